This design comes from an exercise in tuning for small area on the open sky130 flow, not from production work.
At most, simulation tests tie the RTL to the original design; equivalence was not proved.
The runs stand in the order in which they began. Some may have run side by side, so a run need not build on the results above it, and the first need not be the original design.
The series may have gaps, and a smaller design here may also do less where the tests do not look.
Function not checked in runs 2 to 7: the RTL went through the layout flow alone.
Power figures rest on the tool's default switching activity, not on a simulated workload.

==> design.v <==
module spi(
clk,
reset_n,
din,
din_ready,
din_rw,
dout,
dout_ready,
ack,
spi_clk,
spi_cs_n,
spi_do,
spi_dir,
spi_di,
last_byte
);
parameter clk_freq = 1000000;  
localparam clk_freq_l = (clk_freq > 1000000) ? clk_freq : 1000001;
localparam clk_div = (clk_freq_l % 1000000 > 0) ? (clk_freq_l / 1000000)+1:(clk_freq_l / 1000000);
localparam clk_div_bits = $clog2(clk_div);   
input wire clk;
input wire reset_n;
input wire [7:0] din;
input wire din_ready;
input wire din_rw;
output wire [7:0] dout;
output reg dout_ready;
output wire ack;
output reg spi_clk;
output reg spi_cs_n;
output wire spi_do;
output reg spi_dir;
input wire spi_di;
input wire last_byte;
reg [clk_div_bits :0] divider ;
reg [7:0] shift;
reg [7:0] in_buf;
reg rw; 
reg busy; 
reg [3:0] bit_cnt;
reg last_byte_r;
assign ack = (din_ready & !busy & !last_byte_r) ; 
assign spi_do = (spi_dir) ? shift[bit_cnt[2:0]] : 1'b0;
assign dout = shift;
always @(posedge clk) begin
	if (!reset_n) begin
	  divider <= 0;
		spi_clk <= 1'b1;
		busy <= 1'b0;
		bit_cnt <= 0;
		spi_cs_n <= 1'b1;
		spi_dir <= 1'b1;
		dout_ready <= 1'b0;
	end else begin
	  if (dout_ready !=1'b0) dout_ready <= 1'b0;   
	  if (divider != 0) begin 
		  divider <= divider - 1'b1;
		end else begin
		  divider <= clk_div - 1'b1; 
			if (busy) begin
			  spi_dir <= !rw;
				if (spi_cs_n) begin
				  spi_cs_n <= 1'b0;
				end else
				begin
					if (spi_clk) begin
						if ((bit_cnt[3:0]==4'b1111)&&(!rw)) shift<=in_buf; 
						if ((bit_cnt[3:0] < 4'b0111) || (bit_cnt[3:0] == 4'b1111)) begin
						spi_clk <= 1'b0;
						end
						if (!rw) begin 
						end
						bit_cnt <= bit_cnt + 1'b1;
					end else begin   
						spi_clk <= 1'b1;
						if ((bit_cnt[3:0]<=4'b0111) && (rw)) shift[bit_cnt[2:0]] <= spi_di;
						if (bit_cnt == 4'b0111) begin
							busy <= 1'b0;
							if (rw) dout_ready <= 1'b1; 
						end
					end 
				end
			end else begin   
				  spi_cs_n <= 1'b1;
					spi_dir <= 1'b1;
					last_byte_r<= 1'b0;
			end
		end
		if (ack) begin
		  busy 	<= 1'b1;
			rw 		<= din_rw;
			last_byte_r <= last_byte;
			if (!din_rw) begin   
			  in_buf <= din; 
			  bit_cnt <= 4'b1111;
			end else begin   
			  if (rw) bit_cnt <= 4'b1111; else bit_cnt <= 4'b1100;   
			end
		end
	end
end
endmodule
module tm1638 (
clk,
reset_n,
spi_di,
spi_clk,
spi_cs_n,
spi_dir,
spi_do,
buttons,
dig_1,
dig_2,
dig_3,
dig_4,
dig_5,
dig_6,
dig_7,
dig_8,
leds,
disp_on,
bright
);
parameter clk_freq = 1000000;  
input wire 	clk;
input wire 	reset_n;
input wire	spi_di;
output wire spi_clk;
output wire spi_cs_n;
output wire spi_dir;
output wire spi_do;
output reg [7:0] buttons;
input wire [7:0] dig_1;
input wire [7:0] dig_2;
input wire [7:0] dig_3;
input wire [7:0] dig_4;
input wire [7:0] dig_5;
input wire [7:0] dig_6;
input wire [7:0] dig_7;
input wire [7:0] dig_8;
input wire [7:0] leds;
input wire	 		 disp_on;
input wire [2:0] bright;
localparam INIT=0;
localparam MODE=1;
localparam LEDS_OUT=2;
localparam BUTTONS_IN=3;
reg [7:0] din;
reg din_ready;
reg din_rw;
wire [7:0] dout;
wire dout_ready;
wire ack;
reg	last_byte;
reg [2:0]cnt;
reg [1:0]cnt1;
reg [3:0]w_cnt;
reg cs_n_1;
always @(posedge clk)  begin
  if (!reset_n) begin
	  cnt <= INIT;
	  cnt1[1:0] <= 2'b0;
		w_cnt[3:0] <= 4'b0;
		din_ready <= 1'b0;
		din_rw <= 1'b0;
		last_byte <= 1'b0;
		buttons <= 8'h00;
	end else begin
	  cs_n_1 <= spi_cs_n;
	  if (cnt==INIT) begin
			din_rw <= 1'b0;
			din<={4'h8,disp_on,bright[2:0]};
			din_ready <= 1'b1;
			last_byte <= 1'b1;
			if (ack) begin
				cnt <= MODE;
			end
		end else
		if (cnt==MODE) begin
			din_rw <= 1'b0;
			din<=8'h40;
			din_ready <= 1'b1;
			last_byte <= 1'b1;
			if (ack) begin
				cnt <= LEDS_OUT;
				cnt1 <= 0;
			end	
		end else
		if (cnt==LEDS_OUT) begin
		  if (cnt1==0) begin
			  din<=8'hC0;
				din_rw <= 1'b0;
				din_ready <= 1'b1;
				last_byte <= 1'b0;
				if (ack) begin
					cnt1 <= 1;
					w_cnt <= 0;
				end
			end else
			if (cnt1==1) begin
				if (w_cnt ==0) begin
					din<=dig_1;
					din_ready <= 1'b1;
					if (ack) begin
						din_ready <= 1'b0;
						w_cnt <= 1;
					end
				end else if (w_cnt ==1) begin
					din<={7'b0,leds[7]};
					din_ready <= 1'b1;
					if (ack) begin
						din_ready <= 1'b0;
						w_cnt <= 2;
					end
				end else if (w_cnt ==2) begin
					din<=dig_2;
					din_ready <= 1'b1;
					if (ack) begin
						din_ready <= 1'b0;
						w_cnt <= 3;
					end
				end else if (w_cnt ==3) begin
					din<={7'b0,leds[6]};
					din_ready <= 1'b1;
					if (ack) begin
						din_ready <= 1'b0;
						w_cnt <= 4;
					end
				end else if (w_cnt ==4) begin
					din<=dig_3;
					din_ready <= 1'b1;
					if (ack) begin
						din_ready <= 1'b0;
						w_cnt <= 5;
					end
				end else if (w_cnt ==5) begin
					din<={7'b0,leds[5]};
					din_ready <= 1'b1;
					if (ack) begin
						din_ready <= 1'b0;
						w_cnt <= 6;
					end
				end else if (w_cnt ==6) begin
					din<=dig_4;
					din_ready <= 1'b1;
					if (ack) begin
						din_ready <= 1'b0;
						w_cnt <= 7;
					end
				end else if (w_cnt ==7) begin
					din<={7'b0,leds[4]};
					din_ready <= 1'b1;
					if (ack) begin
						din_ready <= 1'b0;
						w_cnt <= 8;
					end
				end else if (w_cnt ==8) begin
					din<=dig_5;
					din_ready <= 1'b1;
					if (ack) begin
						din_ready <= 1'b0;
						w_cnt <= 9;
					end
				end else if (w_cnt ==9) begin
					din<={7'b0,leds[3]};
					din_ready <= 1'b1;
					if (ack) begin
						din_ready <= 1'b0;
						w_cnt <= 10;
					end
				end else if (w_cnt ==10) begin
					din<=dig_6;
					din_ready <= 1'b1;
					if (ack) begin
						din_ready <= 1'b0;
						w_cnt <= 11;
					end
				end else if (w_cnt ==11) begin
					din<={7'b0,leds[2]};
					din_ready <= 1'b1;
					if (ack) begin
						din_ready <= 1'b0;
						w_cnt <= 12;
					end
				end else if (w_cnt ==12) begin
					din<=dig_7;
					din_ready <= 1'b1;
					if (ack) begin
						din_ready <= 1'b0;
						w_cnt <= 13;
					end
				end else if (w_cnt ==13) begin
					din<={7'b0,leds[1]};
					din_ready <= 1'b1;
					if (ack) begin
						din_ready <= 1'b0;
						w_cnt <= 14;
					end
				end else if (w_cnt ==14) begin
					din<=dig_8;
					din_ready <= 1'b1;
					if (ack) begin
						din_ready <= 1'b0;
						w_cnt <= 15;
					end
				end else if (w_cnt ==15) begin
					din<={7'b0,leds[0]};
					din_ready <= 1'b1;
					last_byte <= 1'b1;
					if (ack) begin
						cnt <= BUTTONS_IN;
						cnt1 <= 0;
						w_cnt <= 0;
					end
				end  		
		  end 	
		end 
		if (cnt==BUTTONS_IN) begin
		  if (cnt1==0) begin
			  din<=8'h42;   
				din_ready <= 1'b1;
				last_byte <= 1'b0;
				if (ack) begin
					cnt1 <= 1;
				end
			end else   
		  if (cnt1==1) begin
			  if (w_cnt ==0) begin
					din_rw <= 1'b1;
					if (ack) begin
						din_ready <= 1'b0;
						w_cnt <= 1;
					end
				end else if (w_cnt ==1) begin
					if (dout_ready) {buttons[7],buttons[3]} <= {dout[0],dout[4]};
					din_ready <= 1'b1;
					if (ack) begin
						din_ready <= 1'b0;
						w_cnt <= 2;
					end
				end else if (w_cnt ==2) begin
					if (dout_ready) {buttons[6],buttons[2]} <= {dout[0],dout[4]};
					din_ready <= 1'b1;
					if (ack) begin
						din_ready <= 1'b0;
						w_cnt <= 3;
					end
				end else if (w_cnt ==3) begin
					if (dout_ready) {buttons[5],buttons[1]} <= {dout[0],dout[4]};
					din_ready <= 1'b1;
					last_byte <= 1'b1;
					if (ack) begin
						din_ready <= 1'b0;
						cnt1 <= 2;
					end
				end
			end else
			if (cnt1==2) begin
			  if (dout_ready) begin
				  {buttons[4],buttons[0]} <= {dout[0],dout[4]};
					cnt1 <= 0;
					cnt <= INIT;
				end
			end 	
		end		
  end
end
spi #(.clk_freq( clk_freq))spi_1(
.clk(clk),
.reset_n(reset_n),
.din(din),
.din_ready(din_ready),
.din_rw(din_rw),
.dout(dout),
.dout_ready(dout_ready),
.ack(ack),
.spi_clk(spi_clk),
.spi_cs_n(spi_cs_n),
.spi_do(spi_do),
.spi_dir(spi_dir),
.spi_di(spi_di),
.last_byte(last_byte)
);
endmodule
module tm1638_bus (
clk,
reset_n,
din,
dout,
wr,
rd,
addr,
spi_di,
spi_clk,
spi_cs_n,
spi_dir,
spi_do,
cs_tm1638
);
parameter cfg_addr = 12'hff0;
parameter clk_freq = 50000000;  
input wire 	clk;
input wire 	reset_n;
input wire	spi_di;
output wire spi_clk;
output wire spi_cs_n;
output wire spi_dir;
output wire spi_do;
output reg cs_tm1638;
input wire  [7:0] din;
output reg [7:0] dout;
input wire   			wr;
input wire   			rd;
input wire [15:0] addr;
reg [7:0] dig_1; 
reg [7:0] dig_2; 
reg [7:0] dig_3; 
reg [7:0] dig_4; 
reg [7:0] dig_5; 
reg [7:0] dig_6; 
reg [7:0] dig_7; 
reg [7:0] dig_8; 
reg [7:0] leds; 
reg 			disp_on;
reg [2:0] bright;
wire [7:0] buttons;
always @* begin
  if (addr[15:4] == cfg_addr) begin
	  cs_tm1638 = rd;
	end else begin
	  cs_tm1638 = 1'b0;
	end
	  case (addr[3:0]) 
			4'b 0000: dout = dig_1;
			4'b 0001: dout = dig_2;
			4'b 0010: dout = dig_3;
			4'b 0011: dout = dig_4;
			4'b 0100: dout = dig_5;
			4'b 0101: dout = dig_6;
			4'b 0110: dout = dig_7;
			4'b 0111: dout = dig_8;
			4'b 1000: dout = leds;
			4'b 1111: dout ={4'b0,disp_on,bright};
			default: dout = buttons; 
		endcase
end
always @(posedge clk) begin
  if (!reset_n) begin
	  dig_1<=8'h00;
	  dig_2<=8'h00;
	  dig_3<=8'h00;
	  dig_4<=8'h00;
	  dig_5<=8'h00;
	  dig_6<=8'h00;
	  dig_7<=8'h00;
	  dig_8<=8'h00;
		leds <=8'h00;
	  disp_on <= 1'b1;
		bright<=7;
	end else begin
    if (addr[15:4] == cfg_addr) begin
      if (wr) begin
			  case (addr[3:0]) 
					4'b 0000: dig_1 <= din;
					4'b 0001: dig_2 <= din;
					4'b 0010: dig_3 <= din;
					4'b 0011: dig_4 <= din;
					4'b 0100: dig_5 <= din;
					4'b 0101: dig_6 <= din;
					4'b 0110: dig_7 <= din;
					4'b 0111: dig_8 <= din;
					4'b 1000: leds <= din;
					4'b 1111: {disp_on,bright} <= din[3:0];
				endcase
			end
    end
  end
end
tm1638 #(.clk_freq( clk_freq)) tm1638_inst(
.clk(clk),
.reset_n(reset_n),
.spi_di(spi_di),
.spi_clk(spi_clk),
.spi_cs_n(spi_cs_n),
.spi_dir(spi_dir),
.spi_do(spi_do),
.buttons(buttons),
.dig_1(dig_1),
.dig_2(dig_2),
.dig_3(dig_3),
.dig_4(dig_4),
.dig_5(dig_5),
.dig_6(dig_6),
.dig_7(dig_7),
.dig_8(dig_8),
.leds(leds),
.disp_on(disp_on),
.bright(bright)
);
endmodule
==> run.sh <==
#!/bin/bash
# synth_recipe.tcl (not shown) runs the flow's synth.tcl, then flattens the netlist and writes it again
# the make line also repeats each setting of config.mk as NAME=value (left out here)
make -C /OpenROAD-flow-scripts/flow DESIGN_CONFIG=/design/flow/config.mk WORK_HOME=/design/flow/orfs CLKGATE_MAP_FILE= SYNTH_SCRIPT=/design/flow/synth_recipe.tcl finish
==> config.mk <==
export PLATFORM = sky130hd
export DESIGN_NAME = tm1638_bus
export DESIGN_NICKNAME = tm1638_bus
export VERILOG_FILES = /design/flow/design.v
export SDC_FILE = /design/flow/constraint.sdc
export NUM_CORES = 4
export LEC_CHECK = 0
export CAP_MARGIN = 20
export CORE_MARGIN = 2
export CORE_UTILIZATION = 40
export SLEW_MARGIN = 20
==> constraint.sdc <==
create_clock -name core_clock -period 20.0 [get_ports {clk}]
set_input_delay 4.0000 -clock core_clock [delete_from_list [all_inputs] [get_ports {clk}]]
set_output_delay 4.0000 -clock core_clock [all_outputs]
set_load 0.01 [all_outputs]
==> results.cfg, run 1 <==
[sta]
relSlewSlack_pct = 31.8
fmax_mhz = 92.8
tns_ns = 0
final-max-slew-violation-count = 0
rsz0062_at_grt = false
worst_slew_pin_slew_ns = 1.02
finalHoldViolCount = 0
timing.final.crit_share_pct = 53.9
period_needed_ns = 10.78
setup_ws_ns = 9.22
setup_viol = 0
clock_skew_ns = 0.00971

[critical_path]
path_class = in2out
crit_path_max_fanout = 26
crit_chain = clkdlybuf4s50_1 > buf_4 > and2_1 > nand2_1 > nand3_1 > o21ai_0 > a211oi_1 > clkdlybuf4s50_1
worstRegToRegCells = 6
critPathLaunchType = input pin
cp_common_cell = clkdlybuf4s50_1
cp_slowest_cell = clkdlybuf4s50_1
crit_required_ns = 16.00
cp-end-kind = output pin
cp.arrival_ns = 6.78
cpPeakStageDelay_ns = 0.61

[final_layout]
final_common_cell = nand2_1
areaGrowthSynthToFinish_pct = 12.9
finalNetCount = 906
drive_gt1_share_pct = 12.3
final_cells = 1119
final_cell_mix = nand2_1, dfxtp_1, a21oi_1, nor2_1, mux2i_1
antenna_cells = 0

[yosys]
syn_avg_cell_area_sq_um = 8.77
ys_seq_area_share_pct = 39.5
ys_seq_elements = 138
yosys_warnings = 3
synthesis.area_sq_mm = 0.00764
synth_edf_count = 26
synth_top_area_cell = dfxtp_1
syn_inst = 872
ys.flop_type = dfxtp_1
ys_top_cells_by_area = dfxtp_1, edfxtp_1, nand2_1
synth_cell_types = 72
netlist.area_leader.share_pct = 29.3
synth_fp_nets = 906
async_reset_ff_share_pct = 0

[route]
vias = 6520
viasPerCell = 5.83
ant_nets = 0
met2WireLength_mm = 10.2
wl_per_cell_microns = 19.4
dr_wl_met3_mm = 1.50
drt_iter0_drc = 730
drt_wl_total_mm = 21.7
drc = 0
met1_length_mm = 9.52
first_pass_iters = 5
routed.top_layer = met4

[die]
die_w_microns = 142
rows = 50
start_util_pct = 40.9
io_pins = 42
dieArea_sq_mm = 0.0202
die_h_microns = 142
core_sq_mm = 0.0187

[worst_hold_path]
min_path_type = reg2reg
min_path_cells = 0

[global_routing]
overflow = 0
grt.total_usage_pct = 22.3
grt_pass1_wl_mm = 34.9
grt_pass1_vias = 6205
grt_max_degree = 71
antenna_found_initial = 0

[clock_network]
post_cts_buffers = 0
tritoncts = yes
clk_pin_slew_ns = 0.06
root_buffer = clkbuf_16
cts.path.max_buffers = 2
clk-insertion-delay-late_ns = 0.42
cts-resized-gates = 0
cts_hold_buf = 0
htree_levels = 4
cts.sinks = 138
cts_buffers = 17

[run_status]
status = timing/DRC/antenna clean

[power_and_ir_drop]
leakagePower_nw = 2.87
ir_drop_mv = 0.0641
powerDensity_mw_per_mm2 = 84.8

[placed_design]
dp_cells = 1087
place.gp.congestion = 0.906
io_buffers = 41
preCtsSetupSlack_ns = 9.28
dp_hpwl_mm = 14.7

[job]
maxCapViolCount = 0
-- routing by layer --
metal	vias to the layer above	GRT usage [%]
met5	-	0
met4	0	7.26
met3	39	5.38
met2	253	35.2
li1	3115	-
met1	3113	29.9
-- cell type report --
class / instances / area [sq um]
clock buffer: 22 / 474
clock inverter: 10 / 163
fill: 1844 / 10100
inverter: 15 / 56.3
multi-input combinational: 649 / 4140
sequential: 138 / 3020
tap: 234 / 293
timing repair buffer: 51 / 480
-- Yosys cell counts, types with 5 or more instances --
cell type,n
a22oi_1,12
nor3b_1,5
buf_2,9
nor3_1,14
nand3_1,13
nand4_1,5
inv_1,14
a21oi_1,64
mux2_2,5
xnor2_1,5
o21ai_0,40
mux4_2,14
nand2b_1,10
nand2_1,189
mux2i_1,43
a21boi_2,28
o221ai_1,7
and2_1,7
nor2_1,49
a31oi_1,11
buf_6,12
dfxtp_1,112
o22ai_1,5
and3_1,7
nor4_1,6
ha_1,5
a211oi_1,5
a21boi_0,7
and2_2,8
o21a_1,7
clkbuf_1,39
edfxtp_1,26
nor2b_1,12
nand3b_1,7
-- final timing paths --
| path | start | end | slack (ns) |
|---|---|---|---|
| min | tm1638_inst.din[5] | tm1638_inst.spi_1.in_buf[5] | 0.46 |
| max | addr[0] | dout[2] | 9.22 |
| max reg2reg | tm1638_inst.w_cnt[2] | tm1638_inst.din[7] | 17.61 |
| min reg2reg | tm1638_inst.din[5] | tm1638_inst.spi_1.in_buf[5] | 0.46 |
-- kinds of logic (layout without fill, tap and decap cells) --
family / after synthesis / in the layout / share of synthesized area [%]
AOI/OAI and AO/OA: 219 / 219 / 19.8
DFF: 138 / 138 / 39.5
and+or+nand+nor: 355 / 355 / 22.1
adders and majority gates: 5 / 5 / 0.818
muxes: 62 / 62 / 10.5
xor gates and xnor gates: 8 / 8 / 0.917
buffers and inverters: 85 / 98 / 6.25
-- stage by stage --
step	util, %	cell area, sq um	total power (W)	hold WS (ns)
2_1_floorplan	-	7640	0.000371	0.426
3_3_place_gp	42.7	8000	0.000396	0.436
3_5_place_dp	42.7	8000	0.000397	0.442
4_1_cts	46.2	8630	0.000737	0.455
5_1_grt	46.2	8630	0.000760	0.469
6_report	46.2	8630	0.000732	0.455
-- power by group --
part           internal [W]  switching (W)
Clock              0.000219       0.000122
Sequential         0.000296      0.0000111
Combinational     0.0000399      0.0000447
Total              0.000555       0.000177
-- critical path, delay by kind of cell --
kind                   cells  cell delay [ns]
AO/OA/AOI/OAI              2             0.50
AND/OR/NAND/NOR            3             0.88
buffers and inverters      3             1.37
==> inputs of run 2 (changes only) <==
==> design.v (replaced) <==
module tm1638_bus (
clk,
reset_n,
din,
dout,
wr,
rd,
addr,
spi_di,
spi_clk,
spi_cs_n,
spi_dir,
spi_do,
cs_tm1638
);
input wire        clk;
input wire        reset_n;
input wire        spi_di;
output wire       spi_clk;
output wire       spi_cs_n;
output wire       spi_dir;
output wire       spi_do;
output reg        cs_tm1638;
input wire  [7:0] din;
output reg  [7:0] dout;
input wire        wr;
input wire        rd;
input wire [15:0] addr;
reg [7:0] dig_1, dig_2, dig_3, dig_4, dig_5, dig_6, dig_7, dig_8;
reg [7:0] leds;
reg       disp_on;
reg [2:0] bright;
reg [7:0] buttons;
wire page = (addr[15:4] == 12'hff0);
wire wen  = page & wr;
wire [7:0] wd = din & {8{reset_n}};
wire [3:0] wc = din[3:0] | {4{~reset_n}};
always @(posedge clk) if (~reset_n | (wen & addr[3:0] == 4'd0)) dig_1 <= wd;
always @(posedge clk) if (~reset_n | (wen & addr[3:0] == 4'd1)) dig_2 <= wd;
always @(posedge clk) if (~reset_n | (wen & addr[3:0] == 4'd2)) dig_3 <= wd;
always @(posedge clk) if (~reset_n | (wen & addr[3:0] == 4'd3)) dig_4 <= wd;
always @(posedge clk) if (~reset_n | (wen & addr[3:0] == 4'd4)) dig_5 <= wd;
always @(posedge clk) if (~reset_n | (wen & addr[3:0] == 4'd5)) dig_6 <= wd;
always @(posedge clk) if (~reset_n | (wen & addr[3:0] == 4'd6)) dig_7 <= wd;
always @(posedge clk) if (~reset_n | (wen & addr[3:0] == 4'd7)) dig_8 <= wd;
always @(posedge clk) if (~reset_n | (wen & addr[3:0] == 4'd8)) leds  <= wd;
always @(posedge clk) if (~reset_n | (wen & addr[3:0] == 4'd15)) {disp_on, bright} <= wc;
always @* begin
  cs_tm1638 = rd & page;
  case (addr[3:0])
    4'd0: dout = dig_1;
    4'd1: dout = dig_2;
    4'd2: dout = dig_3;
    4'd3: dout = dig_4;
    4'd4: dout = dig_5;
    4'd5: dout = dig_6;
    4'd6: dout = dig_7;
    4'd7: dout = dig_8;
    4'd8: dout = leds;
    4'd15: dout = {4'b0, disp_on, bright};
    default: dout = buttons;
  endcase
end
reg [5:0] div;
reg [3:0] t;
reg [4:0] slot;
reg       gap;
reg [7:0] shift;
localparam S_C0 = 5'd0, S_L8 = 5'd16, S_42 = 5'd17, S_RX1 = 5'd18, S_RX4 = 5'd21,
           S_CTRL = 5'd22, S_40 = 5'd23;
wire tick  = (div == 6'd0);
wire first = (div == 6'd50);
wire rx    = (slot >= S_RX1) & (slot <= S_RX4);
wire last  = (t == 4'd15);
always @(posedge clk) begin
  if (~reset_n) div <= 6'd50;
  else if (tick) div <= 6'd49;
  else div <= div - 6'd1;
end
wire [4:0] slot_n = (slot == S_40) ? S_C0 : slot + 5'd1;
wire       first_n = (slot_n == S_C0) | (slot_n == S_42) | (slot_n == S_CTRL) | (slot_n == S_40);
always @(posedge clk) begin
  if (~reset_n) begin
    slot <= S_CTRL;
    gap  <= 1'b1;
    t    <= 4'd14;
  end else if (tick) begin
    if (last) begin
      if (gap) begin
        gap <= 1'b0;
        t   <= 4'd0;
      end else begin
        slot <= slot_n;
        if (first_n) begin
          gap <= 1'b1;
          t   <= 4'd14;
        end else if (slot_n == S_RX1) begin
          gap <= 1'b1;
          t   <= 4'd13;
        end else
          t <= 4'd0;
      end
    end else
      t <= t + 4'd1;
  end
end
reg [7:0] nxt;
always @* begin
  case (slot)
    5'd0:  nxt = dig_1;
    5'd1:  nxt = {7'b0, leds[7]};
    5'd2:  nxt = dig_2;
    5'd3:  nxt = {7'b0, leds[6]};
    5'd4:  nxt = dig_3;
    5'd5:  nxt = {7'b0, leds[5]};
    5'd6:  nxt = dig_4;
    5'd7:  nxt = {7'b0, leds[4]};
    5'd8:  nxt = dig_5;
    5'd9:  nxt = {7'b0, leds[3]};
    5'd10: nxt = dig_6;
    5'd11: nxt = {7'b0, leds[2]};
    5'd12: nxt = dig_7;
    5'd13: nxt = {7'b0, leds[1]};
    5'd14: nxt = dig_8;
    5'd15: nxt = {7'b0, leds[0]};
    5'd16: nxt = 8'h42;
    S_RX4: nxt = {4'h8, disp_on, bright};
    S_CTRL: nxt = gap ? {4'h8, disp_on, bright} : 8'h40;
    S_40:  nxt = 8'hC0;
    default: nxt = 8'h00;
  endcase
end
wire load   = first | (tick & ~gap & (rx ? (last & slot == S_RX4) : (t == 4'd14)));
wire samp0  = tick & ~gap & rx & (t == 4'd0);
wire samp4  = tick & ~gap & rx & (t == 4'd8);
always @(posedge clk) begin
  if (load) shift <= nxt;
  else begin
    if (samp0) shift[0] <= spi_di;
    if (samp4) shift[4] <= spi_di;
  end
end
wire kupd = (div == 6'd49) & rx & ~gap & last;
always @(posedge clk) begin
  if (~reset_n) buttons <= 8'h00;
  else if (kupd) begin
    case (slot[1:0])
      2'd2: {buttons[7], buttons[3]} <= {shift[0], shift[4]};
      2'd3: {buttons[6], buttons[2]} <= {shift[0], shift[4]};
      2'd0: {buttons[5], buttons[1]} <= {shift[0], shift[4]};
      2'd1: {buttons[4], buttons[0]} <= {shift[0], shift[4]};
    endcase
  end
end
assign spi_clk  = gap | t[0];
assign spi_cs_n = gap & (t == 4'd14) & (slot != S_RX1);
assign spi_dir  = ~rx;
assign spi_do   = shift[t[3:1]];
endmodule
==> run 2 against run 1 <==
  * Still clean on timing, DRC and antenna
  * Final cell count is 37% lower
  * Power shrank 29%
  * Count of clock-buffer cells in the layout is 13 lower
  * Critical path depth fell by 2
  * Wire length decreased by 29%
  * Non-clock buffer count is 2 lower
  * Global-route usage fell by 0.84 points
  * Highest routed layer unchanged
  * Largest cell class is now flip-flops and latches
  * Critical endpoint is now dout[6]
  * Critical path type unchanged
==> results.cfg, run 2 <==
[clock_network]
cts.path.max_buffers = 2
cts-resized-gates = 0
cts_hold_buf = 0
root_buffer = clkbuf_16
cts.sinks = 108
cts_buffers = 9
clk_pin_slew_ns = 0.07
post_cts_buffers = 0
tritoncts = yes
htree_levels = 3
clk-insertion-delay-late_ns = 0.35

[critical_path]
cp.arrival_ns = 6.88
reg2reg_slack_ns = 17.20
critPathLaunchType = input pin
cp-end-kind = output pin
reg2reg_from = slot[1]
r2r_end = shift[6]
path_class = in2out
crit_path_max_fanout = 25
crit_required_ns = 16.00
worstRegToRegCells = 5

[worst_hold_path]
min_path_cells = 1
min_from = div[0]
min_path_type = reg2reg
hold_end = div[0]

[sta]
holdWs_ns = 0.545
setup_viol = 0
fmax_mhz = 91.9
clock_skew_ns = 0.00546
finalHoldViolCount = 0
tns_ns = 0
final-max-slew-violation-count = 0
period_needed_ns = 10.88
relSlewSlack_pct = 22.4
timing.final.crit_share_pct = 54.4
rsz0062_at_grt = false
worst_slew_pin_slew_ns = 1.16

[power_and_ir_drop]
clockPowerShare_pct = 37.1
leakagePower_nw = 2.38
ir_drop_mv = 0.0527
pwr-share-comb_pct = 10.9
powerDensity_mw_per_mm2 = 78.7
switching_share_pct = 23.3
power_switching_w = 0.000121
intPower_w = 0.000399
power_frac_seq_pct = 52.0

[final_layout]
finish.utilization_pct = 47.4
final_cell_mix = edfxtp_1, clkdlybuf4s50_1, nand2_1, mux2i_1, dfxtp_1
finalNetCount = 557
drive_gt1_share_pct = 10.4
final_cells = 701
fillers = 1246
antenna_cells = 0
final_common_cell = edfxtp_1
areaGrowthSynthToFinish_pct = 15.3

[yosys]
syn_avg_cell_area_sq_um = 11.8
synth_top_area_cell = edfxtp_1
synthMuxAreaShare_pct = 12.7
ys_seq_area_share_pct = 52.4
synth_fa_ha_area_share_pct = 2.62
synth_top_family_by_area = simple AND/OR/NAND/NOR gates
ys.flop_type = edfxtp_1
ys_seq_elements = 108
synth_cell_types = 63
yosys.area_share.xor_xnor_pct = 0.917
yosys_warnings = 1
yosysMostFrequentCell = edfxtp_1
syn_inst = 487
synth_edf_count = 84
ys_top_cells_by_area = edfxtp_1, dfxtp_1, mux4_2
synth_fp_nets = 528
async_reset_ff_share_pct = 0
synthSimpleGateAreaFrac_pct = 14.3
synth_commonest_cells = edfxtp_1, nand2_1, mux2i_1
synth_compound_area_share_pct = 13.3
synthesis.area_sq_mm = 0.00573
netlist.area_leader.share_pct = 44.0

[placed_design]
place.gp.congestion = 0.848
dp_hpwl_mm = 10.8
dp_cells = 685
io_buffers = 41

[global_routing]
antenna_found_initial = 0
grt_max_degree = 46
overflow = 0
grt_pass1_wl_mm = 23.9
grt_pass1_vias = 4154
grt.total_usage_pct = 21.4

[die]
die_w_microns = 124
core_sq_mm = 0.0139
die_h_microns = 124
rows = 43
dieArea_sq_mm = 0.0153
io_pins = 42
start_util_pct = 41.1

[route]
drc = 0
viasPerCell = 5.96
wl_per_cell_microns = 22.0
first_pass_iters = 7
vias = 4177
drt_iter0_drc = 468
ant_nets = 0
drt_wl_total_mm = 15.4

[run_status]
status = timing/DRC/antenna clean

[job]
maxCapViolCount = 0
==> run 2: worst max-delay path, stage by stage <==
cell,delay (ns)
clkdlybuf4s50_1,1.24
nand3_1,0.44
nand3_2,0.37
nor2_1,0.07
a31oi_1,0.17
clkdlybuf4s50_1,0.57
==> run 2: routing by layer <==
layer | vias up | share of wire [%] | track usage (%)
met3 | 13 | 8.0 | 5.59
met5 | - | 0 | 0
met4 | 0 | 0.93 | 3.98
met2 | 162 | 49 | 35.6
met1 | 2074 | 42 | 28.5
li1 | 1928 | - | -
==> run 2: power groups by stage <==
stage	clock [W]	combinational (W)	sequential, W
2_1_floorplan	0	0.0000360	0.000271
3_3_place_gp	0	0.0000552	0.000275
3_5_place_dp	0	0.0000563	0.000276
4_1_cts	0.000197	0.0000565	0.000271
5_1_grt	0.000206	0.0000609	0.000272
6_report	0.000193	0.0000565	0.000271
==> run 2: logic make-up after synthesis <==
kind of cell	after synthesis
DFF	108
xor gates and xnor gates	6
buffers and inverters	48
adders and majority gates	12
muxes	50
AOI/OAI and AO/OA	111
and+or+nand+nor	152
==> run 2: final cells by class <==
| class | count | area [sq um] | area share [%] |
|---|---|---|---|
| Timing Repair Buffer | 49 | 474 | 7.18 |
| Inverter | 17 | 63.8 | 0.966 |
| Multi-Input combinational cell | 331 | 2520 | 38.1 |
| Clock inverter | 7 | 96.3 | 1.46 |
| Tap cell | 180 | 225 | 3.41 |
| Sequential cell | 108 | 3000 | 45.5 |
| Clock buffer | 9 | 225 | 3.41 |
==> run 2: worst max-delay path by stage <==
| stage | from | end | slack (ns) | cells after the start |
|---|---|---|---|---|
| 6_report | addr[1] | dout[6] | 9.12 | 6 |
| 3_3_place_gp | addr[1] | dout[5] | 9.22 | 6 |
| 5_1_grt | addr[1] | dout[6] | 8.95 | 6 |
| 4_1_cts | addr[1] | dout[6] | 9.15 | 6 |
| 2_1_floorplan | addr[0] | dout[6] | 10.76 | 7 |
| 3_5_place_dp | addr[1] | dout[6] | 9.21 | 6 |
==> run 2: per-stage QoR <==
| step | setup WS, ns | total power [W] | area, sq um |
|---|---|---|---|
| final | 9.12 | 0.000520 | 6610 |
| after detailed placement | 9.21 | 0.000332 | 6280 |
| after floorplan | 10.76 | 0.000307 | 5730 |
| after global routing | 8.95 | 0.000539 | 6610 |
| after global placement | 9.22 | 0.000330 | 6270 |
| after CTS | 9.15 | 0.000524 | 6600 |
==> inputs of run 3 (changes only) <==
--- a/config.mk
+++ b/config.mk
@@ -8,4 +8,5 @@
 export CAP_MARGIN = 20
 export CORE_MARGIN = 2
 export CORE_UTILIZATION = 40
+export CTS_BUF_LIST = sky130_fd_sc_hd__clkbuf_8
 export SLEW_MARGIN = 20
==> run 3 against run 2 <==
  * Still clean
  * Final cell count stayed put
  * Via count about the same
  * Hold slack gained 0.0087 ns
  * Non-clock buffer count is the same
  * Clock power fell by 22%
  * Utilization shrank 0.75 points
  * Wire length barely moved
  * Setup slack better by 0.024 ns
  * Final area is 1.6% lower
  * Die area unchanged
  * Maximum frequency up 0.22%
  * Critical endpoint unchanged
  * Largest power group unchanged
==> results.cfg, run 3 <==
[sta]
clock_skew_ns = 0.0103
worst_slew_pin_slew_ns = 1.13
fmax_mhz = 92.1
timing.final.crit_share_pct = 54.3
tns_ns = 0
period_needed_ns = 10.86
finalHoldViolCount = 0
relSlewSlack_pct = 24.2
rsz0062_at_grt = false
final-max-slew-violation-count = 0
setup_viol = 0

[power_and_ir_drop]
power_frac_seq_pct = 56.8
power_switching_w = 0.000117
pwr-share-comb_pct = 11.8
leakagePower_nw = 2.34
clockPowerShare_pct = 31.4
intPower_w = 0.000360
powerDensity_mw_per_mm2 = 73.3
switching_share_pct = 24.5
ir_drop_mv = 0.0466

[worst_hold_path]
hold_end = div[0]
min_from = div[0]
min_path_type = reg2reg
min_path_cells = 1

[final_layout]
final_common_cell = edfxtp_1
seq_area_sq_mm = 0.00300
final_cell_mix = edfxtp_1, clkdlybuf4s50_1, nand2_1, mux2i_1, dfxtp_1
finish.utilization_pct = 46.7
drive_gt1_share_pct = 10.2
multi_input_area_sq_mm = 0.00251
fillers = 1258
antenna_cells = 0
finalNetCount = 557
areaGrowthSynthToFinish_pct = 13.4
design_area_sq_mm = 0.00650

[clock_network]
post_cts_buffers = 0
tritoncts = yes
cts.path.max_buffers = 2
clk-insertion-delay-late_ns = 0.39
root_buffer = clkbuf_8
cts_buffers = 9
cts_hold_buf = 0
cts-resized-gates = 0
clk_pin_slew_ns = 0.11
htree_levels = 3
cts.sinks = 108

[placed_design]
place.gp.congestion = 0.848
io_buffers = 41
dpl-instance-area_sq_mm = 0.00628
dp_hpwl_mm = 10.8

[global_routing]
grt_max_degree = 46
grt.total_usage_pct = 21.5
antenna_found_initial = 0
grt_pass1_vias = 4129
overflow = 0
grt_pass1_wl_mm = 23.9

[critical_path]
cp.arrival_ns = 6.86
cp_common_cell = clkdlybuf4s50_1
worstRegToRegCells = 5
cp-end-kind = output pin
crit_chain = clkdlybuf4s50_1 > nand3_1 > nand3_2 > nor2_1 > a31oi_1 > clkdlybuf4s50_1
critPathLaunchType = input pin
cp_slowest_cell = clkdlybuf4s50_1
cpPeakStageDelay_ns = 1.22
reg2reg_from = slot[1]
path_class = in2out
reg2reg_slack_ns = 17.23
crit_required_ns = 16.00
crit_path_max_fanout = 25
r2r_end = shift[6]

[yosys]
yosys_warnings = 1
syn_avg_cell_area_sq_um = 11.8
synth_commonest_cells = edfxtp_1, nand2_1, mux2i_1
ys_top_cells_by_area = edfxtp_1, dfxtp_1, mux4_2
syn_inst = 487
synth_fp_nets = 528
synth_edf_count = 84
ys.flop_type = edfxtp_1
netlist.area_leader.share_pct = 44.0
ys_seq_elements = 108
synth_top_area_cell = edfxtp_1
async_reset_ff_share_pct = 0
yosysMostFrequentCell = edfxtp_1
synthesis.area_sq_mm = 0.00573
ys_seq_area_share_pct = 52.4
synth_cell_types = 63

[route]
drc = 0
vias = 4181
drt_iter0_drc = 453
drt_wl_total_mm = 15.4
first_pass_iters = 5
viasPerCell = 5.96
wl_per_cell_microns = 22.0
ant_nets = 0

[die]
io_pins = 42
start_util_pct = 41.1
core_sq_mm = 0.0139
dieArea_sq_mm = 0.0153
die_h_microns = 124
rows = 43
die_w_microns = 124

[job]
maxCapViolCount = 0

[run_status]
status = timing/DRC/antenna clean
[run 3: area by class of cell]
class | instances | share of cell area [%]
Timing Repair Buffer | 49 | 7.29
Sequential cell | 108 | 46.2
Tap cell | 180 | 3.46
Multi-Input combinational cell | 331 | 38.7
Clock buffer | 9 | 1.91
Clock inverter | 7 | 1.48
Inverter | 17 | 0.982
[run 3: kinds of logic after synthesis]
kind of cell               after synthesis  synth area share, %
and+or+nand+nor                        152                 14.3
AOI/OAI and AO/OA                      111                 13.3
DFF                                    108                 52.4
muxes                                   50                 12.7
buffers and inverters                   48                 3.73
adders and majority gates               12                 2.62
xor gates and xnor gates                 6                0.917
[run 3: worst max-delay path: cells and delay by family]
kind,cells,cell delay (ns)
buffers and inverters,2,1.79
AND/OR/NAND/NOR,3,0.87
AO/OA/AOI/OAI,1,0.17
[run 3: per-stage QoR]
stage               instances  setup slack (ns)  hold slack (ns)  total power (W)
floorplan                 487             10.76            0.486         0.000307
global placement          684              9.22            0.509         0.000330
detailed placement        685              9.21            0.538         0.000332
CTS                       701              9.15            0.560         0.000480
global route              701              8.94            0.594         0.000494
finish                    701              9.14            0.554         0.000477
[run 3: power by group through the flow]
stage                      logic, W  registers, W  clock network [W]
final                     0.0000564      0.000271           0.000150
after global routing      0.0000608      0.000272           0.000161
after CTS                 0.0000565      0.000270           0.000153
after detailed placement  0.0000563      0.000276                  0
after global placement    0.0000552      0.000275                  0
after floorplan           0.0000360      0.000271                  0
[run 3: worst max path at each step]
stage	end	slack, ns	start	depth (start not counted)
floorplan	dout[6]	10.76	addr[0]	7
global placement	dout[5]	9.22	addr[1]	6
detailed placement	dout[6]	9.21	addr[1]	6
CTS	dout[6]	9.15	addr[1]	6
global route	dout[6]	8.94	addr[1]	6
finish	dout[6]	9.14	addr[1]	6
[run 3: per-layer routing]
metal  wire length, microns  part of all wire, %  global-route usage, %  vias to the layer above
met5                      0                    0                      0                        -
met4                    128                 0.83                   5.04                        0
met3                   1310                  8.5                   5.72                       10
met2                   7470                   48                   35.4                      181
met1                   6520                   42                   28.3                     2058
li1                       -                    -                      -                     1932
==> inputs of run 4 (changes only) <==
==> flow/run.sh (new file) <==
#!/bin/bash
# Standard ORFS layout with three changes:
#  - synthesis maps logic with an area-oriented ABC script (flow/abc_area.script);
#    everything else in synthesis (registers, flattening, renaming) is unchanged
#  - ports are buffered with the smallest buffer (buf_1)
#  - CTS uses small clock buffers and no dummy loads
set -euo pipefail
HERE=$(pwd)
F=$HERE/flow
sed "s#log_cmd abc {\*}\$abc_args#log_cmd abc -script $F/abc_area.script {*}[lrange \$abc_args 2 end]#" \
  $FLOW_HOME/scripts/synth.tcl > $HERE/synth_area.tcl
grep -q "abc_area.script" $HERE/synth_area.tcl
sed "s#source \$::env(SCRIPTS_DIR)/synth.tcl#source $HERE/synth_area.tcl#" $HERE/synth_recipe.tcl > $HERE/synth_recipe_area.tcl
grep -q "synth_area.tcl" $HERE/synth_recipe_area.tcl
export BUFFER_PORTS_ARGS="-buffer_cell sky130_fd_sc_hd__buf_1"
export CTS_ARGS="-sink_clustering_enable -repair_clock_nets -dont_use_dummy_load -buf_list {${CTS_BUFS:-sky130_fd_sc_hd__clkbuf_8}}"
bash standard.sh SYNTH_SCRIPT=$HERE/synth_recipe_area.tcl "BUFFER_PORTS_ARGS=$BUFFER_PORTS_ARGS" "CTS_ARGS=$CTS_ARGS" finish > $HERE/flow_make.log 2>&1
==> flow/abc_area.script (new file) <==
&get -n
&st
&dch -f
&nf -R 1000
&st
&dch -f
&nf -R 1000
&st
&dch -f
&nf -R 1000
&put
==> standard.sh (new file) <==
#!/bin/bash
# synth_recipe.tcl (not shown) runs the flow's synth.tcl, then flattens the netlist and writes it again
# the make line also repeats each setting of config.mk as NAME=value (left out here)
make -C /OpenROAD-flow-scripts/flow DESIGN_CONFIG=/design/flow/config.mk WORK_HOME=/design/flow/orfs CLKGATE_MAP_FILE= SYNTH_SCRIPT=/design/flow/synth_recipe.tcl "${@:-finish}"
--- a/config.mk
+++ b/config.mk
@@ -8,5 +8,4 @@
 export CAP_MARGIN = 20
 export CORE_MARGIN = 2
 export CORE_UTILIZATION = 40
-export CTS_BUF_LIST = sky130_fd_sc_hd__clkbuf_8
 export SLEW_MARGIN = 20
removed: run.sh
==> run 4 against run 3 <==
  * Combinational power down 37%
  * First-iteration DRC count grew 92%
  * Sequential share of layout area grew 7.7 points
  * Setup slack improved by 0.80 ns
  * Clock skew grew 0.011 ns
  * Die area shrank 12%
  * Area after synthesis is 13% lower
  * Wire length is 3.8% lower
  * Sequential power hardly changed
==> results.cfg, run 4 <==
[critical_path]
crit_chain = buf_1 > or3_1 > nor2_1 > a222oi_1 > nand3_1 > a21oi_1 > a21oi_1 > buf_1
worstRegToRegCells = 7
r2r_end = shift[4]
cp-end-kind = output pin
path_buf_inv = 2
cp_slowest_cell = nor2_1
crit_required_ns = 16.00
cpPeakStageDelay_ns = 0.70
cp.arrival_ns = 6.05
critPathLaunchType = input pin
reg2reg_slack_ns = 16.89
path_delay_family = simple AND/OR/NAND/NOR gates
reg2reg_from = slot[0]
path_class = in2out
crit_path_max_fanout = 8

[placed_design]
place.gp.congestion = 0.901
dp_hpwl_mm = 10.1
dp_cells = 645
io_buffers = 41

[global_routing]
grt_max_degree = 46
grt_pass1_vias = 3903
grt.total_usage_pct = 23.0
grt_pass1_wl_mm = 22.2
overflow = 0
antenna_found_initial = 0

[final_layout]
final_common_cell = edfxtp_1
drive_gt1_share_pct = 4.53
final_cells = 654
antenna_cells = 0
final_cell_mix = edfxtp_1, nand2_1, buf_1, nand3_1, nor2_1
areaGrowthSynthToFinish_pct = 11.1
finalNetCount = 529

[yosys]
yosys_warnings = 1
synth_fp_nets = 470
ys_seq_area_share_pct = 59.9
netlist.area_leader.share_pct = 50.3
synthesis.area_sq_mm = 0.00501
syn_avg_cell_area_sq_um = 11.7
synth_top_area_cell = edfxtp_1
synth_cell_types = 39
ys.flop_type = edfxtp_1
yosysMostFrequentCell = edfxtp_1
ys_top_cells_by_area = edfxtp_1, dfxtp_1, a222oi_1
syn_inst = 429
synth_commonest_cells = edfxtp_1, nand2_1, nand3_1
async_reset_ff_share_pct = 0
ys_seq_elements = 108
synth_edf_count = 84

[power_and_ir_drop]
leakagePower_nw = 1.85
ir_drop_mv = 0.0327
powerDensity_mw_per_mm2 = 74.4

[sta]
worst_slew_pin_slew_ns = 1.11
clock_skew_ns = 0.0214
final-max-slew-violation-count = 0
setup_viol = 0
finalHoldViolCount = 0
fmax_mhz = 99.5
timing.final.crit_share_pct = 50.3
rsz0062_at_grt = false
tns_ns = 0
relSlewSlack_pct = 25.3
period_needed_ns = 10.05

[clock_network]
cts_hold_buf = 0
cts.path.max_buffers = 2
clk-insertion-delay-late_ns = 0.39
post_cts_buffers = 0
root_buffer = clkbuf_8
cts-resized-gates = 0
htree_levels = 3
tritoncts = yes
cts.sinks = 108
cts_buffers = 9
clk_pin_slew_ns = 0.09

[route]
drt_iter0_drc = 871
vias = 4058
viasPerCell = 6.20
first_pass_iters = 9
ant_nets = 0
drt_wl_total_mm = 14.8
wl_per_cell_microns = 22.7
drc = 0

[die]
core_sq_mm = 0.0121
die_h_microns = 116
start_util_pct = 41.4
rows = 40
dieArea_sq_mm = 0.0134
die_w_microns = 116
io_pins = 42

[worst_hold_path]
min_from = buttons[5]
hold_end = buttons[5]
min_path_type = reg2reg
min_path_cells = 2

[run_status]
status = timing/DRC/antenna clean

[job]
maxCapViolCount = 0
-- run 4: cell types whose count changed after synthesis, moves of 15 or more --
cell	delta
a22oi_1	+15
a222oi_1	+21
clkbuf_1	-15
inv_1	-16
nand2_1	+16
mux4_2	-15
mux2i_1	-25
-- run 4: cells by family (layout without fill, tap and decap cells) --
group	Yosys count	after routing	share of synthesized area, %
AND/OR/NAND/NOR	169	169	16.0
multiplexers	5	5	1.55
XOR/XNOR	8	8	1.40
buffers and inverters	11	68	0.823
flip-flops	108	108	59.9
AO/OA/AOI/OAI	116	116	17.4
adder cells (fa/ha/maj)	12	12	2.99
-- run 4: report_power, final --
part | switching, W | internal [W]
Sequential | 0.0000113 | 0.000261
Clock | 0.0000668 | 0.0000405
Combinational | 0.0000231 | 0.0000122
Total | 0.000101 | 0.000313
-- run 4: area by class of cell --
class	instances	area, sq um
flip-flops and latches	108	3000
fillers	1154	6540
inverters	11	41.3
multi-input cells	310	1990
repair buffers	48	208
clock buffers	9	124
well taps	168	210
-- run 4: worst max path at each step --
stage | from | to | slack, ns | depth (start not counted)
after detailed placement | addr[1] | dout[5] | 10.04 | 8
after CTS | addr[1] | dout[5] | 10.04 | 8
final | addr[1] | dout[5] | 9.95 | 8
after floorplan | addr[1] | dout[5] | 10.75 | 6
after global routing | addr[1] | dout[5] | 9.87 | 8
after global placement | addr[1] | dout[5] | 10.10 | 8
-- run 4: metrics by stage --
step	area, sq um	utilization (%)	hold WS (ns)	total power (W)	setup slack [ns]
after floorplan	5010	-	0.418	0.000292	10.75
after global placement	5450	45.0	0.446	0.000311	10.10
after detailed placement	5450	45.0	0.436	0.000312	10.04
after CTS	5570	46.0	0.457	0.000416	10.04
after global routing	5570	46.0	0.477	0.000430	9.87
final	5570	46.0	0.458	0.000415	9.95
-- run 4: worst register-to-register path: stages (launching register included) --
cell and delay [ns]:
dfxtp_1 0.44, clkinv_1 0.13, ha_1 0.34, o311ai_0 0.89, nand3_1 0.13, o21ai_0 0.12
a22o_1 0.45, mux2_1 0.38
-- run 4: layer usage --
metal / track usage (%) / share of wire, %
met4: 6.67 / 1.6
met1: 29.3 / 39
met3: 8.63 / 12
met5: 0.741 / 0
met2: 36.8 / 47
==> inputs of run 5 (changes only) <==
--- a/design.v
+++ b/design.v
@@ -68,14 +68,13 @@
 reg [7:0] shift;
 localparam S_C0 = 5'd0, S_L8 = 5'd16, S_42 = 5'd17, S_RX1 = 5'd18, S_RX4 = 5'd21,
            S_CTRL = 5'd22, S_40 = 5'd23;
-wire tick  = (div == 6'd0);
-wire first = (div == 6'd50);
+wire tick  = (div == 6'd14);
+wire first = (div == 6'd46);
 wire rx    = (slot >= S_RX1) & (slot <= S_RX4);
 wire last  = (t == 4'd15);
 always @(posedge clk) begin
-  if (~reset_n) div <= 6'd50;
-  else if (tick) div <= 6'd49;
-  else div <= div - 6'd1;
+  if (~reset_n) div <= 6'd46;
+  else div <= {div[4:0], div[5] ^ div[4] ^ tick};
 end
 wire [4:0] slot_n = (slot == S_40) ? S_C0 : slot + 5'd1;
 wire       first_n = (slot_n == S_C0) | (slot_n == S_42) | (slot_n == S_CTRL) | (slot_n == S_40);
@@ -140,7 +139,7 @@
     if (samp4) shift[4] <= spi_di;
   end
 end
-wire kupd = (div == 6'd49) & rx & ~gap & last;
+wire kupd = (div == 6'd29) & rx & ~gap & last;
 always @(posedge clk) begin
   if (~reset_n) buttons <= 8'h00;
   else if (kupd) begin
--- a/flow/run.sh
+++ b/flow/run.sh
@@ -14,4 +14,4 @@
 grep -q "synth_area.tcl" $HERE/synth_recipe_area.tcl
 export BUFFER_PORTS_ARGS="-buffer_cell sky130_fd_sc_hd__buf_1"
 export CTS_ARGS="-sink_clustering_enable -repair_clock_nets -dont_use_dummy_load -buf_list {${CTS_BUFS:-sky130_fd_sc_hd__clkbuf_8}}"
-bash standard.sh SYNTH_SCRIPT=$HERE/synth_recipe_area.tcl "BUFFER_PORTS_ARGS=$BUFFER_PORTS_ARGS" "CTS_ARGS=$CTS_ARGS" finish > $HERE/flow_make.log 2>&1
+bash standard.sh GPL_TIMING_DRIVEN=0 SYNTH_SCRIPT=$HERE/synth_recipe_area.tcl "BUFFER_PORTS_ARGS=$BUFFER_PORTS_ARGS" "CTS_ARGS=$CTS_ARGS" finish > $HERE/flow_make.log 2>&1
==> run 5 against run 4 <==
  * Clock skew down 0.0035 ns
  * Critical path depth up 1
  * Combinational power down 3%
  * Critical endpoint is now dout[6]
==> results.cfg, run 5 <==
[sta]
fmax_mhz = 97.9
finalHoldViolCount = 0
setup_viol = 0
tns_ns = 0
holdWs_ns = 0.470
final-max-slew-violation-count = 0
period_needed_ns = 10.21
timing.final.crit_share_pct = 51.0
rsz0062_at_grt = false
clock_skew_ns = 0.0178
relSlewSlack_pct = 34.9
worst_slew_pin_slew_ns = 0.964

[clock_network]
cts_hold_buf = 0
cts.path.max_buffers = 2
cts-resized-gates = 0
post_cts_buffers = 0
htree_levels = 3
clk-insertion-delay-late_ns = 0.38
cts_buffers = 9
clk_pin_slew_ns = 0.08
tritoncts = yes
cts.sinks = 108
root_buffer = clkbuf_8

[critical_path]
crit_required_ns = 16.00
crit_chain = buf_1 > clkinv_1 > nand2_1 > nor2_1 > a222oi_1 > nand2_1 > a221oi_1 > nand3_1 > buf_1
path_class = in2out
cpPeakStageDelay_ns = 0.40
crit_path_max_fanout = 9
cp.arrival_ns = 6.21
cp_slowest_cell = a222oi_1
cp-end-kind = output pin
critPathLaunchType = input pin

[job]
maxCapViolCount = 0

[final_layout]
finalNetCount = 522
drive_gt1_share_pct = 5.42
final_common_cell = edfxtp_1
final_cell_mix = edfxtp_1, nand2_1, buf_1, nor2_1, nand3_1
antenna_cells = 0
final_cells = 648
areaGrowthSynthToFinish_pct = 12.1

[global_routing]
grt.total_usage_pct = 22.5
grt_max_degree = 28
grt_pass1_vias = 3829
antenna_found_initial = 0
grt_pass1_wl_mm = 21.8
overflow = 0

[power_and_ir_drop]
leakagePower_nw = 1.83
p_total_w = 0.000409
powerDensity_mw_per_mm2 = 73.7
ir_drop_mv = 0.0515

[yosys]
synth_edf_count = 84
ys_seq_area_share_pct = 60.7
synthesis.area_sq_mm = 0.00495
syn_inst = 424
synth_commonest_cells = edfxtp_1, nand2_1, nor2_1
netlist.area_leader.share_pct = 51.0
ys.flop_type = edfxtp_1
synth_fp_nets = 464
synth_cell_types = 38
yosysMostFrequentCell = edfxtp_1
ys_top_cells_by_area = edfxtp_1, dfxtp_1, a222oi_1
async_reset_ff_share_pct = 0
ys_seq_elements = 108
yosys_warnings = 1
syn_avg_cell_area_sq_um = 11.7
synth_top_area_cell = edfxtp_1

[route]
first_pass_iters = 6
vias = 3997
wl_per_cell_microns = 22.6
ant_nets = 0
drc = 0
viasPerCell = 6.17
drt_wl_total_mm = 14.6
drt_iter0_drc = 568

[die]
core_sq_mm = 0.0121
die_h_microns = 115
io_pins = 42
die_w_microns = 115
rows = 40
dieArea_sq_mm = 0.0133
start_util_pct = 41.0

[placed_design]
dp_cells = 639
place.gp.congestion = 0.907
dp_hpwl_mm = 10.3
io_buffers = 41

[worst_hold_path]
min_path_type = reg2reg

[run_status]
status = timing/DRC/antenna clean
-- run 5: changes by cell type in the layout (fill, tap and decap cells not counted), moves of 3 or more --
cell and delta:
xnor2_1 -3, nor3_1 -5, nand3_1 -7, a211oi_1 +4, nor3_2 +4, nand2b_1 +4
nand2_1 +4, a21oi_1 -4
-- run 5: critical path: cells and delay by family --
| kind | cells | cell delay [ns] |
|---|---|---|
| AO/OA/AOI/OAI | 2 | 0.63 |
| AND/OR/NAND/NOR | 4 | 0.77 |
| buffers and inverters | 3 | 0.80 |
-- run 5: layer usage --
metal | vias to the layer above | global-route usage (%) | share of wire (%)
li1 | 1802 | - | -
met1 | 1936 | 29.2 | 41
met2 | 232 | 36.6 | 47
met3 | 27 | 6.80 | 9.5
met4 | 0 | 6.51 | 1.7
met5 | - | 0 | 0
-- run 5: path summary, 6_finish.rpt --
check,start,endpoint,slack (ns),depth (start not counted)
worst max register to register,slot[0],shift[0],17.00,8
worst max-delay path,addr[3],dout[6],9.79,9
worst min register to register,buttons[7],buttons[7],0.47,2
worst min-delay path,buttons[7],buttons[7],0.47,2
-- run 5: cell families after synthesis --
group,share of synthesized area (%)
multiplexers,0.455
AND/OR/NAND/NOR,16.7
flip-flops,60.7
AO/OA/AOI/OAI,17.6
XOR/XNOR,0.885
adder cells (fa/ha/maj),2.78
buffers and inverters,0.910
-- run 5: metrics by stage --
step	utilization [%]	cell area [sq um]	worst slack, ns
floorplan	-	4950	10.75
global placement	44.0	5310	9.57
detailed placement	45.0	5420	9.87
CTS	46.0	5550	9.82
global route	46.0	5550	9.70
finish	46.0	5550	9.79
-- run 5: final cells by class --
type / instances / area (sq um)
fillers: 1128 / 6520
flip-flops and latches: 108 / 3000
multi-input cells: 304 / 1940
repair buffers: 47 / 220
well taps: 168 / 210
clock buffers: 9 / 124
inverters: 12 / 45.0
-- run 5: report_power, final --
part           internal (W)  switching, W  leakage (nW)
Clock             0.0000406     0.0000660        0.0647
Sequential         0.000258    0.00000959          1.00
Combinational     0.0000116     0.0000228         0.763
==> inputs of run 6 (changes only) <==
--- a/flow/run.sh
+++ b/flow/run.sh
@@ -13,5 +13,5 @@
 sed "s#source \$::env(SCRIPTS_DIR)/synth.tcl#source $HERE/synth_area.tcl#" $HERE/synth_recipe.tcl > $HERE/synth_recipe_area.tcl
 grep -q "synth_area.tcl" $HERE/synth_recipe_area.tcl
 export BUFFER_PORTS_ARGS="-buffer_cell sky130_fd_sc_hd__buf_1"
-export CTS_ARGS="-sink_clustering_enable -repair_clock_nets -dont_use_dummy_load -buf_list {${CTS_BUFS:-sky130_fd_sc_hd__clkbuf_8}}"
+export CTS_ARGS="-sink_clustering_enable -repair_clock_nets -dont_use_dummy_load -sink_clustering_size 30 -sink_clustering_max_diameter 100 -buf_list {${CTS_BUFS:-sky130_fd_sc_hd__clkbuf_8}}"
 bash standard.sh GPL_TIMING_DRIVEN=0 SYNTH_SCRIPT=$HERE/synth_recipe_area.tcl "BUFFER_PORTS_ARGS=$BUFFER_PORTS_ARGS" "CTS_ARGS=$CTS_ARGS" finish > $HERE/flow_make.log 2>&1
==> run 6 against run 5 <==
  * Via count unchanged
  * Sequential share of layout area unchanged
  * Setup slack did not move
  * Die area did not move
  * Sequential power hardly changed
  * Non-clock buffer count did not move
  * Clock skew unchanged
  * Critical endpoint unchanged
==> results.cfg, run 6 <==
[run_status]
status = timing/DRC/antenna clean

[power_and_ir_drop]
switching_share_pct = 24.1
power_frac_seq_pct = 65.5
leakagePower_nw = 1.83
intPower_w = 0.000310
clockPowerShare_pct = 26.1
powerDensity_mw_per_mm2 = 73.7
pwr-share-comb_pct = 8.4
power_switching_w = 0.0000984
ir_drop_mv = 0.0515
p_total_w = 0.000409

[global_routing]
grt.total_usage_pct = 22.5
antenna_found_initial = 0
overflow = 0
grt_pass1_vias = 3829
grt_max_degree = 28
grt_pass1_wl_mm = 21.8

[critical_path]
cp.arrival_ns = 6.21
cp-end-kind = output pin
crit_path_max_fanout = 9
critPathLaunchType = input pin
worstSetupStartpoint = addr[3]
path_class = in2out
crit_required_ns = 16.00
reg2reg_slack_ns = 17.00
reg2reg_from = slot[0]
worstRegToRegCells = 8
r2r_end = shift[0]
worstSetupEndpoint = dout[6]

[sta]
setup_viol = 0
clock_skew_ns = 0.0178
fmax_mhz = 97.9
period_needed_ns = 10.21
timing.final.crit_share_pct = 51.0
worst_slew_pin_slew_ns = 0.964
rsz0062_at_grt = false
relSlewSlack_pct = 34.9
final-max-slew-violation-count = 0
tns_ns = 0
finalHoldViolCount = 0
holdWs_ns = 0.470

[yosys]
netlist.area_leader.share_pct = 51.0
synth_edf_count = 84
ys_seq_area_share_pct = 60.7
yosysMostFrequentCell = edfxtp_1
yosys_warnings = 1
ys_top_cells_by_area = edfxtp_1, dfxtp_1, a222oi_1
async_reset_ff_share_pct = 0
synth_commonest_cells = edfxtp_1, nand2_1, nor2_1
synthesis.area_sq_mm = 0.00495
synth_fp_nets = 464
ys_seq_elements = 108
ys.flop_type = edfxtp_1
synth_cell_types = 38
synth_top_area_cell = edfxtp_1
syn_avg_cell_area_sq_um = 11.7
syn_inst = 424

[die]
core_sq_mm = 0.0121
die_w_microns = 115
start_util_pct = 41.0
die_h_microns = 115
io_pins = 42
rows = 40
dieArea_sq_mm = 0.0133

[placed_design]
dp_hpwl_mm = 10.3
dp_cells = 639
place.gp.congestion = 0.907
io_buffers = 41

[final_layout]
drive_gt1_share_pct = 5.42
finalNetCount = 522
antenna_cells = 0
final_cells = 648
fillers = 1128
areaGrowthSynthToFinish_pct = 12.1
finish.utilization_pct = 46.0
final_common_cell = edfxtp_1
final_cell_mix = edfxtp_1, nand2_1, buf_1, nor2_1, nand3_1

[clock_network]
root_buffer = clkbuf_8
tritoncts = yes
cts_hold_buf = 0
cts.sinks = 108
cts.path.max_buffers = 2
clk_pin_slew_ns = 0.08
cts_buffers = 9
clk-insertion-delay-late_ns = 0.38
cts-resized-gates = 0
post_cts_buffers = 0
htree_levels = 3

[route]
ant_nets = 0
drt_wl_total_mm = 14.6
vias = 3997
viasPerCell = 6.17
drc = 0
drt_iter0_drc = 568
first_pass_iters = 6
wl_per_cell_microns = 22.6

[worst_hold_path]
min_path_type = reg2reg

[job]
maxCapViolCount = 0
[run 6: cell counts in the layout (fill, tap and decap cells not counted)]
Identical to the previous run, type by type.
[run 6: power groups by stage]
stage	clock (W)	combinational, W	sequential, W
2_1_floorplan	0	0.0000188	0.000269
3_3_place_gp	0	0.0000316	0.000272
3_5_place_dp	0	0.0000341	0.000273
4_1_cts	0.000109	0.0000343	0.000267
5_1_grt	0.000115	0.0000376	0.000269
6_report	0.000107	0.0000344	0.000268
[run 6: final cells by class]
class | count | area (sq um) | area share [%]
flip-flops and latches | 108 | 3000 | 54.1
multi-input cells | 304 | 1940 | 35.1
repair buffers | 47 | 220 | 3.97
well taps | 168 | 210 | 3.79
clock buffers | 9 | 124 | 2.23
inverters | 12 | 45.0 | 0.812
[run 6: per-stage QoR]
| stage | instance area, sq um | setup slack (ns) |
|---|---|---|
| after floorplan | 4950 | 10.75 |
| after global placement | 5310 | 9.57 |
| after detailed placement | 5420 | 9.87 |
| after CTS | 5550 | 9.82 |
| after global routing | 5550 | 9.70 |
| final | 5550 | 9.79 |
[run 6: worst min path at each step]
stage	start	to	slack, ns	cells after the start
after floorplan	buttons[7]	buttons[7]	0.42	2
after global placement	div[2]	div[3]	0.45	1
after detailed placement	div[0]	div[1]	0.45	1
after CTS	buttons[7]	buttons[7]	0.47	2
after global routing	div[0]	div[1]	0.50	1
final	buttons[7]	buttons[7]	0.47	2
[run 6: cells by family after synthesis]
| family | count (synthesis) | share of synthesized area (%) |
|---|---|---|
| AO/OA/AOI/OAI | 114 | 17.6 |
| XOR/XNOR | 5 | 0.885 |
| flip-flops | 108 | 60.7 |
| adder cells (fa/ha/maj) | 11 | 2.78 |
| buffers and inverters | 12 | 0.910 |
| AND/OR/NAND/NOR | 173 | 16.7 |
| multiplexers | 1 | 0.455 |
[run 6: routing by layer]
metal  GRT usage (%)  part of all wire, %  up-vias
met5               0                    0        -
met4            6.51                  1.7        0
met3            6.80                  9.5       27
met2            36.6                   47      232
met1            29.2                   41     1936
li1                -                    -     1802
[run 6: worst max-delay path, cell delays in order]
cell,delay (ns)
buf_1,0.36
clkinv_1,0.28
nand2_1,0.26
nor2_1,0.25
a222oi_1,0.40
nand2_1,0.09
a221oi_1,0.23
nand3_1,0.17
buf_1,0.16
==> inputs of run 7 (changes only) <==
--- a/design.v
+++ b/design.v
@@ -132,13 +132,9 @@
 wire load   = first | (tick & ~gap & (rx ? (last & slot == S_RX4) : (t == 4'd14)));
 wire samp0  = tick & ~gap & rx & (t == 4'd0);
 wire samp4  = tick & ~gap & rx & (t == 4'd8);
-always @(posedge clk) begin
-  if (load) shift <= nxt;
-  else begin
-    if (samp0) shift[0] <= spi_di;
-    if (samp4) shift[4] <= spi_di;
-  end
-end
+always @(posedge clk) if (load) {shift[7:5], shift[3:1]} <= {nxt[7:5], nxt[3:1]};
+always @(posedge clk) if (load | samp0) shift[0] <= load ? nxt[0] : spi_di;
+always @(posedge clk) if (load | samp4) shift[4] <= load ? nxt[4] : spi_di;
 wire kupd = (div == 6'd29) & rx & ~gap & last;
 always @(posedge clk) begin
   if (~reset_n) buttons <= 8'h00;
==> flow/run.sh (replaced) <==
#!/bin/bash
# Standard ORFS layout with three changes:
#  - synthesis maps logic with an area-oriented ABC script (flow/abc_area.script);
#    everything else in synthesis (registers, flattening, renaming) is unchanged
#  - ports are buffered with the smallest buffer (buf_1)
#  - CTS uses small clock buffers and no dummy loads
set -euo pipefail
UTIL=75
HERE=$(pwd)
F=$HERE/flow
sed "s#log_cmd abc {\*}\$abc_args#log_cmd abc -script $F/abc_area.script {*}[lrange \$abc_args 2 end]#" \
  $FLOW_HOME/scripts/synth.tcl > $HERE/synth_area.tcl
grep -q "abc_area.script" $HERE/synth_area.tcl
sed "s#source \$::env(SCRIPTS_DIR)/synth.tcl#source $HERE/synth_area.tcl#" $HERE/synth_recipe.tcl > $HERE/synth_recipe_area.tcl
grep -q "synth_area.tcl" $HERE/synth_recipe_area.tcl
export BUFFER_PORTS_ARGS="-buffer_cell sky130_fd_sc_hd__buf_1"
export CTS_ARGS="-sink_clustering_enable -repair_clock_nets -dont_use_dummy_load -buf_list {${CTS_BUFS:-sky130_fd_sc_hd__clkbuf_8}}"
bash standard.sh GPL_TIMING_DRIVEN=0 ADDER_MAP_FILE= SLEW_MARGIN=0 CAP_MARGIN=0 CORE_UTILIZATION=${UTIL} SYNTH_SCRIPT=$HERE/synth_recipe_area.tcl "BUFFER_PORTS_ARGS=$BUFFER_PORTS_ARGS" "CTS_ARGS=$CTS_ARGS" finish > $HERE/flow_make.log 2>&1
==> run 7 against run 6 <==
  * The layout now fails its checks (max-capacitance violations, max-slew violations)
  * Clock skew grew 0.011 ns
  * First-iteration DRC count grew 60%
  * Sequential share of layout area rose by 3.2 points
  * Utilization rose by 37 points
  * Combinational power shrank about 10%
  * Clock power barely moved
  * Setup slack lost 0.35 ns
  * Synthesized cell count shrank 5.4%
  * Final cell count shrank 18%
  * Power fell by 1.6%
==> results.cfg, run 7 <==
[final_layout]
antenna_cells = 0
final_common_cell = edfxtp_1
design_area_sq_mm = 0.00524
areaGrowthSynthToFinish_pct = 8.98
final_cells = 531
final_cell_mix = edfxtp_1, buf_1, nand2_1, a22oi_1
finalNetCount = 485
drive_gt1_share_pct = 4.63

[die]
rows = 29
io_pins = 42
core_sq_mm = 0.00628
die_h_microns = 84.1
die_w_microns = 84.1
dieArea_sq_mm = 0.00707
start_util_pct = 76.6

[power_and_ir_drop]
p_total_w = 0.000402
ir_drop_mv = 0.0812
leakagePower_nw = 1.68
powerDensity_mw_per_mm2 = 76.8

[clock_network]
cts.sinks = 108
cts_hold_buf = 0
post_cts_buffers = 0
cts-resized-gates = 0
clk_pin_slew_ns = 0.08
htree_levels = 3
tritoncts = yes
root_buffer = clkbuf_8
cts_buffers = 9
cts.path.max_buffers = 2
clk-insertion-delay-late_ns = 0.38

[route]
wl_per_cell_microns = 25.5
vias = 4104
drt_wl_total_mm = 13.6
viasPerCell = 7.73
first_pass_iters = 8
drt_iter0_drc = 906
drc = 0
ant_nets = 0

[yosys]
synth_commonest_cells = edfxtp_1, nand2_1, a22oi_1
ys_seq_area_share_pct = 62.5
synth_fp_nets = 430
yosys_warnings = 1
synth_top_area_cell = edfxtp_1
synth_cell_types = 48
async_reset_ff_share_pct = 0
syn_inst = 401
netlist.area_leader.share_pct = 52.5
yosysMostFrequentCell = edfxtp_1
ys_seq_elements = 108
synth_edf_count = 84
synthesis.area_sq_mm = 0.00481
ys_top_cells_by_area = edfxtp_1, dfxtp_1, a22oi_1
ys.flop_type = edfxtp_1
syn_avg_cell_area_sq_um = 12.0

[sta]
final-max-slew-violation-count = 10
clock_skew_ns = 0.0287
setup_viol = 0
fmax_mhz = 94.7
timing.final.crit_share_pct = 52.8
setup_ws_ns = 9.44
rsz0062_at_grt = false
worst_slew_pin_slew_ns = 1.57
finalHoldViolCount = 0
relSlewSlack_pct = -5.14
tns_ns = 0
period_needed_ns = 10.56

[global_routing]
grt_max_degree = 45
grt_pass1_vias = 3829
antenna_found_initial = 0
overflow = 0
grt.total_usage_pct = 39.1
grt_pass1_wl_mm = 20.5

[critical_path]
path_class = in2out
crit_path_max_fanout = 9
crit_required_ns = 16.00
worstSetupStartpoint = addr[3]
cp.arrival_ns = 6.56
critPathLaunchType = input pin
worstRegToRegCells = 7
cp-end-kind = output pin
reg2reg_from = slot[4]

[run_status]
so.violations = max-capacitance violations, max-slew violations
status = complete, but fails checks

[worst_hold_path]
min_path_type = reg2reg
min_from = buttons[5]
min_path_cells = 2

[placed_design]
place.gp.congestion = 0.905
dp_hpwl_mm = 8.77
dp_cells = 521
dpl-instance-area_sq_mm = 0.00510
preCtsSetupSlack_ns = 9.61
io_buffers = 41

[job]
maxCapViolCount = 2
-- run 7: logic make-up after synthesis --
| family | count (synthesis) | synth area share [%] |
|---|---|---|
| muxes | 3 | 0.911 |
| AOI/OAI and AO/OA | 126 | 18.9 |
| xor gates and xnor gates | 5 | 0.911 |
| buffers and inverters | 8 | 0.625 |
| DFF | 108 | 62.5 |
| and+or+nand+nor | 151 | 16.2 |
-- run 7: through the flow --
step	hold WS (ns)	utilization [%]
2_1_floorplan	0.418	-
6_report	0.453	83.5
4_1_cts	0.456	83.3
5_1_grt	0.477	83.5
3_3_place_gp	0.431	80.6
3_5_place_dp	0.445	81.3
-- run 7: where the power goes --
| group | switching (W) | internal [W] |
|---|---|---|
| combinational | 0.0000210 | 0.00000986 |
| sequential | 0.00000981 | 0.000258 |
| clock | 0.0000630 | 0.0000405 |
| total | 0.0000938 | 0.000309 |
-- run 7: final cells by class --
class / count / area (sq um)
sequential: 108 / 3000
multi-input combinational: 285 / 1810
fill: 346 / 1040
timing repair buffer: 44 / 175
clock buffer: 9 / 124
tap: 77 / 96.3
inverter: 8 / 30.0
-- run 7: path summary, 6_finish.rpt --
check | end | slack (ns)
worst min register to register | buttons[5] | 0.45
worst min-delay path | buttons[5] | 0.45
worst max register to register | shift[0] | 16.85
worst max-delay path | dout[7] | 9.44
-- run 7: worst max-delay path, cell delays in order --
cell and delay, ns:
buf_1 0.22, clkinv_1 0.17, nand2_1 0.15, nor3_1 1.10, a222oi_1 0.31, nand4_1 0.18, a21oi_1 0.05, a21oi_1 0.21
buf_1 0.17
-- run 7: routing by layer --
metal	part of all wire (%)	vias to the layer above	global-route usage, %
met5	0	-	0
met4	5.8	0	19.5
met3	16	83	13.9
met2	46	406	60.5
met1	32	1874	49.0
li1	-	1741	-
==> inputs of run 8 (changes only) <==
==> design.v (replaced) <==
module tm1638_bus (
clk,
reset_n,
din,
dout,
wr,
rd,
addr,
spi_di,
spi_clk,
spi_cs_n,
spi_dir,
spi_do,
cs_tm1638
);
input wire        clk;
input wire        reset_n;
input wire        spi_di;
output wire       spi_clk;
output wire       spi_cs_n;
output wire       spi_dir;
output wire       spi_do;
output reg        cs_tm1638;
input wire  [7:0] din;
output reg  [7:0] dout;
input wire        wr;
input wire        rd;
input wire [15:0] addr;
reg [7:0] dig_1, dig_2, dig_3, dig_4, dig_5, dig_6, dig_7, dig_8;
reg [7:0] leds;
reg       disp_on;
reg [2:0] bright;
reg [7:0] buttons;
wire page = (addr[15:4] == 12'hff0);
wire wen  = page & wr;
wire [7:0] wd = din & {8{reset_n}};
wire [3:0] wc = din[3:0] | {4{~reset_n}};
always @(posedge clk) if (~reset_n | (wen & addr[3:0] == 4'd0)) dig_1 <= wd;
always @(posedge clk) if (~reset_n | (wen & addr[3:0] == 4'd1)) dig_2 <= wd;
always @(posedge clk) if (~reset_n | (wen & addr[3:0] == 4'd2)) dig_3 <= wd;
always @(posedge clk) if (~reset_n | (wen & addr[3:0] == 4'd3)) dig_4 <= wd;
always @(posedge clk) if (~reset_n | (wen & addr[3:0] == 4'd4)) dig_5 <= wd;
always @(posedge clk) if (~reset_n | (wen & addr[3:0] == 4'd5)) dig_6 <= wd;
always @(posedge clk) if (~reset_n | (wen & addr[3:0] == 4'd6)) dig_7 <= wd;
always @(posedge clk) if (~reset_n | (wen & addr[3:0] == 4'd7)) dig_8 <= wd;
always @(posedge clk) if (~reset_n | (wen & addr[3:0] == 4'd8)) leds  <= wd;
always @(posedge clk) if (~reset_n | (wen & addr[3:0] == 4'd15)) {disp_on, bright} <= wc;
always @* begin
  cs_tm1638 = rd & page;
  case (addr[3:0])
    4'd0: dout = dig_1;
    4'd1: dout = dig_2;
    4'd2: dout = dig_3;
    4'd3: dout = dig_4;
    4'd4: dout = dig_5;
    4'd5: dout = dig_6;
    4'd6: dout = dig_7;
    4'd7: dout = dig_8;
    4'd8: dout = leds;
    4'd15: dout = {4'b0, disp_on, bright};
    default: dout = buttons;
  endcase
end
reg [5:0] div;
reg [3:0] t;
reg [4:0] slot;
reg [7:0] shift;
wire tick  = (div == 6'd14);
wire first = (div == 6'd46);
wire last  = (t == 4'd15);
wire gap   = (slot == 5'd1) | (slot == 5'd3) | (slot == 5'd8) | (slot == 5'd10) | (slot == 5'd15);
wire rx    = (slot[4:2] == 3'b001);
always @(posedge clk) begin
  if (~reset_n) div <= 6'd46;
  else div <= {div[4:0], div[5] ^ div[4] ^ tick};
end
wire to_gap  = last & ((slot == 5'd0) | (slot == 5'd2) | (slot == 5'd7) | (slot == 5'd9) | (slot == 5'd11));
wire to_wait = (slot == 5'd2);
wire [8:0] pos_i = {slot, t} + 9'd1;
always @(posedge clk) begin
  if (~reset_n) begin
    slot <= 5'd8;
    t    <= 4'd14;
  end else if (tick) begin
    slot <= {pos_i[8:6], pos_i[5:4] | {2{to_gap & (slot == 5'd11)}}};
    t    <= {pos_i[3:2] | {2{to_gap}}, pos_i[1] | (to_gap & ~to_wait), pos_i[0] | (to_gap & to_wait)};
  end
end
reg [7:0] nxt;
always @* begin
  case (slot)
    5'd16: nxt = dig_1;
    5'd17: nxt = {7'b0, leds[7]};
    5'd18: nxt = dig_2;
    5'd19: nxt = {7'b0, leds[6]};
    5'd20: nxt = dig_3;
    5'd21: nxt = {7'b0, leds[5]};
    5'd22: nxt = dig_4;
    5'd23: nxt = {7'b0, leds[4]};
    5'd24: nxt = dig_5;
    5'd25: nxt = {7'b0, leds[3]};
    5'd26: nxt = dig_6;
    5'd27: nxt = {7'b0, leds[2]};
    5'd28: nxt = dig_7;
    5'd29: nxt = {7'b0, leds[1]};
    5'd30: nxt = dig_8;
    5'd31: nxt = {7'b0, leds[0]};
    5'd1:  nxt = 8'h42;
    5'd10: nxt = 8'h40;
    5'd15: nxt = 8'hC0;
    default: nxt = {4'h8, disp_on, bright};
  endcase
end
wire load  = first | (tick & ((t == 4'd14) & (slot[4] | (slot == 5'd1) | (slot == 5'd10) | (slot == 5'd15)) |
                              last & (slot == 5'd7)));
wire samp0 = tick & rx & (t == 4'd0);
wire samp4 = tick & rx & (t == 4'd8);
always @(posedge clk) if (load) {shift[7:5], shift[3:1]} <= {nxt[7:5], nxt[3:1]};
always @(posedge clk) if (load | samp0) shift[0] <= load ? nxt[0] : spi_di;
always @(posedge clk) if (load | samp4) shift[4] <= load ? nxt[4] : spi_di;
wire kupd = (div == 6'd29) & rx & last;
always @(posedge clk) begin
  if (~reset_n) buttons <= 8'h00;
  else if (kupd) begin
    case (slot[1:0])
      2'd0: {buttons[7], buttons[3]} <= {shift[0], shift[4]};
      2'd1: {buttons[6], buttons[2]} <= {shift[0], shift[4]};
      2'd2: {buttons[5], buttons[1]} <= {shift[0], shift[4]};
      2'd3: {buttons[4], buttons[0]} <= {shift[0], shift[4]};
    endcase
  end
end
assign spi_clk  = gap | t[0];
assign spi_cs_n = gap & (t == 4'd14) & (slot != 5'd3);
assign spi_dir  = ~(rx | (slot == 5'd3));
assign spi_do   = shift[t[3:1]];
endmodule
--- a/flow/run.sh
+++ b/flow/run.sh
@@ -5,7 +5,7 @@
 #  - ports are buffered with the smallest buffer (buf_1)
 #  - CTS uses small clock buffers and no dummy loads
 set -euo pipefail
-UTIL=75
+UTIL=60
 HERE=$(pwd)
 F=$HERE/flow
 sed "s#log_cmd abc {\*}\$abc_args#log_cmd abc -script $F/abc_area.script {*}[lrange \$abc_args 2 end]#" \
@@ -15,4 +15,4 @@
 grep -q "synth_area.tcl" $HERE/synth_recipe_area.tcl
 export BUFFER_PORTS_ARGS="-buffer_cell sky130_fd_sc_hd__buf_1"
 export CTS_ARGS="-sink_clustering_enable -repair_clock_nets -dont_use_dummy_load -buf_list {${CTS_BUFS:-sky130_fd_sc_hd__clkbuf_8}}"
-bash standard.sh GPL_TIMING_DRIVEN=0 ADDER_MAP_FILE= SLEW_MARGIN=0 CAP_MARGIN=0 CORE_UTILIZATION=${UTIL} SYNTH_SCRIPT=$HERE/synth_recipe_area.tcl "BUFFER_PORTS_ARGS=$BUFFER_PORTS_ARGS" "CTS_ARGS=$CTS_ARGS" finish > $HERE/flow_make.log 2>&1
+bash standard.sh GPL_TIMING_DRIVEN=0 ADDER_MAP_FILE= SLEW_MARGIN=10 CAP_MARGIN=10 CORE_UTILIZATION=${UTIL} SYNTH_SCRIPT=$HERE/synth_recipe_area.tcl "BUFFER_PORTS_ARGS=$BUFFER_PORTS_ARGS" "CTS_ARGS=$CTS_ARGS" finish > $HERE/flow_make.log 2>&1
==> run 8 against run 7 <==
  * Now clean on timing, DRC and antenna
  * Critical path depth is 1 lower
  * Hold slack worse by 0.0025 ns
  * Die area is 23% higher
  * Count of clock-buffer cells in the layout stayed put
  * Setup slack better by 0.57 ns
  * Power is 0.31% lower
  * Sequential share of layout area is 0.84 points lower
  * Global-route usage is 6.6 points lower
  * Wire length is 1.2% higher
==> results.cfg, run 8 <==
[run_status]
status = timing/DRC/antenna clean

[die]
dieArea_sq_mm = 0.00872
die_h_microns = 93.4
core_sq_mm = 0.00773
die_w_microns = 93.4
start_util_pct = 62.0
rows = 32
io_pins = 42

[critical_path]
path_delay_family = simple AND/OR/NAND/NOR gates
crit_path_max_fanout = 9
cp.depth = 8
reg2reg_slack_ns = 16.47
reg2reg_from = slot[4]
critPathLaunchType = input pin
cp_slowest_cell = nor2_1
worstSetupEndpoint = dout[2]
cpPeakStageDelay_ns = 0.72
worstRegToRegCells = 7
crit_required_ns = 16.00
path_buf_inv = 3
worstSetupStartpoint = addr[3]
cp.arrival_ns = 5.99
path_class = in2out
crit_chain = buf_1 > clkinv_1 > nand2_1 > nor2_1 > a222oi_1 > and3_1 > nand3_1 > buf_1
r2r_end = shift[4]
cp_common_cell = buf_1
cp-end-kind = output pin

[final_layout]
areaGrowthSynthToFinish_pct = 10.2
antenna_cells = 0
drive_gt1_share_pct = 5.38
design_area_sq_mm = 0.00528
final_cells = 567
final_common_cell = edfxtp_1
final_cell_mix = edfxtp_1, nand2_1, buf_1, nor2_1, a22oi_1
finalNetCount = 496
fillers = 593

[power_and_ir_drop]
leakagePower_nw = 1.70
powerDensity_mw_per_mm2 = 76.0
ir_drop_mv = 0.0439

[route]
vias = 4046
first_pass_iters = 6
wl_per_cell_microns = 24.2
drt_iter0_drc = 656
met1_length_mm = 5.29
dr_wl_met3_mm = 1.69
met2WireLength_mm = 6.30
viasPerCell = 7.14
drc = 0
routed.top_layer = met4
ant_nets = 0
drt_wl_total_mm = 13.7

[sta]
timing.final.crit_share_pct = 49.9
finalHoldViolCount = 0
setup_viol = 0
tns_ns = 0
rsz0062_at_grt = false
clock_skew_ns = 0.0266
holdWs_ns = 0.450
final-max-slew-violation-count = 0
relSlewSlack_pct = 14.6
period_needed_ns = 9.99
worst_slew_pin_slew_ns = 1.27
fmax_mhz = 100

[clock_network]
htree_levels = 3
tritoncts = yes
cts_hold_buf = 0
cts.path.max_buffers = 2
cts_buffers = 9
cts.sinks = 107
cts-resized-gates = 0
post_cts_buffers = 0
clk_pin_slew_ns = 0.07
clk-insertion-delay-late_ns = 0.38
root_buffer = clkbuf_8

[placed_design]
dpl-instance-area_sq_mm = 0.00515
dp_cells = 558
place.gp.congestion = 0.929
io_buffers = 41
dp_hpwl_mm = 9.38

[yosys]
ys_seq_area_share_pct = 62.2
yosysMostFrequentCell = edfxtp_1
ys_seq_elements = 107
synth_edf_count = 84
ys_top_cells_by_area = edfxtp_1, dfxtp_1, a22oi_1
syn_avg_cell_area_sq_um = 11.7
netlist.area_leader.share_pct = 52.6
async_reset_ff_share_pct = 0
synth_fp_nets = 440
ys.flop_type = edfxtp_1
syn_inst = 411
yosys_warnings = 1
synthesis.area_sq_mm = 0.00479
synth_cell_types = 38
synth_commonest_cells = edfxtp_1, nand2_1, a22oi_1, nor2_1, nand3_1
synth_top_area_cell = edfxtp_1

[global_routing]
overflow = 0
grt.total_usage_pct = 32.5
antenna_found_initial = 0
grt_pass1_vias = 3750
grt_pass1_wl_mm = 20.5
grt_max_degree = 44

[job]
maxCapViolCount = 0

[worst_hold_path]
min_path_type = reg2reg
run 8: final cells by class:
class	count	area, sq um	area share [%]
clock buffers	9	124	2.35
inverters	8	30.0	0.569
multi-input cells	296	1830	34.7
flip-flops and latches	107	2980	56.5
well taps	102	128	2.42
repair buffers	45	185	3.51
run 8: per-layer routing:
layer | vias up | GRT usage (%)
li1 | 1749 | -
met1 | 1898 | 43.0
met2 | 348 | 51.6
met3 | 51 | 6.45
met4 | 0 | 15.8
met5 | - | 0
run 8: kinds of logic after synthesis:
| group | synth area share, % |
|---|---|
| simple gates | 17.8 |
| compound gates | 17.3 |
| flops | 62.2 |
| buf+inv | 0.626 |
| mux | 1.33 |
| xor+xnor | 0.731 |
run 8: worst register-to-register path: stages, from the launching register on:
cell,delay [ns]
dfxtp_1,0.47
or3_1,0.50
nor3b_1,0.40
a211o_1,0.30
nor2_1,0.25
or3_1,0.42
a21oi_1,0.73
a41o_1,0.19
run 8: power breakdown:
| part | switching [W] | total [W] | internal, W |
|---|---|---|---|
| clock network | 0.0000660 | 0.000107 | 0.0000406 |
| registers | 0.00000932 | 0.000265 | 0.000256 |
| logic | 0.0000199 | 0.0000291 | 0.00000928 |
run 8: worst min path at each step:
| stage | start | end | slack, ns | cells past startpoint |
|---|---|---|---|---|
| floorplan | buttons[2] | buttons[2] | 0.42 | 2 |
| global placement | buttons[7] | buttons[7] | 0.43 | 2 |
| detailed placement | buttons[7] | buttons[7] | 0.44 | 2 |
| CTS | buttons[7] | buttons[7] | 0.45 | 2 |
| global route | buttons[7] | buttons[7] | 0.47 | 2 |
| finish | buttons[7] | buttons[7] | 0.45 | 2 |
run 8: metrics by stage:
step           utilization, %  total power (W)  setup WS, ns
2_1_floorplan               -         0.000282         10.69
6_report                 68.3         0.000401         10.01
5_1_grt                  68.3         0.000413          9.92
3_3_place_gp             65.7         0.000296          9.35
4_1_cts                  68.2         0.000400         10.07
3_5_place_dp             66.6         0.000299         10.08
==> inputs of run 9 (changes only) <==
--- a/flow/run.sh
+++ b/flow/run.sh
@@ -15,4 +15,4 @@
 grep -q "synth_area.tcl" $HERE/synth_recipe_area.tcl
 export BUFFER_PORTS_ARGS="-buffer_cell sky130_fd_sc_hd__buf_1"
 export CTS_ARGS="-sink_clustering_enable -repair_clock_nets -dont_use_dummy_load -buf_list {${CTS_BUFS:-sky130_fd_sc_hd__clkbuf_8}}"
-bash standard.sh GPL_TIMING_DRIVEN=0 ADDER_MAP_FILE= SLEW_MARGIN=10 CAP_MARGIN=10 CORE_UTILIZATION=${UTIL} SYNTH_SCRIPT=$HERE/synth_recipe_area.tcl "BUFFER_PORTS_ARGS=$BUFFER_PORTS_ARGS" "CTS_ARGS=$CTS_ARGS" finish > $HERE/flow_make.log 2>&1
+bash standard.sh GPL_TIMING_DRIVEN=0 ADDER_MAP_FILE= SLEW_MARGIN=20 CAP_MARGIN=20 CORE_UTILIZATION=${UTIL} SYNTH_SCRIPT=$HERE/synth_recipe_area.tcl "BUFFER_PORTS_ARGS=$BUFFER_PORTS_ARGS" "CTS_ARGS=$CTS_ARGS" finish > $HERE/flow_make.log 2>&1
==> flow/abc_area.script (replaced) <==
&get -n
&st
&dch -f
&nf -R 1000
&put
mfs3 -ae -I 6 -O 4
&get -n
&st
&dch -f
&nf -R 1000
&put
==> run 9 against run 8 <==
  * Sequential cell count stayed put
  * Register-to-register slack better by 0.75 ns
  * Via count decreased by 1.9%
  * Count of clock-buffer cells in the layout stayed put
  * Clock skew increased by 0.0051 ns
  * Sequential power about the same
  * Critical path depth is 1 higher
  * Final cell count down 2.6%
==> results.cfg, run 9 <==
[die]
die_w_microns = 92.5
core_sq_mm = 0.00765
die_h_microns = 92.5
start_util_pct = 61.5
dieArea_sq_mm = 0.00856
io_pins = 42
rows = 32

[global_routing]
overflow = 0
grt_pass1_wl_mm = 20.5
use_met2_pct = 50.8
grt_max_degree = 28
grt.total_usage_pct = 33.1
antenna_found_initial = 0
grt_pass1_vias = 3700
grt_util_met3_pct = 9.11
grt_busiest_layer = met2
use_met1_pct = 45.1

[final_layout]
final_common_cell = edfxtp_1
fillers = 582
finalNetCount = 481
seq_area_sq_mm = 0.00298
final_cell_mix = edfxtp_1, buf_1, nand2_1, nand3_1, a22oi_1
drive_gt1_share_pct = 6.89
multi_input_area_sq_mm = 0.00176
antenna_cells = 0
design_area_sq_mm = 0.00524
areaGrowthSynthToFinish_pct = 11.5

[yosys]
ys_seq_elements = 107
syn_inst = 392
netlist.area_leader.share_pct = 53.6
synth_edf_count = 84
ys_top_cells_by_area = edfxtp_1, dfxtp_1, a22oi_1
synthesis.area_sq_mm = 0.00470
synth_cell_types = 35
ys.flop_type = edfxtp_1
synth_top_area_cell = edfxtp_1
synth_commonest_cells = edfxtp_1, nand2_1, nand3_1
syn_avg_cell_area_sq_um = 12.0
async_reset_ff_share_pct = 0
yosys_warnings = 1
ys_seq_area_share_pct = 63.4
yosysMostFrequentCell = edfxtp_1
synth_fp_nets = 421

[route]
drt_wl_total_mm = 13.7
ant_nets = 0
drt_iter0_drc = 691
vias = 3968
viasPerCell = 7.19
drc = 0
first_pass_iters = 7
wl_per_cell_microns = 24.8

[clock_network]
post_cts_buffers = 0
cts-resized-gates = 0
cts.sinks = 107
cts.path.max_buffers = 2
htree_levels = 3
tritoncts = yes
clk_pin_slew_ns = 0.07
cts_hold_buf = 0
clk-insertion-delay-late_ns = 0.37
cts_buffers = 9
root_buffer = clkbuf_8

[run_status]
status = timing/DRC/antenna clean

[sta]
setup_viol = 0
worst_slew_pin_slew_ns = 0.989
tns_ns = 0
clock_skew_ns = 0.0317
timing.final.crit_share_pct = 51.6
finalHoldViolCount = 0
setup_ws_ns = 9.68
relSlewSlack_pct = 33.5
period_needed_ns = 10.32
fmax_mhz = 96.9
rsz0062_at_grt = false
final-max-slew-violation-count = 0
holdWs_ns = 0.470

[placed_design]
dpl-instance-area_sq_mm = 0.00512
place.gp.congestion = 0.878
dp_hpwl_mm = 9.51
io_buffers = 41
preCtsSetupSlack_ns = 9.73

[job]
maxCapViolCount = 0

[critical_path]
cp.arrival_ns = 6.32
path_class = in2out
crit_required_ns = 16.00
crit_path_max_fanout = 9
critPathLaunchType = input pin
cp-end-kind = output pin

[power_and_ir_drop]
p_total_w = 0.000400
leakagePower_nw = 1.70
powerDensity_mw_per_mm2 = 76.2
ir_drop_mv = 0.0474

[worst_hold_path]
min_path_type = reg2reg
run 9: cell families (layout without fill, tap and decap cells):
logic type	after synthesis	after routing	share of synthesized area, %
flops	107	107	63.4
simple gates	159	159	16.6
xor+xnor	3	3	0.559
buf+inv	5	63	0.399
compound gates	116	116	18.0
mux	2	2	0.958
run 9: power by group:
| group | internal [W] | switching [W] |
|---|---|---|
| Clock | 0.0000406 | 0.0000639 |
| Combinational | 0.00000966 | 0.0000206 |
| Sequential | 0.000256 | 0.00000895 |
| Total | 0.000306 | 0.0000934 |
run 9: metal layers:
metal / share of wire [%] / up-vias / wire length, microns
li1: - / 1712 / -
met1: 39 / 1873 / 5350
met2: 45 / 338 / 6230
met3: 12 / 45 / 1680
met4: 3.2 / 0 / 439
met5: 0 / - / 0
run 9: path summary, 6_finish.rpt:
| path | from | end | slack (ns) | depth (start not counted) |
|---|---|---|---|---|
| max | addr[3] | dout[7] | 9.68 | 9 |
| min | div[1] | div[2] | 0.47 | 1 |
| max reg2reg | slot[0] | shift[7] | 17.22 | 6 |
| min reg2reg | div[1] | div[2] | 0.47 | 1 |
run 9: final cells by class:
cell class | count | share of cell area [%]
sequential | 107 | 56.9
multi-input combinational | 280 | 33.5
timing repair buffer | 49 | 4.44
tap | 102 | 2.43
clock buffer | 9 | 2.36
inverter | 5 | 0.358
run 9: metrics by stage:
step | util (%) | cells
3_3_place_gp | 65.2 | 535
3_5_place_dp | 67.0 | 543
2_1_floorplan | - | 392
5_1_grt | 68.6 | 552
6_report | 68.6 | 552
4_1_cts | 68.6 | 552
run 9: critical path, stage by stage:
cell and delay (ns):
buf_1 0.36, clkinv_1 0.21, nand2_1 0.23, nor2_1 0.26, a222oi_1 0.28, nand3_1 0.12, a221oi_1 0.57, nand2_1 0.13
buf_1 0.15

afterwards: timing with drivers on the ports:
The flow's constraints put no driver on any port. The routed layouts listed below were extracted and timed again, unchanged, in two steps.
Step 1 assumes that a clkbuf_16 drives the clock port and a buf_2 every other input.
Step 2 adds t to the input delays and takes it off the output delays; t is the mean of the earliest and latest rising clock arrival at the registers after step 1. Input paths then give back, and output paths get back, about the clock's delay inside the block.
Three values: no drivers, after step 1, after step 2; two values: the first two.
run	t, ns	setup WS [ns]	worst setup path at the end	latest minus earliest clock arrival (ns)	slew at the worst register clock pin (ns)
run 1	0.461	9.224 / 9.203 / 9.203	input to output	0.010 / 0.010	0.06 / 0.06
run 2	0.389	9.121 / 9.099 / 9.099	input to output	0.007 / 0.007	0.07 / 0.07
run 3	0.423	9.145 / 9.122 / 9.122	input to output	0.012 / 0.012	0.11 / 0.11
run 4	0.419	9.948 / 9.927 / 9.927	input to output	0.036 / 0.036	0.11 / 0.11
run 5	0.407	9.790 / 9.765 / 9.765	input to output	0.021 / 0.022	0.10 / 0.10
run 6	0.407	9.790 / 9.765 / 9.765	input to output	0.021 / 0.022	0.10 / 0.10
run 7	0.400	9.438 / 9.416 / 9.416	input to output	0.034 / 0.034	0.11 / 0.11
run 8	0.399	10.011 / 9.991 / 9.991	input to output	0.027 / 0.028	0.11 / 0.11
run 9	0.391	9.682 / 9.659 / 9.659	input to output	0.035 / 0.035	0.11 / 0.11
